Context: an optimization exercise on an open-source flow, tuned for small area and a short achievable clock period. The choices shown serve that exercise and are no tape-out recipe. The RTL was checked by simulation tests, not by an equivalence proof against the original design. Order is by start time. A run may have started before the one above it ended, and the first run may already hold edits. Some runs may be left out. An edit can pass the tests and still lose a function that they never use.

$ cat design/flow/design.v
`timescale 1 ns / 100 ps
module counter(out, enable, reset, clock);
  output [7:0] 	out;
  input 	clock, reset, enable;
  reg [7:0] 	out;
 always @ (posedge clock or posedge reset)
  if(reset)
    out <= 8'h00;
  else if(enable)
    if(out == 8'h5F)  
    	out <= 8'h00;
    else  out <= out+1;
endmodule
`timescale 1 ns / 100 ps
module fifo (size, data_out, full, empty, halffull, halfempty, data_in, write, read, clk_actual, rst);
    parameter   data_width = 8;
    parameter   data_depth = 96;
    parameter   address_width = 8;
    output [data_width-1:0]     data_out;
    output                      full;
    output                      empty;
    output                      halfempty;
    output                      halffull;
	 output [7:0]						size;
    input [data_width-1:0]      data_in;
    input                       write, read;
    input                       clk_actual, rst;  
    reg  [data_width-1:0]  	    data_out;
    reg                         full, empty, halffull, halfempty;
    reg  [data_width-1:0]        data [data_depth -1:0];  
    reg                         just_readorwrote;  
    reg  [7:0]                        size;
    wire [address_width-1:0]    nextread_ptr, nextwrite_ptr;
    wire                        nextread_en, nextwrite_en;  
    wire                        read_equals_write;  
    wire                        full_indicator, empty_indicator, halffull_indicator, halfempty_indicator;  
    counter write_counter(nextwrite_ptr, nextwrite_en, rst, clk_actual);  
    counter read_counter(nextread_ptr, nextread_en, rst, clk_actual);  
    always @ (posedge clk_actual or posedge rst)  
    begin
      if (rst)  
      begin
	    full <= 0;
	    halffull <= 0;
        empty <= 1;
        halfempty <=0;
        just_readorwrote <= 0;  
      end
      else 
      begin
        if(read & write & !full_indicator & !empty_indicator) begin
            data[nextwrite_ptr] <= data_in;
            data_out <= data[nextread_ptr];
            just_readorwrote <= 0; end
        else if(write & !full_indicator) begin  
            data[nextwrite_ptr] <= data_in; 
            just_readorwrote <= 1; end
        else if(read & !empty_indicator) begin  
            data_out <= data[nextread_ptr];
            just_readorwrote <= 0; end
        if(full_indicator) full <= 1; 
        else if(!just_readorwrote)
		  full <= 0;
        if(halffull_indicator) halffull <= 1;
        else halffull<=0;
        if(empty_indicator) empty <= 1; 
        else if (just_readorwrote)
		  empty <= 0;
        if(halfempty_indicator) halfempty <= 1;
        else  halfempty<=0;
      end
    end
    assign nextread_en = read & ~empty_indicator;  
    assign nextwrite_en = write & ~full_indicator;  
    assign read_equals_write = (nextwrite_ptr == nextread_ptr);
    assign empty_indicator = ~just_readorwrote & read_equals_write;  
    assign full_indicator = just_readorwrote & read_equals_write;  
    assign halfempty_indicator = (size == 48) & ~just_readorwrote;  
    assign halffull_indicator = (size == 48) & just_readorwrote;
    always @ (nextwrite_ptr or nextread_ptr or size or just_readorwrote)  
        begin
        if(nextwrite_ptr > nextread_ptr)
            size = nextwrite_ptr - nextread_ptr;  
        else if (nextwrite_ptr < nextread_ptr)
            size = data_depth - (nextread_ptr - nextwrite_ptr);
		  else  
				if (just_readorwrote)  
					size = data_depth;
				else						 
					size = 0;
        end
endmodule
$ cat design/flow/run.sh
#!/bin/bash
# synth_recipe.tcl (not shown) runs the flow's synth.tcl, then flattens the netlist and writes it again
# the make line also repeats each setting of config.mk as NAME=value (left out here)
make -C /OpenROAD-flow-scripts/flow DESIGN_CONFIG=/design/flow/config.mk WORK_HOME=/design/flow/orfs CLKGATE_MAP_FILE= SYNTH_SCRIPT=/design/flow/synth_recipe.tcl finish
$ cat design/flow/config.mk
export PLATFORM = sky130hd
export DESIGN_NAME = fifo
export DESIGN_NICKNAME = fifo
export VERILOG_FILES = /design/flow/design.v
export SDC_FILE = /design/flow/constraint.sdc
export NUM_CORES = 4
export LEC_CHECK = 0
export CAP_MARGIN = 20
export CORE_MARGIN = 2
export CORE_UTILIZATION = 40
export SETUP_SLACK_MARGIN = 0.4
export SLEW_MARGIN = 20
$ cat design/flow/constraint.sdc
create_clock -name core_clock -period 5.0 [get_ports {clk_actual}]
set_input_delay 1.0000 -clock core_clock [delete_from_list [all_inputs] [get_ports {clk_actual}]]
set_output_delay 1.0000 -clock core_clock [all_outputs]
set_load 0.01 [all_outputs]
==> results of run 1 <==
-- registers in the layout (all words and copies together) (netlist names) --
register,count
data,768
data_out,8
read_counter.out,8
write_counter.out,8
empty,1
full,1
halfempty,1
halffull,1
just_readorwrote,1
-- layout by cell type, fill, tap and decap left out, drive strengths merged, types with 17 or more instances in the layout --
| cell type | n |
|---|---|
| and3 | 122 |
| nand3 | 68 |
| a22oi | 143 |
| buf | 251 |
| clkinv | 34 |
| edfxtp | 776 |
| nor4 | 24 |
| clkdlybuf4s50 | 21 |
| inv | 34 |
| ha | 26 |
| a22o | 17 |
| nor2 | 165 |
| dfrtp | 20 |
| nand4 | 49 |
| nand2 | 79 |
| nor3 | 43 |
| clkbuf | 105 |
| a2111oi | 43 |
| a21oi | 21 |
| a32oi | 85 |
-- metal layers --
layer / vias to the layer above / part of all wire / GRT usage
met4: 10 / 0.074 / 0.2183
met5: - / 0.00072 / 0
met2: 2206 / 0.41 / 0.5295
li1: 8845 / - / -
met1: 12070 / 0.36 / 0.4927
met3: 446 / 0.15 / 0.1596
-- worst paths after layout --
path	from	to	slack, ns	cells past startpoint
min in group asynchronous	rst	full	1.08	2
max	read_counter.out[1]	data_out[6]	0.35	11
max in group asynchronous	rst	write_counter.out[3]	3.33	2
max reg2reg	read_counter.out[1]	data_out[6]	0.35	11
min	full	full	0.49	1
min reg2reg	full	full	0.49	1
-- kinds of logic after synthesis --
group / Yosys count / synth area share
simple gates: 646 / 0.1086
buf+inv: 133 / 0.01805
mux: 17 / 0.005873
fa+ha+maj: 31 / 0.01340
compound gates: 392 / 0.09849
flops: 797 / 0.7506
xor+xnor: 18 / 0.004966
-- through the flow --
step,worst slack [ns],instance area (µm²),util
floorplan,0.7880,31750,-
global placement,0.1393,34830,0.4423
detailed placement,0.1629,34870,0.4429
CTS,0.3977,37490,0.4761
global route,0.3488,37540,0.4768
finish,0.3531,37560,0.4770
-- cell type report --
cell class,count,area (µm²)
diodes,7,17.52
well taps,1050,1314
fillers,6794,41180
multi-input cells,1104,7538
clock buffers,103,2216
flip-flops and latches,797,23830
inverters,32,120.1
repair buffers,276,2167
clock inverters,43,357.8
-- repair_timing --
action                                  in CTS  in global routing
setup buffers                                2                  0
gates resized for setup                     10                 10
hold endpoints to repair                     0                  0
pin swaps                                    1                  1
endpoints found under the setup margin      12                 13
==> flow_summary.yaml, run 1 <==
synth:
  ys_seq_elements: 797
  yosysTopAreaCell: "edfxtp_1"
  synth_nets: 2077
  synth.avg_cell_area_um2: 15.61
  synth_cell_type_count: 70
  synthArstFlopShare: 0.02635
  yosys.area.top_type_share: 0.7340
  synth_common_cells: "776 x edfxtp_1, 164 x nor2_1, 143 x a22oi_1"
  synth_edf_count: 776
  synth_cells: 2034
  yosysMostFrequentCell: "edfxtp_1"
  synthTopCellsByArea: "edfxtp_1 73%, a22oi_1 3.4%, and3_1 2.4%, a32oi_1 2.3%, nor2_1 1.9%"
  ys.flop_type: "edfxtp_1"
  netlist_area_mm2: 0.03175
  yosysWarnings: 3
  ys_seq_area_frac: 0.7506
clock_network:
  cts.clk_slew.worst_paths_ns: 0.07
  cts_inserted_buffers: 84
  cts_hold_buf: 0
  cts-root-buf: "clkbuf_16"
  htree_levels: 3
  cts_tree: "yes"
  clock_path_buffers: 3
  clock_latency_ns: 0.65
  cts.sinks: 797
outcome:
  status: "finished clean"
layout:
  layoutNonFillerInstCount: 3412
  area_growth_pct: 18.32
  drive_above_1_share: 0.1847
  nets: 2338
place:
  place_hpwl_um: 107100
  gp_congestion: 1.064
  dp.cells: 3255
  io_buffers: 31
timing:
  rsz0062_at_grt: "yes"
  max_slew_margin: 0.1663
  whs_ns: 0.4933
  hold_viol: 0
  max_freq_mhz: 215.2
  finalSetupTns_ns: 0
  setup_viol: 0
  worst_pin_slew_ns: 1.239
  slew_violations: 0
  finClkSkew_ns: 0.01913
  min_period_ns: 4.647
  fin_crit_sh: 0.9294
global_routing:
  grt_pass1_vias: 21810
  grt_pass1_wl_um: 203900
  grt_use_total: 0.3785
  grt_max_degree: 65
  antenna_found_initial: 15
  grt_remaining_overflow: 0
setup_path:
  worst_setup_path_start_kind: "register"
  slowest_delay_ns: 0.63
  crit_top_cell: "buf_4"
  cp_slowest_cell: "nor4_2"
  worst-path-buf-inv: 3
  cp_max_fo: 13
  crit_type: "register to register"
  worstPathArrival_ns: 5.04
  cp_cell_sequence: "buf_4 > ha_1 > nand2b_1 > nor3_2 > buf_4 > a221o_1 > or4_1 > nor4_2 > buf_4 > nand4b_1 > mux2_2"
  critPathTopFamily: "simple AND/OR/NAND/NOR gates"
  endpoint_kind: "register"
  critPathRequiredTime_ns: 5.39
floorplan:
  io_pins: 32
  initial_utilization: 0.4032
  fp.dieW_um: 285.7
  row_count: 103
  die_area_mm2: 0.08163
  fp.coreArea_mm2: 0.07874
  die_y_um: 285.7
flow_run:
  maxCapViolations: 0
routing:
  drtIter0Drc: 5065
  antenna_left: 0
  drc: 0
  avgViaCountPerCell: 6.910
  wirelength_um: 155000
  vias: 23580
  drt_pass1_iterations: 6
  detail_route.wl_per_cell_um: 45.43
hold_path:
  hold_path_class: "register to register"
Power of run 1 is not shown: the default activity estimate is doubtful for this run.
==> run 2: changes to the inputs <==
==> design/flow/design.v (replaced) <==
`timescale 1 ns / 100 ps
module counter(out, enable, reset, clock);
  output [7:0] 	out;
  input 	clock, reset, enable;
  reg [7:0] 	out;
 always @ (posedge clock or posedge reset)
  if(reset)
    out <= 8'h00;
  else if(enable)
    if(out == 8'h5F)  
    	out <= 8'h00;
    else  out <= out+1;
endmodule
`timescale 1 ns / 100 ps
module fifo (size, data_out, full, empty, halffull, halfempty, data_in, write, read, clk_actual, rst);
    output [7:0] data_out;
    output       full;
    output       empty;
    output       halfempty;
    output       halffull;
    output [7:0] size;
    input  [7:0] data_in;
    input        write, read;
    input        clk_actual, rst;
    reg  [7:0] data_out;
    reg        full, empty, halffull, halfempty;
    reg  [6:0] n;           
    reg        w;           
    reg        nz;          
    reg        nf;          
    reg  [7:0] mem [0:95];
    assign size = {1'b0, n};
    wire wa = write & nf;   
    wire ra = read & nz;    
    integer i;
    always @(posedge clk_actual)
        if (wa) begin
            mem[0] <= data_in;
            for (i = 1; i < 96; i = i + 1)
                mem[i] <= mem[i-1];
        end
    wire [7:0]  lo;
    wire [12:0] hi;
    genvar g;
    generate
        for (g = 0; g < 8; g = g + 1) begin : dlo
            assign lo[g] = (n[2:0] == g);
        end
        for (g = 0; g < 13; g = g + 1) begin : dhi
            assign hi[g] = (n[6:3] == g);
        end
    endgenerate
    reg [7:0] rd;
    integer p;
    always @* begin
        rd = 8'h00;
        for (p = 0; p < 96; p = p + 1)
            rd = rd | ({8{lo[(p+1)%8] & hi[(p+1)/8]}} & mem[p]);
    end
    always @(posedge clk_actual)
        if (ra) data_out <= rd;
    wire [6:0] n_inc = n + 7'd1;
    wire [6:0] n_dec = n - 7'd1;
    wire [6:0] n_next = (wa & ~ra) ? n_inc : (ra & ~wa) ? n_dec : n;
    always @(posedge clk_actual or posedge rst)
        if (rst) begin
            n <= 7'd0;
            nz <= 1'b0;
            nf <= 1'b1;
            w <= 1'b0;
            full <= 1'b0;
            empty <= 1'b1;
            halffull <= 1'b0;
            halfempty <= 1'b0;
        end else begin
            n <= n_next;
            nz <= (n_next != 7'd0);
            nf <= (n_next != 7'd96);
            if (ra) w <= 1'b0;
            else if (wa) w <= 1'b1;
            full <= ~nf | (w & full);
            empty <= ~nz | (~w & empty);
            halffull <= (n == 7'd48) & w;
            halfempty <= (n == 7'd48) & ~w;
        end
endmodule
==> run 2 against run 1 <==
Net effect:
- worst hold slack lost 0.074 ns
- sequential share of layout area grew 5.0 points
- highest routed layer unchanged
- sequential cell count shrank 7
- non-clock buffer count shrank 153
- fmax grew 19%
- critical path type unchanged
- die area shrank 5.8%
- first-iteration DRC count shrank 5.0%
- synthesized cell count shrank 18%
- wire length shrank 26%
- via count shrank 16%
- core utilization shrank 1.1 points
- count of clock-buffer cells in the layout shrank 6
==> flow_summary.yaml, run 2 <==
outcome:
  status: "finished clean"
place:
  post_dp_cell_area_mm2: 0.03202
  io_buffers: 30
  place_hpwl_um: 74930
  gp_congestion: 1.007
synth:
  ys_seq_area_frac: 0.7919
  synth_cell_type_count: 73
  synthTopCellsByArea: "edfxtp_1 78%, a22oi_1 4.4%, a32oi_1 3.0%, and3_1 1.3%, nand4_1 1.3%"
  ys.flop_type: "edfxtp_1"
  synth.avg_cell_area_um2: 17.93
  ys_seq_elements: 790
  yosysWarnings: 2
  synth_cells: 1666
  synth_common_cells: "776 x edfxtp_1, 174 x a22oi_1, 101 x a32oi_1"
  yosysTopAreaCell: "edfxtp_1"
  netlist_area_mm2: 0.02987
  yosysMostFrequentCell: "edfxtp_1"
  yosys.area.top_type_share: 0.7801
  synthArstFlopShare: 0.01772
  synth_edf_count: 776
  synth_nets: 1685
floorplan:
  fp.coreArea_mm2: 0.07420
  die_area_mm2: 0.07688
  io_pins: 32
  row_count: 100
  fp.dieW_um: 277.3
  initial_utilization: 0.4026
  die_y_um: 277.3
setup_path:
  critPathTopFamily: "simple AND/OR/NAND/NOR gates"
  slowest_delay_ns: 0.83
  worst_r2r_endpoint: "data_out[6]"
  cp_max_fo: 13
  endpoint_kind: "register"
  r2r_slack_ns: 1.11
  crit_type: "register to register"
  cp_slowest_cell: "a2111oi_0"
  worst-path-buf-inv: 2
  cp_cell_sequence: "inv_1 > ha_1 > buf_4 > and4b_1 > and3_1 > a2111oi_0 > nand3_1 > nor4_1 > nand4_1"
  worst_setup_path_start_kind: "register"
  critPathRequiredTime_ns: 5.37
  ff2ff_path_depth: 9
  reg2reg_from: "n[0]"
  worstPathArrival_ns: 4.26
hold_path:
  min-delay-start: "mem[33][4]"
  min_delay_worst_endpoint: "mem[34][4]"
  hold_path_class: "register to register"
  worstHoldPathCells: 0
flow_run:
  maxCapViolations: 0
timing:
  slew_violations: 0
  finalSetupTns_ns: 0
  worst_pin_slew_ns: 1.352
  setup_viol: 0
  whs_ns: 0.4190
  rsz0062_at_grt: "no"
  max_slew_margin: 0.09576
  min_period_ns: 3.889
  fin_crit_sh: 0.7778
  max_freq_mhz: 257.1
  hold_viol: 0
  finClkSkew_ns: 0.03770
layout:
  n_fill_cell: 6188
  final_cell_mix: "776 x edfxtp_1, 174 x a22oi_1, 101 x a32oi_1"
  top_register: "mem"
  largest_reg_flops: 768
  multi_input_area_mm2: 0.006071
  drive_above_1_share: 0.1570
  ff_latch_area_mm2: 0.02366
  largestRegisters: "mem x768, data_out x8, n x7"
  design_area_mm2: 0.03456
  final_common_cell: "edfxtp_1"
  area_growth_pct: 15.68
  nets: 1809
global_routing:
  grt_pass1_vias: 18520
  antenna_found_initial: 10
  grt_remaining_overflow: 0
  grt_use_total: 0.2893
  grt_max_degree: 179
  grt_pass1_wl_um: 151800
clock_network:
  cts_hold_buf: 0
  cts.clk_slew.worst_paths_ns: 0.06
  clock_path_buffers: 3
  cts_setup_buffers: 0
  clock_latency_ns: 0.67
  post_cts_resized: 0
  cts.sinks: 790
  cts-root-buf: "clkbuf_16"
  cts_tree: "yes"
  htree_levels: 3
  cts_inserted_buffers: 80
routing:
  drtIter0Drc: 4811
  vias: 19920
  drt_pass1_iterations: 9
  avgViaCountPerCell: 7.063
  antenna_left: 0
  drc: 0
  wirelength_um: 114200
  detail_route.wl_per_cell_um: 40.48
==> run 2: worst max-delay path by stage <==
| stage | start | end | slack, ns | cells past startpoint |
|---|---|---|---|---|
| after floorplan | write | nz | 0.51 | 7 |
| after global placement | write | nz | 1.14 | 8 |
| after detailed placement | write | nz | 1.14 | 8 |
| after CTS | n[1] | data_out[0] | 1.36 | 10 |
| after global routing | n[0] | data_out[3] | 1.11 | 8 |
| final | n[0] | data_out[6] | 1.11 | 9 |
==> run 2: kinds of logic (layout without fill, tap and decap cells) <==
family	Yosys count	count (layout)	synth area share
multiplexers	17	17	0.006032
buffers and inverters	88	269	0.01692
other	1	5	0.0001255
adder cells (fa/ha/maj)	7	7	0.002932
XOR/XNOR	6	6	0.001759
AO/OA/AOI/OAI	369	369	0.1009
AND/OR/NAND/NOR	388	388	0.07941
flip-flops	790	790	0.7919
==> run 2: cell type report <==
cell class	instances	share of cell area
timing repair buffer	123	0.03020
antenna	4	0.0002897
inverter	7	0.001521
clock buffer	97	0.06191
tap	969	0.03508
clock inverter	42	0.01064
multi-input combinational	788	0.1757
sequential	790	0.6847
==> run 2: layer usage <==
layer / global-route usage / share of wire / vias up
met2: 0.3902 / 0.40 / 2226
met4: 0.1642 / 0.075 / 15
met5: 0.01188 / 0.0023 / -
met3: 0.1452 / 0.18 / 549
li1: - / - / 7369
met1: 0.3739 / 0.34 / 9758
==> run 2: stage by stage <==
step,worst slack (ns),std cells,utilization
floorplan,0.5136,1666,-
global placement,1.145,2676,0.4313
detailed placement,1.137,2676,0.4315
CTS,1.358,2815,0.4653
global route,1.105,2817,0.4656
finish,1.111,2820,0.4658
Power of run 2 is not shown: the default activity estimate is doubtful for this run.
==> run 3: changes to the inputs <==
==> design/flow/design.v (replaced) <==
`timescale 1 ns / 100 ps
module counter(out, enable, reset, clock);
  output [7:0] 	out;
  input 	clock, reset, enable;
  reg [7:0] 	out;
 always @ (posedge clock or posedge reset)
  if(reset)
    out <= 8'h00;
  else if(enable)
    if(out == 8'h5F)  
    	out <= 8'h00;
    else  out <= out+1;
endmodule
`timescale 1 ns / 100 ps
module fifo (size, data_out, full, empty, halffull, halfempty, data_in, write, read, clk_actual, rst);
    output [7:0] data_out;
    output       full;
    output       empty;
    output       halfempty;
    output       halffull;
    output [7:0] size;
    input  [7:0] data_in;
    input        write, read;
    input        clk_actual, rst;
    reg  [7:0]  data_out;
    reg         full, empty, halffull, halfempty;
    reg  [6:0]  n;           
    reg  [7:0]  lo;          
    reg  [12:0] hi;          
    reg         w;           
    reg         nz;          
    reg         nf;          
    reg  [7:0]  mem [0:95];
    assign size = {1'b0, n};
    wire wa = write & nf;   
    wire ra = read & nz;    
    integer i;
    always @(posedge clk_actual)
        if (wa) begin
            mem[0] <= data_in;
            for (i = 1; i < 96; i = i + 1)
                mem[i] <= mem[i-1];
        end
    reg [7:0] rd;
    integer p;
    always @* begin
        rd = 8'h00;
        for (p = 0; p < 96; p = p + 1)
            rd = rd | ({8{lo[(p+1)%8] & hi[(p+1)/8]}} & mem[p]);
    end
    always @(posedge clk_actual)
        if (ra) data_out <= rd;
    wire inc = wa & ~ra;
    wire dec = ra & ~wa;
    wire [7:0]  lo_up = {lo[6:0], lo[7]};
    wire [7:0]  lo_dn = {lo[0], lo[7:1]};
    wire [12:0] hi_up = lo[7] ? {hi[11:0], 1'b0} : hi;
    wire [12:0] hi_dn = lo[0] ? {1'b0, hi[12:1]} : hi;
    wire is1  = lo[1] & hi[0];
    wire is95 = lo[7] & hi[11];
    wire is48 = lo[0] & hi[6];
    always @(posedge clk_actual or posedge rst)
        if (rst) begin
            n <= 7'd0;
            lo <= 8'd1;
            hi <= 13'd1;
            nz <= 1'b0;
            nf <= 1'b1;
            w <= 1'b0;
            full <= 1'b0;
            empty <= 1'b1;
            halffull <= 1'b0;
            halfempty <= 1'b0;
        end else begin
            if (inc) begin
                n <= n + 7'd1;
                lo <= lo_up;
                hi <= hi_up;
            end else if (dec) begin
                n <= n - 7'd1;
                lo <= lo_dn;
                hi <= hi_dn;
            end
            nz <= inc | (nz & ~(dec & is1));
            nf <= dec | (nf & ~(inc & is95));
            if (ra) w <= 1'b0;
            else if (wa) w <= 1'b1;
            full <= ~nf | (w & full);
            empty <= ~nz | (~w & empty);
            halffull <= is48 & w;
            halfempty <= is48 & ~w;
        end
endmodule
==> run 3 against run 2 <==
Net effect:
- synthesized area is 1.1% higher
- sequential cell count is 21 higher
- fmax is 23% higher
- synthesized cell count is 5.7% higher
- sequential share of layout area is 2.0 points higher
- first-iteration DRC count is 34% lower
- largest cell class unchanged
==> flow_summary.yaml, run 3 <==
floorplan:
  row_count: 100
  fp.coreArea_mm2: 0.07457
  die_y_um: 278.7
  io_pins: 32
  fp.dieW_um: 278.7
  initial_utilization: 0.4048
  die_area_mm2: 0.07769
layout:
  drive_above_1_share: 0.1024
  top_register: "mem"
  nets: 1813
  area_growth_pct: 13.72
  design_area_mm2: 0.03433
  n_fill_cell: 6331
  final_common_cell: "edfxtp_1"
  layoutNonFillerInstCount: 2825
  largest_reg_flops: 768
  antenna_cells: 0
  final_cell_mix: "776 x edfxtp_1, 244 x a22oi_1, 116 x nand3_1"
  largestRegisters: "mem x768, hi x13"
clock_network:
  cts_setup_buffers: 0
  post_cts_resized: 0
  cts_tree: "yes"
  cts_hold_buf: 0
  cts-root-buf: "clkbuf_16"
  cts.sinks: 811
  htree_levels: 3
  cts.clk_slew.worst_paths_ns: 0.06
  clock_latency_ns: 0.64
  clock_path_buffers: 3
  cts_inserted_buffers: 84
routing:
  drt_pass1_iterations: 6
  drtIter0Drc: 3166
  drc: 0
  wirelength_um: 83900
  avgViaCountPerCell: 6.343
  wl_met2_um: 38160
  vias: 17920
  wl_met3_um: 9308
  dr.max_layer_used: "met4"
  antenna_left: 0
  wirelength_met1_um: 33410
  detail_route.wl_per_cell_um: 29.70
place:
  gp_congestion: 0.8594
  dp.cells: 2675
  place_hpwl_um: 48300
  post_dp_cell_area_mm2: 0.03160
  dpl_worst_slack_ns: 1.274
  io_buffers: 30
synth:
  synth_cells: 1761
  synthTopCellsByArea: "edfxtp_1 77%, a22oi_1 6.1%, dfrtp_1 2.6%, nand3_1 1.9%, a21oi_1 1.0%"
  synth_cell_type_count: 53
  synth_nets: 1782
  synth_common_cells: "776 x edfxtp_1, 244 x a22oi_1, 116 x nand3_1"
  yosys.area.top_type_share: 0.7719
  ys.flop_type: "edfxtp_1"
  yosysMostFrequentCell: "edfxtp_1"
  synth_edf_count: 776
  ys_seq_elements: 811
  yosysTopAreaCell: "edfxtp_1"
  netlist_area_mm2: 0.03019
  synthArstFlopShare: 0.04316
  ys_seq_area_frac: 0.8010
  synth.avg_cell_area_um2: 17.14
  yosysWarnings: 2
hold_path:
  hold_path_class: "register to register"
timing:
  max_slew_margin: 0.2671
  min_period_ns: 3.175
  worst_pin_slew_ns: 1.098
  slew_violations: 0
  rsz0062_at_grt: "no"
  finalWorstSetupSlack_ns: 1.825
  fin_crit_sh: 0.6349
  max_freq_mhz: 315.0
  finClkSkew_ns: 0.01921
  hold_viol: 0
  finalSetupTns_ns: 0
  setup_viol: 0
outcome:
  status: "finished clean"
setup_path:
  endpoint_kind: "register"
  r2r_slack_ns: 1.93
  cp_max_fo: 183
  worst_setup_path_start_kind: "primary input"
  critPathRequiredTime_ns: 5.24
  worstPathArrival_ns: 3.42
  crit_type: "primary input to register"
flow_run:
  maxCapViolations: 0
global_routing:
  grt_use_total: 0.2124
  grt_pass1_vias: 17850
  grt_pass1_wl_um: 120700
  grt_max_degree: 194
  antenna_found_initial: 0
  grt_remaining_overflow: 0
-- run 3: changes by cell type in the layout (fill, tap and decap cells not counted), sizes merged, moves of 19 or more --
cell	previous run	this run
a32oi	101	3
nand3	35	116
a222oi	9	30
o22a	0	21
nor3	64	9
a21oi	13	62
nand4	62	33
o22ai	0	36
buf	93	39
dfrtp	12	31
and3	66	9
a22oi	174	244
-- run 3: layout make-up --
class,instances,area (µm²),share of cell area
repair buffers,69,643.1,0.01873
clock inverters,42,432.9,0.01261
multi-input cells,800,5435,0.1583
inverters,26,108.9,0.003171
well taps,969,1212,0.03531
flip-flops and latches,811,24200,0.7050
clock buffers,108,2296,0.06688
-- run 3: path summary, 6_finish.rpt --
check / startpoint / end / cells after the start
max: write / mem[60][4] / 5
min: mem[73][3] / mem[74][3] / 0
max reg2reg: hi[8] / data_out[1] / 6
min reg2reg: mem[73][3] / mem[74][3] / 0
max in group asynchronous: rst / hi[0] / 3
min in group asynchronous: rst / nz / 3
-- run 3: cells by family (layout without fill, tap and decap cells) --
group,after synthesis,in the layout,synth area share
AND/OR/NAND/NOR,269,269,0.04551
flip-flops,811,811,0.8010
AO/OA/AOI/OAI,495,495,0.1206
other,1,1,0.0001242
adder cells (fa/ha/maj),9,9,0.003979
XOR/XNOR,5,5,0.001451
buffers and inverters,150,245,0.02018
multiplexers,21,21,0.007128
-- run 3: routing by layer --
| layer | vias to the layer above | GRT usage |
|---|---|---|
| li1 | 7362 | - |
| met1 | 9083 | 0.2952 |
| met2 | 1273 | 0.3231 |
| met3 | 200 | 0.05380 |
| met4 | 0 | 0.08051 |
| met5 | - | 0 |
-- run 3: critical path, stage by stage --
cell and delay (ns):
clkdlybuf4s50_1 0.51, nand2_4 0.08, clkinvlp_4 0.09, buf_12 0.70, buf_12 0.67
-- run 3: through the flow --
| stage | hold WS [ns] | utilization |
|---|---|---|
| after detailed placement | 0.4329 | 0.4238 |
| after global routing | 0.4523 | 0.4604 |
| final | 0.4438 | 0.4604 |
| after floorplan | 0.4167 | - |
| after global placement | 0.4298 | 0.4238 |
| after CTS | 0.4393 | 0.4604 |
Power of run 3 is not shown: the default activity estimate is doubtful for this run.
==> run 4: changes to the inputs <==
--- a/design/flow/config.mk
+++ b/design/flow/config.mk
@@ -8,5 +8,5 @@
 export CAP_MARGIN = 20
 export CORE_MARGIN = 2
 export CORE_UTILIZATION = 40
-export SETUP_SLACK_MARGIN = 0.4
+export SETUP_SLACK_MARGIN = 2.5
 export SLEW_MARGIN = 20
==> run 4 against run 3 <==
Net effect:
- still clean
- final cell count is 2.1% higher
- fmax rose by 28%
- die area did not move
- count of clock-buffer cells in the layout did not move
- global-route usage is 1.1 points higher
- wire length increased by 5.6%
- first-iteration DRC count grew 1.3%
- design area increased by 3.0%
- sequential cell count did not move
- worst hold slack got worse by 0.00051 ns
- clock skew fell by 0.0018 ns
- core utilization up 1.4 points
- critical path type unchanged
==> flow_summary.yaml, run 4 <==
timing:
  whs_ns: 0.4433
  fin_crit_sh: 0.4959
  finalSetupTns_ns: 0
  slew_violations: 0
  worst_pin_slew_ns: 0.9579
  hold_viol: 0
  min_period_ns: 2.480
  max_freq_mhz: 403.3
  setup_viol: 0
  max_slew_margin: 0.3614
  finClkSkew_ns: 0.01737
  rsz0062_at_grt: "no"
setup_path:
  startpoint: "read"
  worst-path-buf-inv: 2
  crit_type: "primary input to register"
  cp_cell_sequence: "clkdlybuf4s50_1 > nand2_4 > ha_4 > inv_8 > fa_2 > a21oi_4 > a2bb2oi_2 > nor3_1 > a211oi_2 > xnor2_1"
  ff2ff_path_depth: 6
  critPathTopFamily: "compound AO/OA/AOI/OAI gates"
  reg2reg_from: "hi[7]"
  worst_setup_path_start_kind: "primary input"
  worstPathArrival_ns: 3.04
  crit_path_end: "n[6]"
  cp_slowest_cell: "clkdlybuf4s50_1"
  cp_max_fo: 11
  cp.depth: 10
  r2r_slack_ns: 2.54
  endpoint_kind: "register"
  slowest_delay_ns: 0.45
  critPathRequiredTime_ns: 5.56
  worst_r2r_endpoint: "data_out[7]"
place:
  post_dp_cell_area_mm2: 0.03160
  gp_congestion: 0.8594
  dp.cells: 2675
  io_buffers: 30
  place_hpwl_um: 48300
synth:
  synthTopCellsByArea: "edfxtp_1 77%, a22oi_1 6.1%, dfrtp_1 2.6%, nand3_1 1.9%, a21oi_1 1.0%"
  synth_cell_type_count: 53
  yosys.area.top_type_share: 0.7719
  yosysMostFrequentCell: "edfxtp_1"
  yosysWarnings: 2
  synth.avg_cell_area_um2: 17.14
  synth_cells: 1761
  synth_nets: 1782
  ys_seq_area_frac: 0.8010
  netlist_area_mm2: 0.03019
  synthArstFlopShare: 0.04316
  yosysTopAreaCell: "edfxtp_1"
  synth_edf_count: 776
  ys_seq_elements: 811
  synth_common_cells: "776 x edfxtp_1, 244 x a22oi_1, 116 x nand3_1"
  ys.flop_type: "edfxtp_1"
layout:
  ff_latch_area_mm2: 0.02424
  final_common_cell: "edfxtp_1"
  nets: 1870
  drive_above_1_share: 0.1474
  multi_input_area_mm2: 0.005564
  design_area_mm2: 0.03538
  n_fill_cell: 6226
  area_growth_pct: 17.17
  final_cell_mix: "776 x edfxtp_1, 241 x a22oi_1, 116 x nand3_1"
  top_register: "mem"
  largestRegisters: "mem x768, hi x13"
  largest_reg_flops: 768
  layoutNonFillerInstCount: 2884
global_routing:
  grt_use_total: 0.2232
  grt_pass1_vias: 18220
  grt_remaining_overflow: 0
  antenna_found_initial: 3
  grt_pass1_wl_um: 126500
  grt_max_degree: 98
clock_network:
  cts_tree: "yes"
  cts.sinks: 811
  clock_path_buffers: 3
  cts_hold_buf: 0
  cts-root-buf: "clkbuf_16"
  cts_inserted_buffers: 84
  cts.clk_slew.worst_paths_ns: 0.06
  clock_latency_ns: 0.64
  htree_levels: 3
routing:
  drt_pass1_iterations: 8
  avgViaCountPerCell: 6.435
  wirelength_um: 88600
  detail_route.wl_per_cell_um: 30.72
  antenna_left: 0
  drc: 0
  drtIter0Drc: 3207
  vias: 18560
floorplan:
  die_y_um: 278.7
  initial_utilization: 0.4048
  io_pins: 32
  fp.coreArea_mm2: 0.07457
  die_area_mm2: 0.07769
  fp.dieW_um: 278.7
  row_count: 100
flow_run:
  maxCapViolations: 0
hold_path:
  hold_path_class: "register to register"
outcome:
  status: "finished clean"
[run 4: cell counts after synthesis]
Identical to the previous run, type by type.
[run 4: timing repair]
action / in CTS / in global routing
resized for setup: 83 / 28
gates cloned: 5 / 2
buffers inserted: 32 / 18
pin swaps: 2 / 8
endpoints found under the setup margin: 635 / 521
[run 4: logic make-up after synthesis]
| logic type | Yosys count | share of synthesized area |
|---|---|---|
| and+or+nand+nor | 269 | 0.04551 |
| AOI/OAI and AO/OA | 495 | 0.1206 |
| other | 1 | 0.0001242 |
| muxes | 21 | 0.007128 |
| buffers and inverters | 150 | 0.02018 |
| xor gates and xnor gates | 5 | 0.001451 |
| adders and majority gates | 9 | 0.003979 |
| DFF | 811 | 0.8010 |
[run 4: metal layers]
metal | GRT usage | up-vias | share of wire | wire length, µm
met2 | 0.3404 | 1434 | 0.45 | 40020
met5 | 0 | - | 0 | 0
met4 | 0.08961 | 0 | 0.044 | 3906
met1 | 0.3099 | 9383 | 0.39 | 34530
met3 | 0.05272 | 254 | 0.11 | 10140
li1 | - | 7487 | - | -
[run 4: cell type report]
class	instances	share of cell area
diodes	2	0.0001415
flip-flops and latches	811	0.6853
repair buffers	125	0.04110
clock inverters	42	0.01224
well taps	969	0.03427
multi-input cells	801	0.1573
inverters	26	0.004775
clock buffers	108	0.06490
[run 4: worst min-delay path by stage]
stage | start | to | cells past startpoint
floorplan | nz | empty | 1
global placement | mem[10][3] | mem[11][3] | 0
detailed placement | mem[66][4] | mem[67][4] | 0
CTS | mem[26][7] | mem[27][7] | 0
global route | mem[49][1] | mem[50][1] | 0
finish | mem[86][0] | mem[87][0] | 0
[run 4: through the flow]
stage | utilization | worst slack [ns]
2_1_floorplan | - | -9.306
6_report | 0.4744 | 2.520
5_1_grt | 0.4743 | 2.476
4_1_cts | 0.4700 | 2.417
3_3_place_gp | 0.4238 | 1.336
3_5_place_dp | 0.4238 | 1.274
Power of run 4 is not shown: the default activity estimate is doubtful for this run.
==> run 5: changes to the inputs <==
--- a/design/flow/design.v
+++ b/design/flow/design.v
@@ -23,16 +23,18 @@
     input        write, read;
     input        clk_actual, rst;
     reg  [7:0]  data_out;
-    reg         full, empty, halffull, halfempty;
+    wire        empty;
+    reg         full, empty_n, halffull, halfempty;
+    assign      empty = ~empty_n;
     reg  [6:0]  n;           
     reg  [7:0]  lo;          
     reg  [12:0] hi;          
     reg         w;           
     reg         nz;          
-    reg         nf;          
+    reg         fl;          
     reg  [7:0]  mem [0:95];
     assign size = {1'b0, n};
-    wire wa = write & nf;   
+    wire wa = write & ~fl;   
     wire ra = read & nz;    
     integer i;
     always @(posedge clk_actual)
@@ -41,17 +43,32 @@
             for (i = 1; i < 96; i = i + 1)
                 mem[i] <= mem[i-1];
         end
+    reg [7:0] grp [0:12];
     reg [7:0] rd;
-    integer p;
+    integer g, k;
     always @* begin
+        for (g = 0; g < 13; g = g + 1) begin
+            grp[g] = 8'h00;
+            for (k = 0; k < 8; k = k + 1)
+                if (8*g + k >= 1 && 8*g + k <= 96)
+                    grp[g] = grp[g] | ({8{lo[k]}} & mem[8*g + k - 1]);
+        end
         rd = 8'h00;
-        for (p = 0; p < 96; p = p + 1)
-            rd = rd | ({8{lo[(p+1)%8] & hi[(p+1)/8]}} & mem[p]);
+        for (g = 0; g < 13; g = g + 1)
+            rd = rd | ({8{hi[g] & ra}} & grp[g]);
     end
     always @(posedge clk_actual)
-        if (ra) data_out <= rd;
+        data_out <= rd | ({8{~ra}} & data_out);
     wire inc = wa & ~ra;
     wire dec = ra & ~wa;
+    reg  [6:0]  n_up, n_dn;
+    integer b;
+    always @* begin
+        for (b = 0; b < 7; b = b + 1) begin
+            n_up[b] = n[b] ^ ((n & ((7'd1 << b) - 7'd1)) == ((7'd1 << b) - 7'd1));
+            n_dn[b] = n[b] ^ ((n & ((7'd1 << b) - 7'd1)) == 7'd0);
+        end
+    end
     wire [7:0]  lo_up = {lo[6:0], lo[7]};
     wire [7:0]  lo_dn = {lo[0], lo[7:1]};
     wire [12:0] hi_up = lo[7] ? {hi[11:0], 1'b0} : hi;
@@ -65,28 +82,28 @@
             lo <= 8'd1;
             hi <= 13'd1;
             nz <= 1'b0;
-            nf <= 1'b1;
+            fl <= 1'b0;
             w <= 1'b0;
             full <= 1'b0;
-            empty <= 1'b1;
+            empty_n <= 1'b0;
             halffull <= 1'b0;
             halfempty <= 1'b0;
         end else begin
             if (inc) begin
-                n <= n + 7'd1;
+                n <= n_up;
                 lo <= lo_up;
                 hi <= hi_up;
             end else if (dec) begin
-                n <= n - 7'd1;
+                n <= n_dn;
                 lo <= lo_dn;
                 hi <= hi_dn;
             end
             nz <= inc | (nz & ~(dec & is1));
-            nf <= dec | (nf & ~(inc & is95));
+            fl <= ~dec & (fl | (inc & is95));
             if (ra) w <= 1'b0;
             else if (wa) w <= 1'b1;
-            full <= ~nf | (w & full);
-            empty <= ~nz | (~w & empty);
+            full <= fl | (w & full);
+            empty_n <= nz & (w | empty_n);
             halffull <= is48 & w;
             halfempty <= is48 & ~w;
         end
==> design/flow/flow/run.sh (new file) <==
#!/bin/bash
# Layout flow: the standard ORFS flow (standard.sh), with clock tree
# synthesis set to larger sink clusters and no dummy loads, and repair free to
# change a cell's footprint. Make's output goes to flow_make.log here; each
# ORFS step keeps its own log under orfs/logs/.
set -euo pipefail
CTS="-sink_clustering_enable -repair_clock_nets -dont_use_dummy_load"
CTS="$CTS -sink_clustering_size 25 -sink_clustering_max_diameter 90"
bash standard.sh MATCH_CELL_FOOTPRINT=0 "CTS_ARGS=$CTS" finish > flow_make.log 2>&1
==> design/flow/standard.sh (new file) <==
#!/bin/bash
# synth_recipe.tcl (not shown) runs the flow's synth.tcl, then flattens the netlist and writes it again
# the make line also repeats each setting of config.mk as NAME=value (left out here)
make -C /OpenROAD-flow-scripts/flow DESIGN_CONFIG=/design/flow/config.mk WORK_HOME=/design/flow/orfs CLKGATE_MAP_FILE= SYNTH_SCRIPT=/design/flow/synth_recipe.tcl "${@:-finish}"
--- a/design/flow/config.mk
+++ b/design/flow/config.mk
@@ -7,6 +7,7 @@
 export LEC_CHECK = 0
 export CAP_MARGIN = 20
 export CORE_MARGIN = 2
-export CORE_UTILIZATION = 40
-export SETUP_SLACK_MARGIN = 2.5
+export CORE_UTILIZATION = 55
+export SETUP_SLACK_MARGIN = 3.0
 export SLEW_MARGIN = 20
+export TNS_END_PERCENT = 5
removed: design/flow/run.sh
==> run 5 against run 4 <==
Net effect:
- synthesized cell count down 8.8%
- clock skew up 0.029 ns
- critical path depth down 3
- fmax up 4.0%
- die area down 29%
==> flow_summary.yaml, run 5 <==
layout:
  antenna_cells: 0
  design_area_mm2: 0.03280
  n_fill_cell: 3666
  layoutNonFillerInstCount: 2353
  largestRegisters: "mem x768, hi x13"
  largest_reg_flops: 768
  final_common_cell: "edfxtp_1"
  area_growth_pct: 11.75
  nets: 1682
  final_cell_mix: "768 x edfxtp_1, 368 x a22oi_1, 97 x nand4_1"
  drive_above_1_share: 0.1225
  top_register: "mem"
global_routing:
  antenna_found_initial: 0
  grt_max_degree: 102
  grt_remaining_overflow: 0
  grt_use_total: 0.2596
  grt_pass1_vias: 15400
  grt_pass1_wl_um: 106300
timing:
  finClkSkew_ns: 0.04677
  fin_crit_sh: 0.4768
  min_period_ns: 2.384
  finalSetupTns_ns: 0
  whs_ns: 0.4252
  worst_pin_slew_ns: 0.8555
  max_freq_mhz: 419.4
  max_slew_margin: 0.4297
  rsz0062_at_grt: "yes"
  setup_viol: 0
  hold_viol: 0
  slew_violations: 0
setup_path:
  cp_slowest_cell: "dfrtp_4"
  worst_setup_path_start_kind: "register"
  endpoint_kind: "register"
  slowest_delay_ns: 0.56
  cp_cell_sequence: "buf_12 > buf_12 > clkbuf_16 > a22oi_1 > nand4_1 > a22o_1 > or3_1"
  crit_top_cell: "buf_12"
  critPathRequiredTime_ns: 5.46
  worst-path-buf-inv: 3
  cp_max_fo: 20
  critPathTopFamily: "simple AND/OR/NAND/NOR gates"
  worstPathArrival_ns: 2.84
  crit_type: "register to register"
hold_path:
  hold_path_class: "register to register"
synth:
  synth.avg_cell_area_um2: 18.27
  yosysTopAreaCell: "edfxtp_1"
  netlist_area_mm2: 0.02935
  synthTopCellsByArea: "edfxtp_1 79%, a22oi_1 10%, dfrtp_1 2.8%, nand4_1 2.1%, clkbuf_1 0.86%"
  synth_nets: 1621
  ys_seq_elements: 811
  yosysWarnings: 3
  yosys.area.top_type_share: 0.7858
  yosysMostFrequentCell: "edfxtp_1"
  synth_edf_count: 768
  synth_cell_type_count: 39
  ys_seq_area_frac: 0.8212
  ys.flop_type: "edfxtp_1"
  synth_common_cells: "768 x edfxtp_1, 400 x a22oi_1, 97 x nand4_1"
  synthArstFlopShare: 0.04316
  synth_cells: 1606
floorplan:
  initial_utilization: 0.5573
  fp.dieW_um: 235.0
  fp.coreArea_mm2: 0.05266
  io_pins: 32
  die_area_mm2: 0.05522
  row_count: 84
  die_y_um: 235.0
place:
  place_hpwl_um: 36770
  dp.cells: 2239
  gp_congestion: 0.8048
  io_buffers: 30
  post_dp_cell_area_mm2: 0.03037
routing:
  drc: 0
  avgViaCountPerCell: 6.959
  wirelength_um: 75300
  detail_route.wl_per_cell_um: 32.00
  vias: 16370
  drt_pass1_iterations: 6
  drtIter0Drc: 2213
  antenna_left: 0
clock_network:
  clock_latency_ns: 0.60
  cts_inserted_buffers: 38
  cts.sinks: 811
  cts-root-buf: "clkbuf_16"
  cts_tree: "yes"
  htree_levels: 2
  cts_hold_buf: 0
  clock_path_buffers: 3
  cts.clk_slew.worst_paths_ns: 0.10
flow_run:
  maxCapViolations: 0
outcome:
  status: "finished clean"
run 5: layer usage:
layer  wire length (µm)  share of wire  track usage
met1              31320           0.42       0.3915
met5                  0              0            0
met3               6461          0.086      0.04182
met4               1818          0.024      0.07096
met2              35700           0.47       0.3984
run 5: final cells by class:
type,count,area [µm²],area share
multi-input combinational,682,4987,0.1521
tap,688,860.8,0.02625
clock buffer,38,950.9,0.02899
sequential,811,24150,0.7363
inverter,5,26.28,0.0008012
timing repair buffer,129,1822,0.05555
run 5: logic make-up after synthesis:
group	after synthesis	synth area share
buf+inv	114	0.01722
mux	18	0.006182
flops	811	0.8212
fa+ha+maj	3	0.001279
simple gates	188	0.03547
other cells	1	0.0001278
xor+xnor	8	0.002388
compound gates	463	0.1161
run 5: path summary, 6_finish.rpt:
check	startpoint	end	slack (ns)	cells past startpoint
worst min register to register	mem[21][5]	mem[22][5]	0.43	0
worst max register to register	lo[3]	data_out[4]	2.62	7
min in group asynchronous	rst	hi[6]	0.83	3
worst min-delay path	mem[21][5]	mem[22][5]	0.43	0
max in group asynchronous	rst	lo[1]	3.81	3
worst max-delay path	lo[3]	data_out[4]	2.62	7
run 5: per-stage QoR:
step                        util  setup WS, ns
final                     0.6229         2.616
after global routing      0.6229         2.562
after CTS                 0.6086         2.555
after detailed placement  0.5768         1.493
after global placement    0.5768         1.518
after floorplan                -        -8.909
run 5: repair_timing:
item,CTS,global route
gates cloned,7,7
resized for setup,60,49
hold endpoints to repair,0,0
pin swaps,13,53
setup buffers,27,35
setup endpoints to repair,796,795
Power of run 5 is not shown: the default activity estimate is doubtful for this run.
==> run 6: changes to the inputs <==
--- a/design/flow/design.v
+++ b/design/flow/design.v
@@ -43,19 +43,19 @@
             for (i = 1; i < 96; i = i + 1)
                 mem[i] <= mem[i-1];
         end
-    reg [7:0] grp [0:12];
+    reg [7:0] col [0:7];
     reg [7:0] rd;
     integer g, k;
     always @* begin
-        for (g = 0; g < 13; g = g + 1) begin
-            grp[g] = 8'h00;
-            for (k = 0; k < 8; k = k + 1)
+        for (k = 0; k < 8; k = k + 1) begin
+            col[k] = 8'h00;
+            for (g = 0; g < 13; g = g + 1)
                 if (8*g + k >= 1 && 8*g + k <= 96)
-                    grp[g] = grp[g] | ({8{lo[k]}} & mem[8*g + k - 1]);
+                    col[k] = col[k] | ({8{hi[g]}} & mem[8*g + k - 1]);
         end
         rd = 8'h00;
-        for (g = 0; g < 13; g = g + 1)
-            rd = rd | ({8{hi[g] & ra}} & grp[g]);
+        for (k = 0; k < 8; k = k + 1)
+            rd = rd | ({8{lo[k] & ra}} & col[k]);
     end
     always @(posedge clk_actual)
         data_out <= rd | ({8{~ra}} & data_out);
==> run 6 against run 5 <==
Net effect:
- design area down 0.34%
- worst setup slack better by 0.24 ns
- critical endpoint is now data_out[3]
- fmax up 11%
- wire length about the same
- register-to-register slack better by 0.24 ns
- synthesized area down 0.29%
- critical path type unchanged
==> flow_summary.yaml, run 6 <==
floorplan:
  fp.coreArea_mm2: 0.05255
  die_area_mm2: 0.05507
  fp.dieW_um: 234.7
  die_y_um: 234.7
  io_pins: 32
  row_count: 84
  initial_utilization: 0.5568
clock_network:
  cts.sinks: 811
  clock_path_buffers: 3
  cts.clk_slew.worst_paths_ns: 0.10
  cts_inserted_buffers: 38
  cts-root-buf: "clkbuf_16"
  cts_tree: "yes"
  htree_levels: 2
  clock_latency_ns: 0.58
setup_path:
  cp_max_fo: 7
  worst_setup_path_start_kind: "register"
  endpoint_kind: "register"
  worst-path-buf-inv: 2
  cp.depth: 7
  worstPathArrival_ns: 2.60
  slowest_delay_ns: 0.52
  cp_cell_sequence: "buf_12 > clkbuf_16 > a22o_1 > a221oi_1 > a31oi_1 > nor4_1 > a41oi_1"
  ff2ff_path_depth: 7
  critPathTopFamily: "compound AO/OA/AOI/OAI gates"
  critPathRequiredTime_ns: 5.45
  cp_slowest_cell: "dfrtp_4"
  crit_type: "register to register"
routing:
  wirelength_um: 75260
  drt_pass1_iterations: 5
  detail_route.wl_per_cell_um: 33.07
  drc: 0
  vias: 15990
  antenna_left: 0
  avgViaCountPerCell: 7.024
  drtIter0Drc: 2287
synth:
  yosysTopAreaCell: "edfxtp_1"
  synth_cell_type_count: 38
  synth_nets: 1530
  yosysWarnings: 3
  ys_seq_area_frac: 0.8236
  synthArstFlopShare: 0.04316
  synth.avg_cell_area_um2: 19.31
  yosysMostFrequentCell: "edfxtp_1"
  synth_common_cells: "768 x edfxtp_1, 192 x a22o_1, 188 x a221oi_1"
  ys_seq_elements: 811
  synth_cells: 1515
  ys.flop_type: "edfxtp_1"
  yosys.area.top_type_share: 0.7881
  synth_edf_count: 768
  synthTopCellsByArea: "edfxtp_1 79%, a22o_1 5.7%, a221oi_1 5.6%, dfrtp_1 2.8%, a31oi_1 1.0%"
  netlist_area_mm2: 0.02926
layout:
  area_growth_pct: 11.69
  final_common_cell: "edfxtp_1"
  largest_reg_flops: 768
  top_register: "mem"
  n_fill_cell: 3665
  drive_above_1_share: 0.1278
  antenna_cells: 0
  final_cell_mix: "768 x edfxtp_1, 192 x a22o_1, 169 x a221oi_1"
  nets: 1605
  largestRegisters: "mem x768, hi x13"
place:
  io_buffers: 30
  place_hpwl_um: 40260
  gp_congestion: 0.7982
timing:
  max_freq_mhz: 465.7
  finClkSkew_ns: 0.04267
  min_period_ns: 2.147
  fin_crit_sh: 0.4294
  rsz0062_at_grt: "yes"
  setup_viol: 0
  hold_viol: 0
  worst_pin_slew_ns: 1.109
  finalSetupTns_ns: 0
  max_slew_margin: 0.2609
  slew_violations: 0
hold_path:
  worstHoldPathCells: 0
  hold_path_class: "register to register"
outcome:
  status: "finished clean"
global_routing:
  grt_pass1_vias: 15390
  antenna_found_initial: 1
  grt_remaining_overflow: 0
  grt_use_total: 0.2637
  grt_pass1_wl_um: 105300
  grt_max_degree: 82
flow_run:
  maxCapViolations: 0
## run 6: cell types whose count changed in the layout (fill, tap and decap cells not counted), sizes merged, moves of 6 or more
cell / change
or3: -8
nor2: +9
inv: +6
and3: -10
a41oi: +8
a31oi: +39
a22o: +184
nand4: -96
a22oi: -400
a221oi: +192
nand2: -9
nor4: +7
a222oi: -8
a21oi: +8
## run 6: path summary, 6_finish.rpt
path                            startpoint     endpoint  slack, ns
worst max-delay path                 hi[3]  data_out[3]       2.85
worst min-delay path            mem[32][1]   mem[33][1]       0.43
worst max register to register       hi[3]  data_out[3]       2.85
worst min register to register  mem[32][1]   mem[33][1]       0.43
max in group asynchronous              rst        lo[0]       3.85
min in group asynchronous              rst        hi[1]       0.81
## run 6: logic make-up (layout without fill, tap and decap cells)
logic type      after synthesis  in the layout  share of synthesized area
flops                       811            811                     0.8236
compound gates              487            489                     0.1371
buf+inv                     108            179                    0.01702
simple gates                 79             79                    0.01227
mux                          18             18                   0.006200
xor+xnor                      8              8                   0.002395
fa+ha+maj                     3              3                   0.001283
other cells                   1              1                  0.0001282
## run 6: repair_timing
item,4_1_cts,5_1_grt
endpoints found under the setup margin,808,768
pin swaps,5,23
buffers inserted,35,17
hold buffers,0,0
gates resized for setup,91,51
gates cloned,13,5
hold endpoints to repair,0,0
## run 6: per-layer routing
metal  global-route usage  part of all wire
met2               0.3983              0.46
met1               0.3968              0.41
met5                    0                 0
met3              0.04429             0.096
met4              0.08554             0.029
## run 6: worst register-to-register path, delay by kind of cell (launching register included)
kind            cells  cell delay, ns
compound gates      4            0.78
buf+inv             2            0.36
simple gates        1            0.35
flops               1            0.52
## run 6: final cells by class
type,instances,area [µm²],area share
Sequential cell,811,24150,0.7388
Multi-Input combinational cell,598,4907,0.1501
Tap cell,688,860.8,0.02634
Inverter,12,52.55,0.001608
Timing Repair Buffer,129,1764,0.05398
Clock buffer,38,950.9,0.02909
## run 6: through the flow
stage,hold WS (ns),worst slack [ns],instances,instance area [µm²],utilization
after CTS,0.4262,2.816,2254,32210,0.6130
final,0.4291,2.853,2276,32680,0.6220
after floorplan,0.4267,-8.951,1515,29310,-
after global routing,0.4369,2.807,2276,32680,0.6220
after global placement,0.4277,1.435,2168,30310,0.5768
after detailed placement,0.4339,1.399,2168,30310,0.5768
Power of run 6 is not shown: the default activity estimate is doubtful for this run.
==> run 7: changes to the inputs <==
--- a/design/flow/design.v
+++ b/design/flow/design.v
@@ -30,11 +30,11 @@
     reg  [7:0]  lo;          
     reg  [12:0] hi;          
     reg         w;           
-    reg         nz;          
-    reg         fl;          
     reg  [7:0]  mem [0:95];
     assign size = {1'b0, n};
-    wire wa = write & ~fl;   
+    wire fl = hi[12];             
+    wire nz = ~(lo[0] & hi[0]);   
+    wire wa = write & ~fl;        
     wire ra = read & nz;    
     integer i;
     always @(posedge clk_actual)
@@ -73,16 +73,12 @@
     wire [7:0]  lo_dn = {lo[0], lo[7:1]};
     wire [12:0] hi_up = lo[7] ? {hi[11:0], 1'b0} : hi;
     wire [12:0] hi_dn = lo[0] ? {1'b0, hi[12:1]} : hi;
-    wire is1  = lo[1] & hi[0];
-    wire is95 = lo[7] & hi[11];
     wire is48 = lo[0] & hi[6];
     always @(posedge clk_actual or posedge rst)
         if (rst) begin
             n <= 7'd0;
             lo <= 8'd1;
             hi <= 13'd1;
-            nz <= 1'b0;
-            fl <= 1'b0;
             w <= 1'b0;
             full <= 1'b0;
             empty_n <= 1'b0;
@@ -98,8 +94,6 @@
                 lo <= lo_dn;
                 hi <= hi_dn;
             end
-            nz <= inc | (nz & ~(dec & is1));
-            fl <= ~dec & (fl | (inc & is95));
             if (ra) w <= 1'b0;
             else if (wa) w <= 1'b1;
             full <= fl | (w & full);
--- a/design/flow/config.mk
+++ b/design/flow/config.mk
@@ -8,6 +8,6 @@
 export CAP_MARGIN = 20
 export CORE_MARGIN = 2
 export CORE_UTILIZATION = 55
-export SETUP_SLACK_MARGIN = 3.0
+export SETUP_SLACK_MARGIN = 2.9
 export SLEW_MARGIN = 20
-export TNS_END_PERCENT = 5
+export TNS_END_PERCENT = 0
==> run 7 against run 6 <==
Net effect:
- critical endpoint is now data_out[7]
- still clean on timing, DRC and antenna
- first-iteration DRC count is 0.92% higher
- worst setup slack worse by 0.015 ns
- final cell count is 0.18% lower
- critical path depth is 1 lower
- worst hold slack worse by 0.0073 ns
- die area is 0.33% higher
==> flow_summary.yaml, run 7 <==
synth:
  synthTopCellsByArea: "edfxtp_1 79%, a22o_1 5.7%, a221oi_1 5.3%, dfrtp_1 2.6%, buf_2 0.84%"
  ys.flop_type: "edfxtp_1"
  synth_cells: 1509
  yosys.area.top_type_share: 0.7854
  yosysWarnings: 3
  synth_nets: 1523
  synth_cell_type_count: 40
  ys_seq_elements: 809
  synthArstFlopShare: 0.04079
  netlist_area_mm2: 0.02936
  synth.avg_cell_area_um2: 19.46
  synth_common_cells: "768 x edfxtp_1, 192 x a22o_1, 178 x a221oi_1"
  ys_seq_area_frac: 0.8191
  yosysTopAreaCell: "edfxtp_1"
  yosysMostFrequentCell: "edfxtp_1"
  synth_edf_count: 768
timing:
  min_period_ns: 2.163
  finClkSkew_ns: 0.02827
  max_slew_margin: 0.1291
  slew_violations: 0
  rsz0062_at_grt: "yes"
  max_freq_mhz: 462.4
  hold_viol: 0
  setup_viol: 0
  fin_crit_sh: 0.4325
  worst_pin_slew_ns: 1.306
floorplan:
  initial_utilization: 0.5576
  fp.coreArea_mm2: 0.05266
  fp.dieW_um: 235.1
  die_y_um: 235.1
  die_area_mm2: 0.05525
  row_count: 84
  io_pins: 32
setup_path:
  cp_max_fo: 45
  cp_cell_sequence: "buf_12 > a22o_1 > a221oi_1 > a31oi_2 > a2111oi_4 > a41oi_1"
  endpoint_kind: "register"
  cp_slowest_cell: "dfrtp_4"
  worstPathArrival_ns: 2.62
  crit_type: "register to register"
  worst-path-buf-inv: 1
  critPathRequiredTime_ns: 5.45
  slowest_delay_ns: 0.54
  critPathTopFamily: "compound AO/OA/AOI/OAI gates"
  worst_setup_path_start_kind: "register"
place:
  io_buffers: 30
  post_dp_cell_area_mm2: 0.03033
  place_hpwl_um: 40420
  gp_congestion: 0.7942
layout:
  final_common_cell: "edfxtp_1"
  antenna_cells: 0
  area_growth_pct: 11.94
  design_area_mm2: 0.03287
  drive_above_1_share: 0.1604
  top_register: "mem"
  largestRegisters: "mem x768, hi x13"
  largest_reg_flops: 768
  final_cell_mix: "768 x edfxtp_1, 191 x a22o_1, 146 x a221oi_1"
  nets: 1600
routing:
  drt_pass1_iterations: 7
  antenna_left: 0
  detail_route.wl_per_cell_um: 33.97
  drc: 0
  drtIter0Drc: 2308
  wirelength_um: 77170
  vias: 16030
  avgViaCountPerCell: 7.057
outcome:
  status: "finished clean"
clock_network:
  cts_inserted_buffers: 38
  cts_tree: "yes"
  cts-root-buf: "clkbuf_16"
  clock_path_buffers: 3
  htree_levels: 2
  clock_latency_ns: 0.59
  cts.sinks: 809
  cts.clk_slew.worst_paths_ns: 0.10
global_routing:
  antenna_found_initial: 0
  grt_pass1_wl_um: 107600
  grt_max_degree: 80
  grt_remaining_overflow: 0
  grt_use_total: 0.2694
  grt_pass1_vias: 15510
hold_path:
  hold_path_class: "register to register"
flow_run:
  maxCapViolations: 0
-- run 7: cell types whose count changed after synthesis, moves of 2 or more --
cell,delta
dfrtp_1,-2
a31oi_1,-9
a221oi_2,+10
inv_1,-2
a2111oi_2,+7
buf_1,-7
buf_6,+6
buf_2,-4
a221oi_1,-10
nand3_1,+7
nand2_1,-2
clkbuf_1,+3
buf_4,+5
nor4_1,-7
-- run 7: kinds of logic (layout without fill, tap and decap cells) --
| family | Yosys count | in the layout | synth area share |
|---|---|---|---|
| adder cells (fa/ha/maj) | 2 | 2 | 0.0008521 |
| AND/OR/NAND/NOR | 77 | 77 | 0.01176 |
| multiplexers | 18 | 18 | 0.006179 |
| buffers and inverters | 109 | 183 | 0.01909 |
| XOR/XNOR | 8 | 8 | 0.002386 |
| flip-flops | 809 | 809 | 0.8191 |
| AO/OA/AOI/OAI | 485 | 486 | 0.1405 |
| other | 1 | 1 | 0.0001277 |
-- run 7: area by class of cell --
| type | instances | area (µm²) |
|---|---|---|
| inverters | 10 | 48.80 |
| repair buffers | 135 | 1739 |
| fillers | 3663 | 19790 |
| flip-flops and latches | 809 | 24100 |
| well taps | 688 | 860.8 |
| clock buffers | 38 | 950.9 |
| multi-input cells | 592 | 5164 |
-- run 7: worst reg2reg max path: stages, from the launching register on --
cell       delay [ns]
dfrtp_4          0.54
buf_12           0.23
a22o_1           0.34
a221oi_1         0.28
a31oi_2          0.18
a2111oi_4        0.31
a41oi_1          0.15
-- run 7: worst paths after layout --
check                              end  slack (ns)  cells after the start      start
setup / recovery           data_out[7]        2.84                      6      hi[7]
hold / removal               mem[2][7]        0.42                      0  mem[1][7]
setup reg to reg           data_out[7]        2.84                      6      hi[7]
hold reg to reg              mem[2][7]        0.42                      0  mem[1][7]
max in group asynchronous       hi[11]        3.83                      3        rst
min in group asynchronous         n[3]        0.82                      3        rst
-- run 7: metrics by stage --
stage	cells	hold slack [ns]	util	TNS [ns]	worst slack (ns)
floorplan	1509	0.4267	-	-6422.68	-8.932
global placement	2157	0.4289	0.5760	0	1.057
detailed placement	2157	0.4338	0.5760	0	0.9358
CTS	2252	0.4269	0.6122	0	2.783
global route	2272	0.4422	0.6242	0	2.796
finish	2272	0.4218	0.6242	0	2.837
-- run 7: routing by layer --
metal,wire [µm],vias to the layer above,track usage
met2,35780,913,0.4113
met3,7184,114,0.05122
li1,-,6586,-
met5,0,-,0
met1,32110,8420,0.4038
met4,2093,0,0.07077
-- run 7: what timing repair did --
item,CTS,global route
pin swaps,5,25
cloned,10,5
endpoints found under the setup margin,811,50
endpoints found under the hold margin,0,0
hold buffers,0,0
resized for setup,89,89
buffers inserted,47,15
Power of run 7 is not shown: the default activity estimate is doubtful for this run.
==> run 8: changes to the inputs <==
--- a/design/flow/design.v
+++ b/design/flow/design.v
@@ -35,7 +35,7 @@
     wire fl = hi[12];             
     wire nz = ~(lo[0] & hi[0]);   
     wire wa = write & ~fl;        
-    wire ra = read & nz;    
+    wire ra = read & nz;          
     integer i;
     always @(posedge clk_actual)
         if (wa) begin
@@ -61,6 +61,10 @@
         data_out <= rd | ({8{~ra}} & data_out);
     wire inc = wa & ~ra;
     wire dec = ra & ~wa;
+    integer j;
+    always @*
+        for (j = 0; j < 8; j = j + 1)
+            lo[j] = (n[2:0] == j);
     reg  [6:0]  n_up, n_dn;
     integer b;
     always @* begin
@@ -69,15 +73,12 @@
             n_dn[b] = n[b] ^ ((n & ((7'd1 << b) - 7'd1)) == 7'd0);
         end
     end
-    wire [7:0]  lo_up = {lo[6:0], lo[7]};
-    wire [7:0]  lo_dn = {lo[0], lo[7:1]};
     wire [12:0] hi_up = lo[7] ? {hi[11:0], 1'b0} : hi;
     wire [12:0] hi_dn = lo[0] ? {1'b0, hi[12:1]} : hi;
     wire is48 = lo[0] & hi[6];
     always @(posedge clk_actual or posedge rst)
         if (rst) begin
             n <= 7'd0;
-            lo <= 8'd1;
             hi <= 13'd1;
             w <= 1'b0;
             full <= 1'b0;
@@ -87,11 +88,9 @@
         end else begin
             if (inc) begin
                 n <= n_up;
-                lo <= lo_up;
                 hi <= hi_up;
             end else if (dec) begin
                 n <= n_dn;
-                lo <= lo_dn;
                 hi <= hi_dn;
             end
             if (ra) w <= 1'b0;
==> run 8 against run 7 <==
Net effect:
- design area decreased by 1.9%
- non-clock buffer count grew 2
- fmax down 6.7%
- still clean on timing, DRC and antenna
==> flow_summary.yaml, run 8 <==
outcome:
  status: "finished clean"
synth:
  synth.avg_cell_area_um2: 18.87
  synth_edf_count: 768
  yosys.area.top_type_share: 0.7998
  synth_common_cells: "768 x edfxtp_1, 120 x a221oi_1, 111 x a22oi_1"
  yosysTopAreaCell: "edfxtp_1"
  yosysMostFrequentCell: "edfxtp_1"
  ys_seq_area_frac: 0.8270
  synth_cell_type_count: 43
  synthArstFlopShare: 0.03121
  yosysWarnings: 3
  synth_cells: 1528
  ys.flop_type: "edfxtp_1"
  ys_seq_elements: 801
  netlist_area_mm2: 0.02884
  synthTopCellsByArea: "edfxtp_1 80%, a221oi_1 3.6%, a22oi_1 2.9%, a22o_1 2.8%, dfrtp_1 2.1%"
  synth_nets: 1542
layout:
  nets: 1617
  ff_latch_area_mm2: 0.02390
  top_register: "mem"
  area_growth_pct: 11.84
  design_area_mm2: 0.03225
  multi_input_area_mm2: 0.004725
  final_cell_mix: "768 x edfxtp_1, 111 x a22oi_1, 109 x a221oi_1"
  final_common_cell: "edfxtp_1"
  n_fill_cell: 3608
  largest_reg_flops: 768
  largestRegisters: "mem x768, hi x13, data_out x8"
  drive_above_1_share: 0.1249
floorplan:
  fp.dieW_um: 233.0
  die_y_um: 233.0
  row_count: 83
  io_pins: 32
  initial_utilization: 0.5587
  fp.coreArea_mm2: 0.05161
  die_area_mm2: 0.05428
place:
  place_hpwl_um: 41150
  io_buffers: 30
  post_dp_cell_area_mm2: 0.02990
  gp_congestion: 0.8116
  dpl_worst_slack_ns: 1.080
routing:
  antenna_left: 0
  avgViaCountPerCell: 7.062
  wirelength_um: 76930
  detail_route.wl_per_cell_um: 33.70
  drtIter0Drc: 2598
  drt_pass1_iterations: 6
  drc: 0
  vias: 16120
clock_network:
  cts_inserted_buffers: 38
  clock_latency_ns: 0.61
  cts_hold_buf: 0
  cts.clk_slew.worst_paths_ns: 0.10
  clock_path_buffers: 3
  cts_tree: "yes"
  cts.sinks: 801
  cts-root-buf: "clkbuf_16"
  htree_levels: 2
timing:
  rsz0062_at_grt: "yes"
  max_slew_margin: 0.3587
  finalWorstSetupSlack_ns: 2.683
  whs_ns: 0.4268
  slew_violations: 0
  min_period_ns: 2.317
  hold_viol: 0
  setup_viol: 0
  fin_crit_sh: 0.4634
  finClkSkew_ns: 0.04375
  worst_pin_slew_ns: 0.9561
  max_freq_mhz: 431.6
global_routing:
  grt_max_degree: 75
  grt_remaining_overflow: 0
  grt_use_total: 0.2832
  grt_pass1_vias: 15480
  grt_pass1_wl_um: 108700
  antenna_found_initial: 3
setup_path:
  critPathRequiredTime_ns: 4.00
  slowest_delay_ns: 0.44
  ff2ff_path_depth: 8
  crit_path_end: "size[0]"
  reg2reg_from: "n[1]"
  worst_r2r_endpoint: "data_out[0]"
  crit_type: "register to output pin"
  worst_setup_path_start_kind: "register"
  r2r_slack_ns: 2.71
  cp_slowest_cell: "dfrtp_2"
  worstPathArrival_ns: 1.32
  endpoint_kind: "output pin"
  startpoint: "n[0]"
  cp_cell_sequence: "clkbuf_16 > buf_6"
  cp_max_fo: 3
hold_path:
  hold_path_class: "register to register"
flow_run:
  maxCapViolations: 0
-- run 8: cell count changes after synthesis, moves of 32 or more --
cell / previous run / this run
buf_2: 49 / 17
a22o_1: 192 / 93
a222oi_1: 0 / 34
a22oi_1: 1 / 111
clkbuf_1: 26 / 68
a221oi_1: 178 / 120
-- run 8: kinds of logic (layout without fill, tap and decap cells) --
kind of cell	count (synthesis)	count (layout)	synth area share
other cells	1	3	0.0001300
flops	801	801	0.8270
compound gates	449	449	0.1250
simple gates	148	149	0.02504
xor+xnor	8	8	0.002430
buf+inv	107	179	0.01532
fa+ha+maj	2	2	0.0008677
mux	12	12	0.004209
-- run 8: worst min path at each step --
stage,startpoint,end,slack [ns],cells after the start
after CTS,mem[35][0],mem[36][0],0.42,0
after detailed placement,mem[71][0],mem[72][0],0.43,0
after global routing,mem[85][0],mem[86][0],0.43,0
after global placement,mem[3][0],mem[4][0],0.42,0
after floorplan,mem[19][5],mem[20][5],0.42,0
final,mem[85][0],mem[86][0],0.43,0
-- run 8: layout make-up --
type,instances,area share
clock buffers,38,0.02949
diodes,2,0.0001552
flip-flops and latches,801,0.7411
well taps,680,0.02638
repair buffers,137,0.05583
inverters,4,0.0005820
multi-input cells,621,0.1465
-- run 8: metrics by stage --
step / cells / setup TNS, ns / util
2_1_floorplan: 1528 / -6367.24 / -
3_3_place_gp: 2166 / 0 / 0.5793
3_5_place_dp: 2166 / 0 / 0.5793
4_1_cts: 2265 / 0 / 0.6193
5_1_grt: 2281 / 0 / 0.6247
6_report: 2283 / 0 / 0.6248
-- run 8: critical path, delay by kind of cell (launching register included) --
family                 cells  cell delay, ns
flip-flops                 1            0.44
buffers and inverters      2            0.27
-- run 8: routing by layer --
metal	up-vias	track usage	part of all wire	routed length, µm
li1	6619	-	-	-
met1	8355	0.4245	0.41	31190
met2	1015	0.4359	0.46	35740
met3	133	0.03897	0.10	7750
met4	0	0.08997	0.029	2248
met5	-	0	0	0
-- run 8: timing repair --
item	4_1_cts	5_1_grt
resized for setup	99	24
pin swaps	7	6
buffers inserted	41	10
gates cloned	20	6
hold endpoints to repair	0	0
setup endpoints to repair	815	772
Power of run 8 is not shown: the default activity estimate is doubtful for this run.
==> run 9: changes to the inputs <==
--- a/design/flow/design.v
+++ b/design/flow/design.v
@@ -30,12 +30,12 @@
     reg  [7:0]  lo;          
     reg  [12:0] hi;          
     reg         w;           
+    reg         nz;          
+    reg         fl;          
     reg  [7:0]  mem [0:95];
     assign size = {1'b0, n};
-    wire fl = hi[12];             
-    wire nz = ~(lo[0] & hi[0]);   
-    wire wa = write & ~fl;        
-    wire ra = read & nz;          
+    wire wa = write & ~fl;   
+    wire ra = read & nz;    
     integer i;
     always @(posedge clk_actual)
         if (wa) begin
@@ -61,10 +61,6 @@
         data_out <= rd | ({8{~ra}} & data_out);
     wire inc = wa & ~ra;
     wire dec = ra & ~wa;
-    integer j;
-    always @*
-        for (j = 0; j < 8; j = j + 1)
-            lo[j] = (n[2:0] == j);
     reg  [6:0]  n_up, n_dn;
     integer b;
     always @* begin
@@ -73,13 +69,20 @@
             n_dn[b] = n[b] ^ ((n & ((7'd1 << b) - 7'd1)) == 7'd0);
         end
     end
+    wire [7:0]  lo_up = {lo[6:0], lo[7]};
+    wire [7:0]  lo_dn = {lo[0], lo[7:1]};
     wire [12:0] hi_up = lo[7] ? {hi[11:0], 1'b0} : hi;
     wire [12:0] hi_dn = lo[0] ? {1'b0, hi[12:1]} : hi;
+    wire is1  = lo[1] & hi[0];
+    wire is95 = lo[7] & hi[11];
     wire is48 = lo[0] & hi[6];
     always @(posedge clk_actual or posedge rst)
         if (rst) begin
             n <= 7'd0;
+            lo <= 8'd1;
             hi <= 13'd1;
+            nz <= 1'b0;
+            fl <= 1'b0;
             w <= 1'b0;
             full <= 1'b0;
             empty_n <= 1'b0;
@@ -88,11 +91,15 @@
         end else begin
             if (inc) begin
                 n <= n_up;
+                lo <= lo_up;
                 hi <= hi_up;
             end else if (dec) begin
                 n <= n_dn;
+                lo <= lo_dn;
                 hi <= hi_dn;
             end
+            nz <= inc | (nz & ~(dec & is1));
+            fl <= ~dec & (fl | (inc & is95));
             if (ra) w <= 1'b0;
             else if (wa) w <= 1'b1;
             full <= fl | (w & full);
==> design/flow/flow/run.sh (replaced) <==
#!/bin/bash
# Layout flow: the standard ORFS flow (standard.sh), with clock tree
# synthesis set to larger sink clusters and no dummy loads, buf_4 as the port
# buffer, and repair free to change a cell's footprint. Make's output goes to
# flow_make.log here; each ORFS step keeps its own log under orfs/logs/.
set -euo pipefail
CTS="-sink_clustering_enable -repair_clock_nets -dont_use_dummy_load"
CTS="$CTS -sink_clustering_size 25 -sink_clustering_max_diameter 90"
bash standard.sh MATCH_CELL_FOOTPRINT=0 "CTS_ARGS=$CTS" \
  "BUFFER_PORTS_ARGS=-buffer_cell sky130_fd_sc_hd__buf_4" finish > flow_make.log 2>&1
--- a/design/flow/config.mk
+++ b/design/flow/config.mk
@@ -8,6 +8,6 @@
 export CAP_MARGIN = 20
 export CORE_MARGIN = 2
 export CORE_UTILIZATION = 55
-export SETUP_SLACK_MARGIN = 2.9
+export SETUP_SLACK_MARGIN = 3.0
 export SLEW_MARGIN = 20
-export TNS_END_PERCENT = 0
+export TNS_END_PERCENT = 5
==> run 9 against run 8 <==
Net effect:
- still clean on timing, DRC and antenna
- fmax grew 4.9%
- wire length down 4.8%
- synthesized cell count is 0.85% lower
- die area up 1.5%
- sequential cell count up 10
- first-iteration DRC count is 11% lower
- critical path type is now register to register
- via count is 3.1% lower
- critical endpoint is now data_out[3]
==> flow_summary.yaml, run 9 <==
setup_path:
  crit_path_end: "data_out[3]"
  cp_cell_sequence: "buf_12 > a22o_1 > a221oi_1 > a31oi_1 > nor4_1 > a41oi_1"
  worst_r2r_endpoint: "data_out[3]"
  worstPathArrival_ns: 2.65
  critPathTopFamily: "compound AO/OA/AOI/OAI gates"
  startpoint: "hi[2]"
  cp.depth: 6
  slowest_delay_ns: 0.57
  crit_type: "register to register"
  r2r_slack_ns: 2.79
  cp_slowest_cell: "dfrtp_4"
  ff2ff_path_depth: 6
  endpoint_kind: "register"
  reg2reg_from: "hi[2]"
  worst-path-buf-inv: 1
  critPathRequiredTime_ns: 5.44
  cp_max_fo: 6
  worst_setup_path_start_kind: "register"
floorplan:
  io_pins: 32
  fp.dieW_um: 234.7
  row_count: 84
  die_y_um: 234.7
  fp.coreArea_mm2: 0.05255
  initial_utilization: 0.5568
  die_area_mm2: 0.05507
place:
  dpl_worst_slack_ns: 1.510
  io_buffers: 30
  gp_congestion: 0.7980
  post_dp_cell_area_mm2: 0.03025
  place_hpwl_um: 41710
synth:
  netlist_area_mm2: 0.02926
  ys_seq_elements: 811
  synth_nets: 1530
  yosysTopAreaCell: "edfxtp_1"
  synth.avg_cell_area_um2: 19.31
  synth_cell_type_count: 38
  yosys.area.top_type_share: 0.7881
  ys_seq_area_frac: 0.8236
  ys.flop_type: "edfxtp_1"
  synth_common_cells: "768 x edfxtp_1, 192 x a22o_1, 188 x a221oi_1"
  yosysWarnings: 3
  synthArstFlopShare: 0.04316
  synth_edf_count: 768
  synthTopCellsByArea: "edfxtp_1 79%, a22o_1 5.7%, a221oi_1 5.6%, dfrtp_1 2.8%, a31oi_1 1.0%"
  synth_cells: 1515
  yosysMostFrequentCell: "edfxtp_1"
layout:
  n_fill_cell: 3755
  largest_reg_flops: 768
  nets: 1598
  final_common_cell: "edfxtp_1"
  drive_above_1_share: 0.1392
  design_area_mm2: 0.03229
  final_cell_mix: "768 x edfxtp_1, 192 x a22o_1, 170 x a221oi_1"
  post-route-util: 0.6145
  area_growth_pct: 10.36
  antenna_cells: 0
  largestRegisters: "mem x768, hi x13"
  top_register: "mem"
global_routing:
  grt_pass1_wl_um: 104500
  antenna_found_initial: 2
  grt_use_total: 0.2614
  grt_max_degree: 205
  grt_pass1_vias: 15360
  grt_remaining_overflow: 0
timing:
  max_slew_margin: 0.3208
  setup_viol: 0
  slew_violations: 0
  finalWorstSetupSlack_ns: 2.790
  min_period_ns: 2.210
  finClkSkew_ns: 0.03118
  fin_crit_sh: 0.4420
  whs_ns: 0.4363
  hold_viol: 0
  rsz0062_at_grt: "yes"
  worst_pin_slew_ns: 1.019
  max_freq_mhz: 452.5
routing:
  antenna_left: 0
  vias: 15620
  wirelength_um: 73260
  detail_route.wl_per_cell_um: 32.29
  avgViaCountPerCell: 6.882
  drtIter0Drc: 2315
  drc: 0
  drt_pass1_iterations: 5
clock_network:
  cts-root-buf: "clkbuf_16"
  clock_latency_ns: 0.59
  htree_levels: 2
  cts_inserted_buffers: 38
  cts_tree: "yes"
  clock_path_buffers: 3
  cts.sinks: 811
  cts.clk_slew.worst_paths_ns: 0.09
outcome:
  status: "finished clean"
hold_path:
  hold_path_class: "register to register"
flow_run:
  maxCapViolations: 0
[run 9: cell families (layout without fill, tap and decap cells)]
family                     Yosys count  count (layout)  share of synthesized area
DFF                                811             811                     0.8236
AOI/OAI and AO/OA                  487             488                     0.1371
buffers and inverters              108             173                    0.01702
and+or+nand+nor                     79              79                    0.01227
muxes                               18              18                   0.006200
xor gates and xnor gates             8               8                   0.002395
adders and majority gates            3               3                   0.001283
other                                1               1                  0.0001282
[run 9: worst min path at each step]
stage	slack [ns]	start	cells after the start	to
2_1_floorplan	0.43	mem[9][0]	0	mem[10][0]
3_3_place_gp	0.43	mem[86][2]	0	mem[87][2]
3_5_place_dp	0.43	mem[76][1]	0	mem[77][1]
4_1_cts	0.44	mem[94][7]	0	mem[95][7]
5_1_grt	0.45	mem[94][7]	0	mem[95][7]
6_report	0.44	mem[94][7]	0	mem[95][7]
[run 9: cell type report]
type / count / area (µm²) / area share
tap: 688 / 860.8 / 0.02666
timing repair buffer: 123 / 1359 / 0.04208
sequential: 811 / 24150 / 0.7478
inverter: 12 / 56.30 / 0.001744
multi-input combinational: 597 / 4916 / 0.1522
clock buffer: 38 / 950.9 / 0.02945
[run 9: timing repair]
item | CTS | global route
resized for setup | 57 | 45
pin swaps | 4 | 11
cloned | 1 | 3
hold buffers | 0 | 0
endpoints found under the setup margin | 585 | 594
setup buffers | 42 | 13
[run 9: per-stage QoR]
step / cells / setup TNS (ns)
after floorplan: 1515 / -6438.73
after global placement: 2172 / 0
after detailed placement: 2172 / 0
after CTS: 2253 / 0
after global routing: 2269 / 0
final: 2269 / 0
[run 9: per-layer routing]
metal / vias up / GRT usage / part of all wire
met4: 0 / 0.07173 / 0.026
met1: 8148 / 0.3834 / 0.41
met2: 792 / 0.4067 / 0.47
li1: 6566 / - / -
met3: 110 / 0.05028 / 0.087
met5: - / 0 / 0
Power of run 9 is not shown: the default activity estimate is doubtful for this run.
==> run 10: changes to the inputs <==
--- a/design/flow/design.v
+++ b/design/flow/design.v
@@ -30,11 +30,11 @@
     reg  [7:0]  lo;          
     reg  [12:0] hi;          
     reg         w;           
-    reg         nz;          
-    reg         fl;          
     reg  [7:0]  mem [0:95];
     assign size = {1'b0, n};
-    wire wa = write & ~fl;   
+    wire fl = hi[12];             
+    wire nz = ~(lo[0] & hi[0]);   
+    wire wa = write & ~fl;        
     wire ra = read & nz;    
     integer i;
     always @(posedge clk_actual)
@@ -73,16 +73,12 @@
     wire [7:0]  lo_dn = {lo[0], lo[7:1]};
     wire [12:0] hi_up = lo[7] ? {hi[11:0], 1'b0} : hi;
     wire [12:0] hi_dn = lo[0] ? {1'b0, hi[12:1]} : hi;
-    wire is1  = lo[1] & hi[0];
-    wire is95 = lo[7] & hi[11];
     wire is48 = lo[0] & hi[6];
     always @(posedge clk_actual or posedge rst)
         if (rst) begin
             n <= 7'd0;
             lo <= 8'd1;
             hi <= 13'd1;
-            nz <= 1'b0;
-            fl <= 1'b0;
             w <= 1'b0;
             full <= 1'b0;
             empty_n <= 1'b0;
@@ -98,8 +94,6 @@
                 lo <= lo_dn;
                 hi <= hi_dn;
             end
-            nz <= inc | (nz & ~(dec & is1));
-            fl <= ~dec & (fl | (inc & is95));
             if (ra) w <= 1'b0;
             else if (wa) w <= 1'b1;
             full <= fl | (w & full);
--- a/design/flow/config.mk
+++ b/design/flow/config.mk
@@ -8,6 +8,6 @@
 export CAP_MARGIN = 20
 export CORE_MARGIN = 2
 export CORE_UTILIZATION = 55
-export SETUP_SLACK_MARGIN = 3.0
+export SETUP_SLACK_MARGIN = 2.9
 export SLEW_MARGIN = 20
-export TNS_END_PERCENT = 5
+export TNS_END_PERCENT = 0
==> run 10 against run 9 <==
Net effect:
- still clean on timing, DRC and antenna
- count of clock-buffer cells in the layout unchanged
- first-iteration DRC count decreased by 2.9%
- core utilization decreased by 0.16 points
- die area increased by 0.33%
- global-route usage decreased by 0.068 points
- critical path depth decreased by 5
- highest routed layer unchanged
==> flow_summary.yaml, run 10 <==
outcome:
  status: "finished clean"
floorplan:
  die_y_um: 235.1
  die_area_mm2: 0.05525
  row_count: 84
  fp.coreArea_mm2: 0.05266
  io_pins: 32
  initial_utilization: 0.5576
  fp.dieW_um: 235.1
layout:
  final_common_cell: "edfxtp_1"
  largestRegisters: "mem x768, hi x13"
  final_cell_mix: "768 x edfxtp_1, 192 x a22o_1, 156 x a221oi_1"
  top_register: "mem"
  area_growth_pct: 9.908
  largest_reg_flops: 768
  n_fill_cell: 3714
  nets: 1569
  drive_above_1_share: 0.1442
  antenna_cells: 0
synth:
  synthArstFlopShare: 0.04079
  netlist_area_mm2: 0.02936
  synth_cells: 1509
  yosys.area.top_type_share: 0.7854
  synth_cell_type_count: 40
  synth_common_cells: "768 x edfxtp_1, 192 x a22o_1, 178 x a221oi_1"
  synth_nets: 1523
  yosysTopAreaCell: "edfxtp_1"
  yosysMostFrequentCell: "edfxtp_1"
  yosysWarnings: 3
  synth.avg_cell_area_um2: 19.46
  ys_seq_elements: 809
  ys_seq_area_frac: 0.8191
  ys.flop_type: "edfxtp_1"
  synthTopCellsByArea: "edfxtp_1 79%, a22o_1 5.7%, a221oi_1 5.3%, dfrtp_1 2.6%, buf_2 0.84%"
  synth_edf_count: 768
timing:
  max_freq_mhz: 465.0
  finClkSkew_ns: 0.02282
  rsz0062_at_grt: "yes"
  setup_viol: 0
  hold_viol: 0
  min_period_ns: 2.151
  max_slew_margin: 0.2903
  worst_pin_slew_ns: 1.065
  finalWorstSetupSlack_ns: 2.849
  slew_violations: 0
  fin_crit_sh: 0.4301
hold_path:
  hold_path_class: "register to register"
routing:
  drt_pass1_iterations: 6
  avgViaCountPerCell: 6.954
  drc: 0
  drtIter0Drc: 2249
  wirelength_um: 74160
  vias: 15580
  detail_route.wl_per_cell_um: 33.09
  antenna_left: 0
setup_path:
  critPathRequiredTime_ns: 4.00
  critPathTopFamily: "flip-flops"
  cp_slowest_cell: "dfrtp_2"
  slowest_delay_ns: 0.44
  endpoint_kind: "output pin"
  cp_cell_sequence: "buf_6"
  worst_setup_path_start_kind: "register"
  cp_max_fo: 4
  worstPathArrival_ns: 1.15
  worst-path-buf-inv: 1
  crit_type: "register to output pin"
global_routing:
  grt_pass1_wl_um: 104700
  antenna_found_initial: 0
  grt_use_total: 0.2608
  grt_pass1_vias: 15450
  grt_remaining_overflow: 0
  grt_max_degree: 97
place:
  dpl_worst_slack_ns: 1.260
  io_buffers: 30
  place_hpwl_um: 38580
  gp_congestion: 0.7947
clock_network:
  cts_inserted_buffers: 38
  cts.clk_slew.worst_paths_ns: 0.10
  clock_latency_ns: 0.60
  cts-root-buf: "clkbuf_16"
  cts_tree: "yes"
  cts.sinks: 809
  htree_levels: 2
  clock_path_buffers: 3
flow_run:
  maxCapViolations: 0
## run 10: cell count changes in the layout (fill, tap and decap cells not counted), moves of 5 or more
cell and change:
a2111oi_2 +5, a221oi_1 -14, a221oi_2 +16, a31oi_1 -8
buf_4 -12, buf_6 -10, buf_8 -6, clkbuf_16 +5
nand3_1 +6, nor4_1 -6
## run 10: layout make-up
cell class,instances,area [µm²],area share
inverter,10,55.05,0.001706
clock buffer,38,950.9,0.02947
tap,688,860.8,0.02667
timing repair inverter,1,5.005,0.0001551
timing repair buffer,103,1287,0.03990
multi-input combinational,592,5019,0.1555
sequential,809,24090,0.7466
## run 10: path summary, 6_finish.rpt
check / cells after the start / endpoint / slack, ns / start
setup / recovery: 1 / size[3] / 2.85 / n[3]
hold / removal: 0 / mem[46][3] / 0.44 / mem[45][3]
setup reg to reg: 6 / data_out[3] / 2.86 / hi[7]
hold reg to reg: 0 / mem[46][3] / 0.44 / mem[45][3]
max in group asynchronous: 3 / hi[7] / 4.15 / rst
min in group asynchronous: 3 / lo[4] / 0.51 / rst
## run 10: stage by stage
| step | utilization | TNS, ns | instance area (µm²) | std cells | hold slack, ns |
|---|---|---|---|---|---|
| floorplan | - | -6422.68 | 29400 | 1509 | 0.4267 |
| global placement | 0.5748 | 0 | 30270 | 2152 | 0.4290 |
| detailed placement | 0.5748 | 0 | 30270 | 2152 | 0.4338 |
| CTS | 0.6047 | 0 | 31840 | 2225 | 0.4372 |
| global route | 0.6129 | 0 | 32270 | 2241 | 0.4577 |
| finish | 0.6129 | 0 | 32270 | 2241 | 0.4430 |
## run 10: cell families after synthesis
group,share of synthesized area
AO/OA/AOI/OAI,0.1405
XOR/XNOR,0.002386
adder cells (fa/ha/maj),0.0008521
buffers and inverters,0.01909
flip-flops,0.8191
multiplexers,0.006179
other,0.0001277
AND/OR/NAND/NOR,0.01176
## run 10: per-layer routing
layer / global-route usage / vias to the layer above / routed length, µm
met4: 0.06157 / 0 / 1419
met1: 0.3872 / 8158 / 30810
met3: 0.05005 / 96 / 6923
met5: 0 / - / 0
li1: - / 6510 / -
met2: 0.4052 / 820 / 35010
## run 10: timing repair
action	in CTS	in global routing
buffers inserted	26	14
hold buffers	0	0
resized for setup	52	45
setup endpoints to repair	823	627
gates cloned	9	2
pin swaps	2	13
Power of run 10 is not shown: the default activity estimate is doubtful for this run.
==> run 11: changes to the inputs <==
--- a/design/flow/design.v
+++ b/design/flow/design.v
@@ -29,6 +29,7 @@
     reg  [6:0]  n;           
     reg  [7:0]  lo;          
     reg  [12:0] hi;          
+    reg  [12:0] hi2;         
     reg         w;           
     reg  [7:0]  mem [0:95];
     assign size = {1'b0, n};
@@ -51,7 +52,7 @@
             col[k] = 8'h00;
             for (g = 0; g < 13; g = g + 1)
                 if (8*g + k >= 1 && 8*g + k <= 96)
-                    col[k] = col[k] | ({8{hi[g]}} & mem[8*g + k - 1]);
+                    col[k] = col[k] | ({8{k[0] ? hi2[g] : hi[g]}} & mem[8*g + k - 1]);
         end
         rd = 8'h00;
         for (k = 0; k < 8; k = k + 1)
@@ -73,12 +74,15 @@
     wire [7:0]  lo_dn = {lo[0], lo[7:1]};
     wire [12:0] hi_up = lo[7] ? {hi[11:0], 1'b0} : hi;
     wire [12:0] hi_dn = lo[0] ? {1'b0, hi[12:1]} : hi;
+    wire [12:0] hi2_up = lo[7] ? {hi2[11:0], 1'b0} : hi2;
+    wire [12:0] hi2_dn = lo[0] ? {1'b0, hi2[12:1]} : hi2;
     wire is48 = lo[0] & hi[6];
     always @(posedge clk_actual or posedge rst)
         if (rst) begin
             n <= 7'd0;
             lo <= 8'd1;
             hi <= 13'd1;
+            hi2 <= 13'd1;
             w <= 1'b0;
             full <= 1'b0;
             empty_n <= 1'b0;
@@ -89,10 +93,12 @@
                 n <= n_up;
                 lo <= lo_up;
                 hi <= hi_up;
+                hi2 <= hi2_up;
             end else if (dec) begin
                 n <= n_dn;
                 lo <= lo_dn;
                 hi <= hi_dn;
+                hi2 <= hi2_dn;
             end
             if (ra) w <= 1'b0;
             else if (wa) w <= 1'b1;
==> run 11 against run 10 <==
Net effect:
- die area up 1.8%
- sequential share of layout area increased by 0.18 points
- count of clock-buffer cells in the layout grew 1
- critical endpoint is now mem[18][6]
- core utilization fell by 0.56 points
- critical path type is now register to register
- register-to-register slack worse by 0.11 ns
- largest cell class unchanged
- wire length increased by 11%
- first-iteration DRC count is 11% higher
- critical path depth up 5
- fmax decreased by 4.2%
==> flow_summary.yaml, run 11 <==
outcome:
  status: "finished clean"
setup_path:
  worstPathArrival_ns: 2.47
  crit_type: "register to register"
  ff2ff_path_depth: 6
  cp_max_fo: 72
  worst_setup_path_start_kind: "register"
  endpoint_kind: "register"
  critPathRequiredTime_ns: 5.23
clock_network:
  cts.clk_slew.worst_paths_ns: 0.10
  cts_tree: "yes"
  cts.sinks: 822
  clock_path_buffers: 3
  htree_levels: 2
  clock_latency_ns: 0.59
  cts-root-buf: "clkbuf_16"
  cts_hold_buf: 0
  cts_inserted_buffers: 39
layout:
  ff_latch_area_mm2: 0.02446
  top_register: "mem"
  final_common_cell: "edfxtp_1"
  area_growth_pct: 9.262
  largestRegisters: "mem x768, hi2 x13, hi x13"
  drive_above_1_share: 0.1364
  nets: 1644
  multi_input_area_mm2: 0.005030
  n_fill_cell: 3873
  layoutNonFillerInstCount: 2324
  final_cell_mix: "768 x edfxtp_1, 192 x a22o_1, 181 x a221oi_1"
  largest_reg_flops: 768
  antenna_cells: 0
synth:
  yosysTopAreaCell: "edfxtp_1"
  synthArstFlopShare: 0.05596
  synth_edf_count: 768
  netlist_area_mm2: 0.02991
  synth_common_cells: "768 x edfxtp_1, 192 x a22o_1, 187 x a221oi_1"
  synth_cells: 1577
  synth_cell_type_count: 41
  yosys.area.top_type_share: 0.7711
  synthTopCellsByArea: "edfxtp_1 77%, a22o_1 5.6%, a221oi_1 5.5%, dfrtp_1 3.6%, buf_2 0.99%"
  yosysMostFrequentCell: "edfxtp_1"
  ys_seq_elements: 822
  ys_seq_area_frac: 0.8150
  yosysWarnings: 3
  synth.avg_cell_area_um2: 18.97
  ys.flop_type: "edfxtp_1"
  synth_nets: 1591
floorplan:
  fp.coreArea_mm2: 0.05381
  die_y_um: 237.2
  fp.dieW_um: 237.2
  initial_utilization: 0.5558
  row_count: 85
  die_area_mm2: 0.05626
  io_pins: 32
place:
  gp_congestion: 0.8344
  place_hpwl_um: 45670
  dp.cells: 2225
  io_buffers: 30
timing:
  min_period_ns: 2.246
  slew_violations: 0
  whs_ns: 0.3872
  worst_pin_slew_ns: 1.092
  setup_viol: 0
  max_slew_margin: 0.2714
  fin_crit_sh: 0.4492
  finClkSkew_ns: 0.05582
  max_freq_mhz: 445.3
  hold_viol: 0
  rsz0062_at_grt: "yes"
routing:
  wirelength_um: 82170
  antenna_left: 0
  drc: 0
  drt_pass1_iterations: 6
  avgViaCountPerCell: 7.141
  drtIter0Drc: 2498
  detail_route.wl_per_cell_um: 35.36
  vias: 16600
global_routing:
  grt_pass1_vias: 16080
  grt_remaining_overflow: 0
  grt_max_degree: 97
  grt_use_total: 0.2913
  grt_pass1_wl_um: 115300
  antenna_found_initial: 0
flow_run:
  maxCapViolations: 0
hold_path:
  worstHoldPathCells: 0
  hold_path_class: "register to register"
## run 11: timing repair
action	CTS	global route
setup endpoints to repair	669	611
gates cloned	6	2
resized for setup	68	10
pin swaps	5	1
buffers inserted	47	5
## run 11: worst paths after layout
| kind | from | endpoint | slack [ns] |
|---|---|---|---|
| max | hi[12] | mem[18][6] | 2.75 |
| min | mem[82][3] | mem[83][3] | 0.39 |
| max reg2reg | hi[12] | mem[18][6] | 2.75 |
| min reg2reg | mem[82][3] | mem[83][3] | 0.39 |
| max in group asynchronous | rst | hi2[5] | 3.84 |
| min in group asynchronous | rst | halfempty | 0.55 |
## run 11: cell families (layout without fill, tap and decap cells)
kind of cell,Yosys count,in the layout,share of synthesized area
AND/OR/NAND/NOR,91,91,0.01355
XOR/XNOR,8,8,0.002343
AO/OA/AOI/OAI,499,500,0.1371
buffers and inverters,125,175,0.02129
adder cells (fa/ha/maj),2,2,0.0008365
flip-flops,822,822,0.8150
other,1,1,0.0001254
multiplexers,29,29,0.009747
## run 11: metal layers
metal	routed length, µm	share of wire	global-route usage
met4	2494	0.030	0.08672
met5	0	0	0
met2	38610	0.47	0.4582
met1	32180	0.39	0.4246
met3	8890	0.11	0.04982
## run 11: per-stage QoR
| stage | setup TNS [ns] | setup WS (ns) | util | cell area, µm² |
|---|---|---|---|---|
| global placement | 0 | 1.490 | 0.5719 | 30780 |
| detailed placement | 0 | 1.628 | 0.5721 | 30790 |
| global route | 0 | 2.709 | 0.6073 | 32680 |
| floorplan | -6543.35 | -9.061 | - | 29950 |
| CTS | 0 | 2.792 | 0.6052 | 32570 |
| finish | 0 | 2.754 | 0.6073 | 32680 |
## run 11: cell type report
type | count | area share
well taps | 696 | 0.02665
inverters | 11 | 0.001417
multi-input cells | 631 | 0.1539
repair buffers | 125 | 0.03978
clock buffers | 39 | 0.02986
flip-flops and latches | 822 | 0.7484
## run 11: worst max-delay path: stages (launching register included)
cell and delay [ns]:
dfrtp_1 0.40, buf_6 0.18, nand2b_4 0.18, clkinvlp_4 0.10, buf_4 0.14, buf_16 0.26
buf_8 0.49
Power of run 11 is not shown: the default activity estimate is doubtful for this run.
==> run 12: changes to the inputs <==
--- a/design/flow/design.v
+++ b/design/flow/design.v
@@ -29,7 +29,6 @@
     reg  [6:0]  n;           
     reg  [7:0]  lo;          
     reg  [12:0] hi;          
-    reg  [12:0] hi2;         
     reg         w;           
     reg  [7:0]  mem [0:95];
     assign size = {1'b0, n};
@@ -52,7 +51,7 @@
             col[k] = 8'h00;
             for (g = 0; g < 13; g = g + 1)
                 if (8*g + k >= 1 && 8*g + k <= 96)
-                    col[k] = col[k] | ({8{k[0] ? hi2[g] : hi[g]}} & mem[8*g + k - 1]);
+                    col[k] = col[k] | ({8{hi[g]}} & mem[8*g + k - 1]);
         end
         rd = 8'h00;
         for (k = 0; k < 8; k = k + 1)
@@ -74,15 +73,12 @@
     wire [7:0]  lo_dn = {lo[0], lo[7:1]};
     wire [12:0] hi_up = lo[7] ? {hi[11:0], 1'b0} : hi;
     wire [12:0] hi_dn = lo[0] ? {1'b0, hi[12:1]} : hi;
-    wire [12:0] hi2_up = lo[7] ? {hi2[11:0], 1'b0} : hi2;
-    wire [12:0] hi2_dn = lo[0] ? {1'b0, hi2[12:1]} : hi2;
     wire is48 = lo[0] & hi[6];
     always @(posedge clk_actual or posedge rst)
         if (rst) begin
             n <= 7'd0;
             lo <= 8'd1;
             hi <= 13'd1;
-            hi2 <= 13'd1;
             w <= 1'b0;
             full <= 1'b0;
             empty_n <= 1'b0;
@@ -93,12 +89,10 @@
                 n <= n_up;
                 lo <= lo_up;
                 hi <= hi_up;
-                hi2 <= hi2_up;
             end else if (dec) begin
                 n <= n_dn;
                 lo <= lo_dn;
                 hi <= hi_dn;
-                hi2 <= hi2_dn;
             end
             if (ra) w <= 1'b0;
             else if (wa) w <= 1'b1;
--- a/design/flow/config.mk
+++ b/design/flow/config.mk
@@ -7,7 +7,7 @@
 export LEC_CHECK = 0
 export CAP_MARGIN = 20
 export CORE_MARGIN = 2
-export CORE_UTILIZATION = 55
+export CORE_UTILIZATION = 60
 export SETUP_SLACK_MARGIN = 2.9
 export SLEW_MARGIN = 20
 export TNS_END_PERCENT = 0
==> run 12 against run 11 <==
Net effect:
- global-route usage rose by 0.39 points
- synthesized cell count shrank 4.3%
- clock skew down 0.033 ns
- highest routed layer is now met5
- critical path type unchanged
- still clean
- sequential cell count fell by 13
- core utilization grew 5.8 points
- largest cell class unchanged
- sequential share of layout area fell by 0.36 points
- wire length fell by 8.5%
- design area shrank 0.98%
- worst setup slack improved by 0.065 ns
- critical endpoint is now data_out[4]
==> flow_summary.yaml, run 12 <==
timing:
  worst_pin_slew_ns: 1.140
  fin_crit_sh: 0.4361
  max_freq_mhz: 458.6
  max_slew_margin: 0.2399
  finClkSkew_ns: 0.02239
  rsz0062_at_grt: "yes"
  setup_viol: 0
  slew_violations: 0
  min_period_ns: 2.181
  hold_viol: 0
floorplan:
  initial_utilization: 0.6036
  die_y_um: 225.2
  row_count: 81
  fp.coreArea_mm2: 0.04865
  fp.dieW_um: 225.2
  die_area_mm2: 0.05072
  io_pins: 32
synth:
  netlist_area_mm2: 0.02936
  ys_seq_elements: 809
  yosys.area.top_type_share: 0.7854
  ys_seq_area_frac: 0.8191
  yosysWarnings: 3
  synth_nets: 1523
  synth_edf_count: 768
  yosysMostFrequentCell: "edfxtp_1"
  ys.flop_type: "edfxtp_1"
  synth.avg_cell_area_um2: 19.46
  synthArstFlopShare: 0.04079
  synth_cell_type_count: 40
  synth_cells: 1509
  yosysTopAreaCell: "edfxtp_1"
  synthTopCellsByArea: "edfxtp_1 79%, a22o_1 5.7%, a221oi_1 5.3%, dfrtp_1 2.6%, buf_2 0.84%"
  synth_common_cells: "768 x edfxtp_1, 192 x a22o_1, 178 x a221oi_1"
routing:
  drc: 0
  wirelength_um: 75200
  avgViaCountPerCell: 7.241
  drtIter0Drc: 2141
  detail_route.wl_per_cell_um: 34.24
  vias: 15900
  antenna_left: 0
  drt_pass1_iterations: 6
layout:
  layoutNonFillerInstCount: 2196
  area_growth_pct: 10.21
  nets: 1590
  drive_above_1_share: 0.1512
  top_register: "mem"
  final_cell_mix: "768 x edfxtp_1, 192 x a22o_1, 160 x a221oi_1"
  largest_reg_flops: 768
  antenna_cells: 0
  final_common_cell: "edfxtp_1"
  largestRegisters: "mem x768, hi x13"
clock_network:
  cts.clk_slew.worst_paths_ns: 0.10
  cts_hold_buf: 0
  cts_tree: "yes"
  htree_levels: 2
  clock_latency_ns: 0.60
  cts-root-buf: "clkbuf_16"
  cts.sinks: 809
  clock_path_buffers: 3
  cts_inserted_buffers: 38
setup_path:
  cp_slowest_cell: "dfrtp_4"
  endpoint_kind: "register"
  critPathTopFamily: "compound AO/OA/AOI/OAI gates"
  worst-path-buf-inv: 1
  worst_setup_path_start_kind: "register"
  cp_max_fo: 10
  crit_type: "register to register"
  worstPathArrival_ns: 2.65
  slowest_delay_ns: 0.57
  cp_cell_sequence: "buf_4 > a22o_1 > a221oi_1 > a31oi_1 > a2111oi_2 > a41oi_1"
  critPathRequiredTime_ns: 5.47
global_routing:
  grt_pass1_wl_um: 105000
  grt_remaining_overflow: 0
  grt_pass1_vias: 15090
  antenna_found_initial: 2
  grt_max_degree: 103
  grt_use_total: 0.2952
hold_path:
  hold_path_class: "register to register"
flow_run:
  maxCapViolations: 0
outcome:
  status: "finished clean"
place:
  place_hpwl_um: 39820
  dp.cells: 2092
  gp_congestion: 0.7878
  io_buffers: 30
[run 12: changes by cell type after synthesis, moves of 5 or more]
cell,before,now
a2111oi_2,3,8
a221oi_1,187,178
a221oi_2,5,14
buf_1,2,9
buf_2,59,49
buf_4,1,6
clkbuf_1,40,26
dfrtp_1,43,31
mux2i_1,28,17
nand2_1,38,23
o21ai_0,29,16
[run 12: per-layer routing]
layer | vias up | wire length, µm | GRT usage
met5 | - | 13 | 0
li1 | 6563 | - | -
met4 | 2 | 2406 | 0.09485
met2 | 901 | 34490 | 0.4406
met3 | 150 | 7693 | 0.06688
met1 | 8286 | 30590 | 0.4390
[run 12: final cells by class]
| cell class | count | area (µm²) |
|---|---|---|
| repair buffers | 125 | 1506 |
| multi-input cells | 592 | 4975 |
| fillers | 3199 | 16290 |
| clock buffers | 38 | 950.9 |
| flip-flops and latches | 809 | 24100 |
| well taps | 622 | 778.2 |
| inverters | 10 | 47.55 |
[run 12: path summary, 6_finish.rpt]
path	from	to	slack, ns	cells past startpoint
worst max-delay path	hi[8]	data_out[4]	2.82	6
worst min-delay path	mem[6][1]	mem[7][1]	0.44	0
worst max register to register	hi[8]	data_out[4]	2.82	6
worst min register to register	mem[6][1]	mem[7][1]	0.44	0
max in group asynchronous	rst	hi[5]	4.17	3
min in group asynchronous	rst	full	0.49	3
[run 12: cells by family (layout without fill, tap and decap cells)]
kind of cell    after synthesis  in the layout  synth area share
compound gates              485            486            0.1405
xor+xnor                      8              8          0.002386
fa+ha+maj                     2              2         0.0008521
buf+inv                     109            173           0.01909
flops                       809            809            0.8191
mux                          18             18          0.006179
other cells                   1              1         0.0001277
simple gates                 77             77           0.01176
[run 12: worst register-to-register path, stage by stage (launching register included)]
cell	delay, ns
dfrtp_4	0.57
buf_4	0.25
a22o_1	0.23
a221oi_1	0.29
a31oi_1	0.20
a2111oi_2	0.37
a41oi_1	0.15
[run 12: per-stage QoR]
| stage | utilization | cell area [µm²] | hold slack [ns] | setup TNS, ns | worst slack [ns] |
|---|---|---|---|---|---|
| floorplan | - | 29400 | 0.4267 | -6422.68 | -8.932 |
| global placement | 0.6209 | 30200 | 0.4274 | 0 | 1.548 |
| detailed placement | 0.6209 | 30200 | 0.4338 | 0 | 1.477 |
| CTS | 0.6587 | 32040 | 0.4443 | 0 | 2.829 |
| global route | 0.6652 | 32360 | 0.4512 | 0 | 2.799 |
| finish | 0.6652 | 32360 | 0.4421 | 0 | 2.819 |
[run 12: repair_timing]
item,4_1_cts,5_1_grt
setup buffers,47,11
setup endpoints to repair,823,503
gates resized for setup,57,34
pin swaps,2,14
gates cloned,6,2
Power of run 12 is not shown: the default activity estimate is doubtful for this run.
==> run 13: changes to the inputs <==
--- a/design/flow/config.mk
+++ b/design/flow/config.mk
@@ -7,7 +7,7 @@
 export LEC_CHECK = 0
 export CAP_MARGIN = 20
 export CORE_MARGIN = 2
-export CORE_UTILIZATION = 60
-export SETUP_SLACK_MARGIN = 2.9
+export CORE_UTILIZATION = 55
+export SETUP_SLACK_MARGIN = 3.0
 export SLEW_MARGIN = 20
-export TNS_END_PERCENT = 0
+export TNS_END_PERCENT = 5
==> run 13 against run 12 <==
Net effect:
- still clean on timing, DRC and antenna
- register-to-register slack barely moved
- core utilization fell by 3.6 points
- die area rose by 8.9%
- sequential share of layout area fell by 1.7 points
- largest cell class unchanged
==> flow_summary.yaml, run 13 <==
hold_path:
  worstHoldPathCells: 0
  min_delay_worst_endpoint: "mem[68][7]"
  min-delay-start: "mem[67][7]"
  hold_path_class: "register to register"
layout:
  largestRegisters: "mem x768, hi x13"
  top_register: "mem"
  largest_reg_flops: 768
  drive_above_1_share: 0.1864
  final_cell_mix: "768 x edfxtp_1, 192 x a22o_1, 134 x a221oi_1"
  final_common_cell: "edfxtp_1"
  area_growth_pct: 12.82
  nets: 1615
global_routing:
  grt_max_degree: 176
  grt_remaining_overflow: 0
  grt_pass1_vias: 15770
  grt_pass1_wl_um: 109800
  grt_use_total: 0.2770
  antenna_found_initial: 0
synth:
  synth_common_cells: "768 x edfxtp_1, 192 x a22o_1, 178 x a221oi_1"
  synth_cell_type_count: 40
  synthTopCellsByArea: "edfxtp_1 79%, a22o_1 5.7%, a221oi_1 5.3%, dfrtp_1 2.6%, buf_2 0.84%"
  yosysWarnings: 3
  synth_edf_count: 768
  ys_seq_elements: 809
  ys_seq_area_frac: 0.8191
  synth_nets: 1523
  netlist_area_mm2: 0.02936
  yosysTopAreaCell: "edfxtp_1"
  synth_cells: 1509
  yosys.area.top_type_share: 0.7854
  synth.avg_cell_area_um2: 19.46
  synthArstFlopShare: 0.04079
  ys.flop_type: "edfxtp_1"
  yosysMostFrequentCell: "edfxtp_1"
clock_network:
  cts.sinks: 809
  clock_path_buffers: 3
  cts_hold_buf: 0
  cts.clk_slew.worst_paths_ns: 0.10
  htree_levels: 2
  cts-root-buf: "clkbuf_16"
  clock_latency_ns: 0.58
  cts_inserted_buffers: 38
  cts_tree: "yes"
outcome:
  status: "finished clean"
timing:
  finalWorstSetupSlack_ns: 2.827
  rsz0062_at_grt: "yes"
  finClkSkew_ns: 0.03643
  min_period_ns: 2.173
  hold_viol: 0
  max_slew_margin: 0.2402
  whs_ns: 0.4173
  fin_crit_sh: 0.4346
  slew_violations: 0
  worst_pin_slew_ns: 1.140
  finalSetupTns_ns: 0
  setup_viol: 0
  max_freq_mhz: 460.2
floorplan:
  io_pins: 32
  initial_utilization: 0.5576
  die_area_mm2: 0.05525
  fp.dieW_um: 235.1
  die_y_um: 235.1
  row_count: 84
  fp.coreArea_mm2: 0.05266
setup_path:
  ff2ff_path_depth: 7
  worst_setup_path_start_kind: "register"
  crit_type: "register to register"
  critPathRequiredTime_ns: 5.47
  worstPathArrival_ns: 2.64
  worst_r2r_endpoint: "data_out[4]"
  slowest_delay_ns: 0.52
  cp_max_fo: 8
  critPathTopFamily: "compound AO/OA/AOI/OAI gates"
  reg2reg_from: "hi[3]"
  cp_cell_sequence: "buf_12 > buf_8 > a22o_1 > a221oi_2 > a31oi_1 > a2111oi_2 > a41oi_1"
  worst-path-buf-inv: 2
  endpoint_kind: "register"
  r2r_slack_ns: 2.83
  cp_slowest_cell: "dfrtp_4"
routing:
  antenna_left: 0
  avgViaCountPerCell: 7.083
  vias: 16210
  wirelength_um: 77540
  drt_pass1_iterations: 5
  detail_route.wl_per_cell_um: 33.89
  drc: 0
  drtIter0Drc: 2380
place:
  dpl_worst_slack_ns: 1.312
  place_hpwl_um: 39800
  io_buffers: 30
  gp_congestion: 0.7972
flow_run:
  maxCapViolations: 0
-- run 13: layout make-up --
class                   count  area (µm²)
well taps                 688       860.8
fillers                  3641       19530
diodes                      1       2.502
inverters                  10       52.55
clock buffers              38       950.9
flip-flops and latches    809       24100
repair buffers            148        1918
multi-input cells         594        5240
-- run 13: worst max path at each step --
stage           from          end  slack, ns  cells past startpoint
4_1_cts         n[2]      size[2]       2.74                      1
5_1_grt        hi[3]  data_out[4]       2.75                      7
3_5_place_dp   write       hi[11]       1.31                      8
3_3_place_gp   write       hi[10]       1.43                      8
2_1_floorplan  write         n[6]      -8.93                      9
6_report       hi[3]  data_out[4]       2.83                      7
-- run 13: repair_timing --
| action | 4_1_cts | 5_1_grt |
|---|---|---|
| buffers inserted | 62 | 20 |
| setup endpoints to repair | 815 | 737 |
| cloned | 14 | 1 |
| gates resized for setup | 109 | 38 |
| pin swaps | 23 | 14 |
-- run 13: logic make-up after synthesis --
logic type	after synthesis	synth area share
AOI/OAI and AO/OA	485	0.1405
xor gates and xnor gates	8	0.002386
adders and majority gates	2	0.0008521
buffers and inverters	109	0.01909
DFF	809	0.8191
muxes	18	0.006179
other	1	0.0001277
and+or+nand+nor	77	0.01176
-- run 13: through the flow --
stage               utilization  std cells  cell area [µm²]
floorplan                     -       1509            29410
global placement         0.5746       2152            30250
detailed placement       0.5746       2152            30260
CTS                      0.6216       2266            32730
global route             0.6291       2287            33120
finish                   0.6291       2288            33130
-- run 13: routing by layer --
| layer | track usage | routed length [µm] | up-vias |
|---|---|---|---|
| li1 | - | - | 6620 |
| met4 | 0.08151 | 2333 | 0 |
| met1 | 0.4165 | 31570 | 8529 |
| met3 | 0.05146 | 7854 | 137 |
| met5 | 0 | 0 | - |
| met2 | 0.4182 | 35780 | 920 |
Power of run 13 is not shown: the default activity estimate is doubtful for this run.
==> run 14: changes to the inputs <==
--- a/design/flow/config.mk
+++ b/design/flow/config.mk
@@ -8,6 +8,6 @@
 export CAP_MARGIN = 20
 export CORE_MARGIN = 2
 export CORE_UTILIZATION = 55
-export SETUP_SLACK_MARGIN = 3.0
+export SETUP_SLACK_MARGIN = 2.8
 export SLEW_MARGIN = 20
-export TNS_END_PERCENT = 5
+export TNS_END_PERCENT = 0
==> run 14 against run 13 <==
Net effect:
- largest cell class unchanged
- sequential cell count stayed put
- synthesized area is the same
- still clean
- worst setup slack worse by 0.28 ns
- worst hold slack gained 0.025 ns
- first-iteration DRC count is 9.1% lower
- critical path depth decreased by 3
- global-route usage decreased by 2.4 points
==> flow_summary.yaml, run 14 <==
synth:
  synth_common_cells: "768 x edfxtp_1, 192 x a22o_1, 178 x a221oi_1"
  synth_cell_type_count: 40
  synth_nets: 1523
  netlist_area_mm2: 0.02936
  synth.avg_cell_area_um2: 19.46
  yosysTopAreaCell: "edfxtp_1"
  synthTopCellsByArea: "edfxtp_1 79%, a22o_1 5.7%, a221oi_1 5.3%, dfrtp_1 2.6%, buf_2 0.84%"
  synth_edf_count: 768
  synthArstFlopShare: 0.04079
  yosysWarnings: 3
  yosysMostFrequentCell: "edfxtp_1"
  ys_seq_area_frac: 0.8191
  ys.flop_type: "edfxtp_1"
  synth_cells: 1509
  yosys.area.top_type_share: 0.7854
  ys_seq_elements: 809
global_routing:
  met2_usage: 0.3921
  grt_use_met3: 0.04934
  grt_use_total: 0.2526
  use_met1: 0.3752
  grt_max_degree: 193
  antenna_found_initial: 1
  grt_pass1_wl_um: 102200
  grt_pass1_vias: 15250
  grt.busiest_layer: "met2"
  grt_remaining_overflow: 0
layout:
  drive_above_1_share: 0.09795
  nets: 1527
  ff_latch_area_mm2: 0.02408
  antenna_cells: 0
  multi_input_area_mm2: 0.004830
  largest_reg_flops: 768
  n_fill_cell: 3777
  final_common_cell: "edfxtp_1"
  final_cell_mix: "768 x edfxtp_1, 192 x a22o_1, 177 x a221oi_1"
  largestRegisters: "mem x768, hi x13"
  area_growth_pct: 7.146
  top_register: "mem"
place:
  gp_congestion: 0.7947
  place_hpwl_um: 38580
  dpl_worst_slack_ns: 1.260
  io_buffers: 30
timing:
  rsz0062_at_grt: "yes"
  min_period_ns: 2.454
  worst_pin_slew_ns: 1.100
  setup_viol: 0
  finClkSkew_ns: 0.01997
  fin_crit_sh: 0.4907
  slew_violations: 0
  finalWorstSetupSlack_ns: 2.546
  max_slew_margin: 0.2665
  max_freq_mhz: 407.6
  hold_viol: 0
routing:
  drt_pass1_iterations: 7
  drtIter0Drc: 2164
  antenna_left: 0
  wirelength_um: 70180
  avgViaCountPerCell: 6.944
  detail_route.wl_per_cell_um: 31.91
  vias: 15270
  drc: 0
floorplan:
  die_area_mm2: 0.05525
  fp.dieW_um: 235.1
  die_y_um: 235.1
  fp.coreArea_mm2: 0.05266
  initial_utilization: 0.5576
  row_count: 84
  io_pins: 32
clock_network:
  cts_tree: "yes"
  cts-root-buf: "clkbuf_16"
  cts.clk_slew.worst_paths_ns: 0.09
  clock_path_buffers: 3
  clock_latency_ns: 0.58
  cts.sinks: 809
  cts_hold_buf: 0
  htree_levels: 2
  cts_inserted_buffers: 38
setup_path:
  slowest_delay_ns: 0.61
  cp_slowest_cell: "dfrtp_4"
  cp_max_fo: 192
  worstPathArrival_ns: 2.65
  critPathRequiredTime_ns: 5.20
  critPathTopFamily: "buffers and inverters"
  cp_cell_sequence: "nand2b_4 > clkinvlp_4 > buf_4 > buf_16"
  reg2reg_from: "hi[12]"
  ff2ff_path_depth: 4
  crit_type: "register to register"
  r2r_slack_ns: 2.55
  cp.depth: 4
  endpoint_kind: "register"
  startpoint: "hi[12]"
  worst_setup_path_start_kind: "register"
  worst-path-buf-inv: 3
hold_path:
  worstHoldPathCells: 0
  hold_path_class: "register to register"
  min-delay-start: "mem[45][3]"
flow_run:
  maxCapViolations: 0
outcome:
  status: "finished clean"
==> run 14: cell counts after synthesis <==
Identical to the previous run, type by type.
==> run 14: layout make-up <==
cell class                 count  share of cell area
tap                          688             0.02736
timing repair inverter         1           0.0001591
multi-input combinational    592              0.1535
timing repair buffer          61             0.02195
clock buffer                  38             0.03023
inverter                      10            0.001312
sequential                   809              0.7655
==> run 14: repair_timing <==
item,4_1_cts,5_1_grt
gates resized for setup,22,2
setup endpoints to repair,791,785
gates cloned,3,0
buffers inserted,6,0
pin swaps,1,0
==> run 14: path summary, 6_finish.rpt <==
| kind | endpoint |
|---|---|
| min reg2reg | mem[46][3] |
| max | mem[32][7] |
| max reg2reg | mem[32][7] |
| min in group asynchronous | lo[3] |
| min | mem[46][3] |
| max in group asynchronous | hi[7] |
==> run 14: cell families after synthesis <==
group	count (synthesis)	synth area share
adder cells (fa/ha/maj)	2	0.0008521
multiplexers	18	0.006179
flip-flops	809	0.8191
buffers and inverters	109	0.01909
other	1	0.0001277
AO/OA/AOI/OAI	485	0.1405
XOR/XNOR	8	0.002386
AND/OR/NAND/NOR	77	0.01176
==> run 14: through the flow <==
| stage | hold slack, ns | cells | setup TNS, ns | instance area, µm² | util |
|---|---|---|---|---|---|
| 3_5_place_dp | 0.4338 | 2152 | 0 | 30270 | 0.5748 |
| 3_3_place_gp | 0.4290 | 2152 | 0 | 30270 | 0.5748 |
| 6_report | 0.4420 | 2199 | 0 | 31460 | 0.5975 |
| 2_1_floorplan | 0.4267 | 1509 | -6422.68 | 29400 | - |
| 4_1_cts | 0.4372 | 2199 | 0 | 31450 | 0.5973 |
| 5_1_grt | 0.4577 | 2199 | 0 | 31460 | 0.5975 |
==> run 14: worst reg2reg max path, cell delays in order (launching register included) <==
cell	delay [ns]
dfrtp_4	0.61
nand2b_4	0.22
clkinvlp_4	0.10
buf_4	0.29
buf_16	0.56
==> run 14: layer usage <==
layer,vias up,routed length (µm)
li1,6419,-
met2,738,33330
met1,8021,29430
met3,92,6082
met4,0,1332
met5,-,0
Power of run 14 is not shown: the default activity estimate is doubtful for this run.

## re-timing with driven ports
In the flow no input, the clock included, has a driving cell. The finished layouts below were timed again as built, in two steps. Step 1 sets driving cells, clkbuf_16 on the clock port and buf_2 on the other inputs (assumed; they add their load-dependent delay and slew). Step 2 times the ports against the registers' clock, not the clock port: input delays grow and output delays shrink by t, the midpoint of the rising clock arrivals with the driver on. Three values: no drivers, after step 1, after step 2; two values: the first two.
| run | t, ns | setup slack, ns | clock arrival spread, ns | worst slew at a driven data input, ns | cell pins on the clock port's net |
|---|---|---|---|---|---|
| run 1 | 0.706 | 0.353 / 0.353 / 0.353 | 0.019 / 0.019 | 0.05 | 1 |
| run 2 | 0.712 | 1.111 / 1.111 / 1.100 | 0.039 / 0.039 | 0.05 | 1 |
| run 3 | 0.688 | 1.825 / 1.863 / 1.176 | 0.021 / 0.021 | 0.06 | 1 |
| run 4 | 0.692 | 2.520 / 2.488 / 1.864 | 0.022 / 0.022 | 0.06 | 1 |
| run 5 | 0.641 | 2.616 / 2.616 / 2.252 | 0.050 / 0.050 | 0.04 | 1 |
| run 6 | 0.625 | 2.853 / 2.798 / 2.602 | 0.054 / 0.053 | 0.04 | 1 |
| run 7 | 0.638 | 2.837 / 2.797 / 2.333 | 0.033 / 0.032 | 0.03 | 1 |
| run 8 | 0.646 | 2.683 / 2.622 / 2.272 | 0.047 / 0.048 | 0.10 | 1 |
| run 9 | 0.639 | 2.790 / 2.790 / 2.207 | 0.037 / 0.038 | 0.04 | 1 |
| run 10 | 0.641 | 2.849 / 2.790 / 2.331 | 0.036 / 0.036 | 0.04 | 1 |
| run 11 | 0.627 | 2.754 / 2.754 / 2.357 | 0.073 / 0.073 | 0.05 | 1 |
| run 12 | 0.645 | 2.819 / 2.800 / 2.327 | 0.030 / 0.029 | 0.04 | 1 |
| run 13 | 0.631 | 2.827 / 2.772 / 2.333 | 0.050 / 0.050 | 0.04 | 1 |
| run 14 | 0.637 | 2.546 / 2.546 / 2.132 | 0.035 / 0.035 | 0.04 | 1 |
After both steps setup and hold are still met in every run listed. For run 4, which loses most, drivers alone change the setup slack by -0.032 ns; drivers and shift together by -0.656 ns.
